Context: an optimization exercise on an open-source flow, tuned for small area. The choices shown serve that exercise and are no tape-out recipe.
Function was checked by simulation only, so behaviour that the tests miss may differ from the original.
The runs stand in the order in which they began. Some may have run side by side, so a run need not build on the results above it, and the first need not be the original design.
The series may have gaps, and a smaller design here may also do less where the tests do not look.
The clock port is modelled as an ideal driver; clocking choices that lean on that would not hold on a real chip.

File: flow/design.v
module keyboard (input clk,
					  input reset,
					  input ps2_data,
					  input ps2_clk,
					  output reg [7:0] data_o);
parameter idle    = 2'b01;
parameter receive = 2'b10;
parameter ready   = 2'b11;
reg [1:0]  state;
reg [15:0] rxtimeout;
reg [10:0] rxregister;
reg [1:0]  clksr;
reg [7:0]  rxdata;
reg datafetched;
always @(posedge clk) begin
	if (reset)
		data_o <= 8'b00000000;
	else if(datafetched==1)
		data_o <= rxdata;
end
always @(posedge clk) begin
	if (reset) begin
		state       <= idle;
		rxtimeout   <= 16'b0000000000000000;
		rxregister  <= 11'b11111111111;
		clksr       <= 2'b11;
		rxdata      <= 8'b00000000;
		datafetched <= 1'b0;
	end else begin
	rxtimeout <= rxtimeout + 1;
	clksr <= {clksr[0], ps2_clk};
	if (clksr==2'b10)
		rxregister <= {ps2_data,rxregister[10:1]};
	case (state)
		idle:
		begin
			rxregister <= 11'b11111111111;
			rxtimeout  <= 16'b0000000000000000;
			if(ps2_data==0 && clksr[1]==1)
			begin 
				state <= receive;
			end
		end
		receive:
		begin
      if(rxtimeout==50000)
        state<=idle;
      else if(rxregister[0]==0)
			begin
			  rxdata<=rxregister[8:1];
			  state<=ready;
			  datafetched<=1;
			end
		end
		ready: 
		begin
			if(datafetched==1)
			begin
				state     <=idle;
			end  
		end  
		endcase
	end
end
endmodule
module ps2_to_ascii(
    input [7:0] ps2_code,
    output reg [7:0] lcd_dbOut,
    output reg rsOut
);
always@* begin
    case (ps2_code)
        8'h5A : rsOut = 1'b0;  
        default : rsOut = 1'b1;
    endcase
end
always@* begin
    case(ps2_code)
        8'h1C : lcd_dbOut = 8'h61;  
        8'h32 : lcd_dbOut = 8'h62;  
        8'h21 : lcd_dbOut = 8'h63;  
        8'h23 : lcd_dbOut = 8'h64;  
        8'h24 : lcd_dbOut = 8'h65;  
        8'h2B : lcd_dbOut = 8'h66;  
        8'h34 : lcd_dbOut = 8'h67;  
        8'h33 : lcd_dbOut = 8'h68;  
        8'h43 : lcd_dbOut = 8'h69;  
        8'h3B : lcd_dbOut = 8'h6A;  
        8'h42 : lcd_dbOut = 8'h6B;  
        8'h4B : lcd_dbOut = 8'h6C;  
        8'h3A : lcd_dbOut = 8'h6D;  
        8'h31 : lcd_dbOut = 8'h6E;  
        8'h44 : lcd_dbOut = 8'h6F;  
        8'h4D : lcd_dbOut = 8'h70;  
        8'h15 : lcd_dbOut = 8'h71;  
        8'h2D : lcd_dbOut = 8'h72;  
        8'h1B : lcd_dbOut = 8'h73;  
        8'h2C : lcd_dbOut = 8'h74;  
        8'h3C : lcd_dbOut = 8'h75;  
        8'h2A : lcd_dbOut = 8'h76;  
        8'h1D : lcd_dbOut = 8'h77;  
        8'h22 : lcd_dbOut = 8'h78;  
        8'h35 : lcd_dbOut = 8'h79;  
        8'h1A : lcd_dbOut = 8'h7A;  
        8'h45 : lcd_dbOut = 8'h30;  
        8'h16 : lcd_dbOut = 8'h31;  
        8'h1E : lcd_dbOut = 8'h32;  
        8'h26 : lcd_dbOut = 8'h33;  
        8'h25 : lcd_dbOut = 8'h34;  
        8'h2E : lcd_dbOut = 8'h35;  
        8'h36 : lcd_dbOut = 8'h36;  
        8'h3D : lcd_dbOut = 8'h37;  
        8'h3E : lcd_dbOut = 8'h38;  
        8'h46 : lcd_dbOut = 8'h39;  
        8'h5A : lcd_dbOut = 8'hC0;  
        8'h29 : lcd_dbOut = 8'h20;  
        8'hF0 : lcd_dbOut = 8'hF0;  
        default : lcd_dbOut = 8'hF0;
    endcase
end
endmodule
module lcd(
  clock,
  internal_reset,
  d_in,
  data_ready,
  rs,
  e,
  d,
  busy_flag
);
parameter CLK_FREQ = 100000000;
parameter integer D_50ns  = (CLK_FREQ + 10000000) / 20000000;
parameter integer D_250ns = (CLK_FREQ + 2000000) / 4000000;
parameter integer D_40us  = (CLK_FREQ + 12500) / 25000;
parameter integer D_60us  = (3 * CLK_FREQ + 25000) / 50000;
parameter integer D_200us = (CLK_FREQ + 2500) / 5000;
parameter integer D_2ms   = (CLK_FREQ + 250) / 500;
parameter integer D_5ms   = (CLK_FREQ + 100) / 200;
parameter integer D_100ms = (CLK_FREQ + 5) / 10;
parameter STATE00 = 5'b00000;
parameter STATE01 = 5'b00001;
parameter STATE02 = 5'b00010;
parameter STATE03 = 5'b00011;
parameter STATE04 = 5'b00100;
parameter STATE05 = 5'b00101;
parameter STATE06 = 5'b00110;
parameter STATE07 = 5'b00111;
parameter STATE08 = 5'b01000;
parameter STATE09 = 5'b01001;
parameter STATE10 = 5'b01010;
parameter STATE11 = 5'b01011;
parameter STATE12 = 5'b01100;
parameter STATE13 = 5'b01101;
parameter STATE14 = 5'b01110;
parameter STATE15 = 5'b01111;
parameter STATE16 = 5'b10000;
parameter STATE17 = 5'b10001;
parameter STATE18 = 5'b10010;
parameter STATE19 = 5'b10011;
parameter STATE20 = 5'b10100;
parameter STATE21 = 5'b10101;
parameter STATE22 = 5'b10110;
parameter STATE23 = 5'b10111;
parameter STATE24 = 5'b11000;
parameter STATE25 = 5'b11001;
input clock;
input internal_reset;
input [8:0] d_in;
input data_ready;
output rs;
output e;
output [7:0] d;
output busy_flag;
reg rs;
reg e;
reg [7:0] d;
reg busy_flag;
reg [4:0] state;
reg start;
reg [23:0] count;
reg counter_clear;
reg flag_50ns;
reg flag_250ns;
reg flag_40us;
reg flag_60us;
reg flag_200us;
reg flag_2ms;
reg flag_5ms;
reg flag_100ms;
always @(posedge clock) begin
  if (internal_reset) begin
    rs <= 1'b0;
    e <= 1'b0;
    d <= 8'b00000000;
    busy_flag <= 1'b0;
    state <= 5'b00000;
    start <= 1'b0;
    count <= 24'h000000;
    counter_clear <= 1'b0;
    flag_50ns  <= 1'b0;
    flag_250ns <= 1'b0;
    flag_40us  <= 1'b0;
    flag_60us  <= 1'b0;
    flag_200us <= 1'b0;
    flag_2ms   <= 1'b0;
    flag_5ms   <= 1'b0;
    flag_100ms <= 1'b0;
  end else begin
  if (data_ready) begin
    start <= 1'b1;
  end
  if (counter_clear) begin
    count <= 24'h000000;
    counter_clear <= 1'b0;  
    flag_50ns  <= 1'b0;
    flag_250ns <= 1'b0;
    flag_40us  <= 1'b0;
    flag_60us  <= 1'b0;
    flag_200us <= 1'b0;
    flag_2ms   <= 1'b0;
    flag_5ms   <= 1'b0;
    flag_100ms <= 1'b0;
  end
  if (!counter_clear) begin
    count <= count + 1;
    if (count == D_50ns) begin
      flag_50ns  <= 1'b1;
    end
    if (count == D_250ns) begin
      flag_250ns <= 1'b1;
    end
    if (count == D_40us) begin
      flag_40us  <= 1'b1;
    end
    if (count == D_60us) begin
      flag_60us  <= 1'b1;
    end
    if (count == D_200us) begin
      flag_200us <= 1'b1;
    end
    if (count == D_2ms) begin
      flag_2ms   <= 1'b1;
    end
    if (count == D_5ms) begin
      flag_5ms   <= 1'b1;
    end
    if (count == D_100ms) begin
      flag_100ms <= 1'b1;
    end
  end
case (state)
  STATE00: begin                        
    busy_flag <= 1'b1;                   
    if (flag_100ms) begin                
      rs <= 1'b0;                        
      d  <= 8'b00110000;                 
      counter_clear <= 1'b1;             
      state <= STATE01;                  
    end
  end
  STATE01: begin                        
    if (flag_50ns) begin                 
      e <= 1'b1;                         
      counter_clear <= 1'b1;             
      state <= STATE02;                  
    end
  end
  STATE02: begin                         
    if (flag_250ns) begin                
      e <= 1'b0;                         
      counter_clear <= 1'b1;             
      state <= STATE03;                  
    end
  end
  STATE03: begin
    if (flag_5ms) begin                  
      e <= 1'b1;                         
      counter_clear <= 1'b1;             
      state <= STATE04;                  
    end
  end
  STATE04: begin
    if (flag_250ns) begin                
      e <= 1'b0;                         
      counter_clear <= 1'b1;             
      state <= STATE05;                  
    end
  end
  STATE05: begin
    if (flag_200us) begin 
      e <= 1'b1;                           
      counter_clear <= 1'b1;
      state <= STATE06;
      end
    end
  STATE06: begin
    if (flag_250ns) begin
      e <= 1'b0;      
      counter_clear <= 1'b1;
      state <= STATE07;                          
    end
  end
  STATE07: begin
    if (flag_200us) begin
      d  <= 8'b00111000;                 
      counter_clear <= 1'b1;
      state <= STATE08;
    end
  end
  STATE08: begin                        
    if (flag_50ns) begin 
      e <= 1'b1; 
      counter_clear <= 1'b1; 
      state <= STATE09;
    end
  end
  STATE09: begin                        
    if (flag_250ns) begin
      e <= 1'b0; 
      counter_clear <= 1'b1; 
      state <= STATE10;
    end
  end
  STATE10: begin
    if (flag_60us) begin
      d  <= 8'b00001000;                 
      counter_clear <= 1'b1;
      state <= STATE11;
    end
  end
  STATE11: begin                        
    if (flag_50ns) begin 
      e <= 1'b1;                       
      counter_clear <= 1'b1;
      state <= STATE12;
    end
  end
  STATE12: begin                        
    if (flag_250ns) begin
      e <= 1'b0;
      counter_clear <= 1'b1;
      state <= STATE13;
    end
  end
  STATE13: begin
    if (flag_60us) begin
      d  <= 8'b00000001;                 
      counter_clear <= 1'b1;
      state <= STATE14;
     end
  end
  STATE14: begin                        
    if (flag_50ns) begin
      e <= 1'b1;
      counter_clear <= 1'b1;
      state <= STATE15;   
    end
  end
  STATE15: begin                        
    if (flag_250ns) begin
      e <= 1'b0;
      counter_clear <= 1'b1;
      state <= STATE16;     
    end
  end
  STATE16: begin
    if (flag_5ms) begin                  
      d  <= 8'b00000110;                 
      counter_clear <= 1'b1;
      state <= STATE17;
     end
  end
  STATE17: begin                        
    if (flag_50ns) begin
      e <= 1'b1;   
      counter_clear <= 1'b1;
      state <= STATE18;
    end
  end
  STATE18: begin                        
    if (flag_250ns) begin 
      e <= 1'b0;  
      counter_clear <= 1'b1;
      state <= STATE19;    
    end
  end
  STATE19: begin
    if (flag_60us) begin
      d  <= 8'b00001100;                 
      counter_clear <= 1'b1;
      state <= STATE20;
    end
  end
  STATE20: begin                        
    if (flag_50ns) begin
      e <= 1'b1;
      counter_clear <= 1'b1;
      state <= STATE21;
    end
  end
  STATE21: begin                        
    if (flag_250ns) begin
      e <= 1'b0;
      counter_clear <= 1'b1;
      state <= STATE22;
    end
  end
  STATE22: begin
    if (flag_60us) begin
      busy_flag <= 1'b0;                 
      counter_clear <= 1'b1;
      state <= STATE23;  
    end
  end
  STATE23: begin
    if (start && !busy_flag) begin       
      start <= 1'b0;                     
      counter_clear <= 1'b1;
      rs <= d_in[8];                     
      d  <= d_in[7:0];                   
      busy_flag <= 1'b1;                 
      end  
    else if (flag_50ns && busy_flag) begin    
       counter_clear <= 1'b1;            
       state <= STATE24;                 
       end
  end
  STATE24: begin   
    if (counter_clear) begin             
      e <= 1'b1;                         
    end
    else if (flag_250ns) begin           
      counter_clear <= 1'b1;             
      state <= STATE25;                  
    end
  end
  STATE25: begin
    if (counter_clear) begin             
      e <= 1'b0;                         
    end
    else if (flag_40us == 1'b1 && rs == 1'b1) begin   
      busy_flag <= 1'b0;                 
      counter_clear <= 1'b1;             
      state <= STATE23;                  
    end
    else if (flag_2ms == 1'b1 && rs == 1'b0) begin  
      busy_flag <= 1'b0;                 
      counter_clear <= 1'b1;             
      state <= STATE23;                  
    end
  end
  default: ;
endcase
  end
end
endmodule
module controller(input clk,
                  input lcd_busy,
                  input internal_reset,
                  input [7:0]d_i,
                  output reg data_ready);
reg r;              
always@(posedge clk) begin
  if(internal_reset)begin
    data_ready<=1'b0;
    r <= 0;
  end else begin
  if (lcd_busy == 1)
    data_ready <= 0;
  if (!lcd_busy && d_i == 8'hF0)
    r <= 1;
  if (r == 1 && d_i != 8'hF0) begin
    data_ready <= 1;  
    r <= 0;  
  end
  end
end
endmodule
module top(input clk,
           input ps2_clk,
           input ps2_data,
           input internal_reset_lcd,
           output rs,
           output e,
           output [7:0] d
           );
wire [7:0]d_i_p2a;
wire [8:0]d_i_lcd;
wire data_ready;
wire busy_flag;
keyboard kb(clk,internal_reset_lcd,ps2_data,ps2_clk,d_i_p2a);
ps2_to_ascii p2a(d_i_p2a,d_i_lcd[7:0],d_i_lcd[8]);
lcd #(.CLK_FREQ(10000000)) l(clk,internal_reset_lcd,d_i_lcd,data_ready,rs,e,d,busy_flag);
controller ctl(clk,busy_flag,internal_reset_lcd,d_i_p2a,data_ready);
endmodule
File: flow/run.sh
#!/bin/bash
# synth_recipe.tcl (not shown) runs the flow's synth.tcl, then flattens the netlist and writes it again
# the make line also repeats each setting of config.mk as NAME=value (left out here)
make -C /OpenROAD-flow-scripts/flow DESIGN_CONFIG=/design/flow/config.mk WORK_HOME=/design/flow/orfs CLKGATE_MAP_FILE= SYNTH_SCRIPT=/design/flow/synth_recipe.tcl finish
File: flow/config.mk
export PLATFORM = sky130hd
export DESIGN_NAME = top
export DESIGN_NICKNAME = top
export VERILOG_FILES = /design/flow/design.v
export SDC_FILE = /design/flow/constraint.sdc
export NUM_CORES = 4
export LEC_CHECK = 0
export CAP_MARGIN = 20
export CORE_MARGIN = 2
export CORE_UTILIZATION = 40
export SLEW_MARGIN = 20
File: flow/constraint.sdc
create_clock -name core_clock -period 100.0 [get_ports {clk}]
set_input_delay 20.0000 -clock core_clock [delete_from_list [all_inputs] [get_ports {clk}]]
set_output_delay 20.0000 -clock core_clock [all_outputs]
set_load 0.01 [all_outputs]
==> impl_metrics.env, run 1 <==
export IMPL_wire_per_inst_um=14.9
export IMPL_final_hold_violation_count=0
export IMPL_htree_num_levels=3
export IMPL_clk_pin_slew_worst_paths_ns=0.07
export IMPL_hold_path_end="kb.clksr[1]"
export IMPL_grt_start_max_net_pins=47
export IMPL_place_gp_congestion=0.880
export IMPL_synthCells=695
export IMPL_synthFlopType="sky130_fd_sc_hd__dfxtp_1"
export IMPL_synth_compound_gate_area_share=0.151
export IMPL_ant_nets=0
export IMPL_drtPass1Iterations=5
export IMPL_setup_tns_final_ns=0
export IMPL_cts_hold_buffers=0
export IMPL_timing_slew_headroom=0.317
export IMPL_wirelength_met1_um=6370
export IMPL_antenna_violations_before_repair=0
export IMPL_post_route_cells_drive_above_1_share=0.0619
export IMPL_min_period_over_period=0.214
export IMPL_yosys_area_share_simple=0.326
export IMPL_post_synth_num_cell_types=76
export IMPL_core_um2=13800
export IMPL_synth_edf_count=0
export IMPL_num_antenna_cells=0
export IMPL_cts_tree="built"
export IMPL_largest_family_of_logic_cells_by_synthesized_area="simple AND/OR/NAND/NOR gates"
export IMPL_cp_data_arrival_time_ns=21.58
export IMPL_dp_slack_ns=78.27
export IMPL_reg2reg_slack_ns=97.18
export IMPL_max_cap_violations=0
export IMPL_overflow=0
export IMPL_topRoutingLayerUsed="met4"
export IMPL_layout_cells_most_common="sky130_fd_sc_hd__dfxtp_1"
export IMPL_std_cell_rows=43
export IMPL_grt_pass1_wl_um=22000
export IMPL_timing_critical_path_buf_inv=2
export IMPL_cts_repair_timing_setup_buffer_count=0
export IMPL_grt_pass1_vias=4536
export IMPL_total_track_usage=0.179
export IMPL_holdCritPathClass="reg -> reg"
export IMPL_detail_route_drc_violations=0
export IMPL_timing_setup_critical_path_class="in -> reg"
export IMPL_worst_clock_skew_ns=0.00997
export IMPL_finish_instance_area_um2=6040
export IMPL_synth_mux_area_frac=0.0420
export IMPL_cts_root_buf="sky130_fd_sc_hd__clkbuf_16"
export IMPL_worstPathRequired_ns=100.20
export IMPL_synthXorXnorAreaFrac=0.0625
export IMPL_grt_setup_unrepaired="false"
export IMPL_detailedRoute_firstIterationViolations=424
export IMPL_period_minus_slack_ns=21.38
export IMPL_synthesis_area_per_instance_um2=8.07
export IMPL_crit_path_end_kind="flop"
export IMPL_vias_per_cell=5.63
export IMPL_synth_nets=704
export IMPL_dieHeight_um=122
export IMPL_master_of_the_slowest_instance_on_the_critical_path="sky130_fd_sc_hd__or2_2"
export IMPL_route_vias_total=4833
export IMPL_routed_wl_met2_um=5680
export IMPL_hold_path_startpoint="kb.clksr[0]"
export IMPL_floorplan_die_area_um2=15000
export IMPL_finalNetCount=683
export IMPL_synth_adder_area_share=0.0112
export IMPL_cp_cell_instances="clkdlybuf4s50_1, buf_4, or2_2, nor2_1"
export IMPL_status="finished clean"
export IMPL_cp_startpoint_kind="primary input"
export IMPL_path_delay_family="buffers and inverters"
export IMPL_clkLatencyLatePin_ns=0.34
export IMPL_io_pins=14
export IMPL_clock_sink_count=100
export IMPL_met3_wirelength_um=530
export IMPL_syn_area_um2=5610
export IMPL_worst_slew_pin_tran_ns=1.02
export IMPL_initial_core_util=0.407
export IMPL_cts_resized_gates=0
export IMPL_tritoncts_num_buffers=9
export IMPL_postPlaceCellArea_um2=5750
export IMPL_ys_seq_area_frac=0.357
export IMPL_cts_root_to_sink_buffers=2
export IMPL_max_freq_mhz=46.8
export IMPL_setup_viol=0
export IMPL_flow_area_growth_from_synthesis_pct=7.68
export IMPL_slowest_delay_ns=0.59
export IMPL_setup_slack_ns=78.62
export IMPL_postSynthRegisterBits=100
export IMPL_number_of_warnings_reported_in_the_yosys_synthesis_log=4
export IMPL_asyncSetResetFlopFracSynth=0
export IMPL_r2r_end="l.state[2]"
export IMPL_postRouteWirelength_um=12800
export IMPL_min_path_cells=1
export IMPL_maximum_fanout_along_the_worst_path=46
export IMPL_die_width_um=122
export IMPL_commonest_cells_after_routing_fill_and_taps_aside="sky130_fd_sc_hd__dfxtp_1 (100), sky130_fd_sc_hd__nor2_1 (94), sky130_fd_sc_hd__nand2_1 (60)"
export IMPL_worst_r2r_path_depth=6
export IMPL_timing_final_max_slew_violations=0
export IMPL_hpwlAfterDp_um=9010
export IMPL_io_buffers=13
export IMPL_worst_r2r_startpoint="l.state[2]"
export IMPL_fin_hold_ws_ns=0.464
[state kept, by name (all words and copies together) (netlist names), 2 cells and up]
name / flops
l.d: 8
l.state: 5
kb.rxregister: 11
kb.rxtimeout: 16
kb.data_o: 8
l.count: 24
kb.rxdata: 8
kb.state: 2
kb.clksr: 2
[cells in the mapped netlist (all sizes together), types with 19 or more instances]
library cell | number | share of area
clkbuf | 22 | 0.015
nor2 | 94 | 0.063
a21oi | 38 | 0.035
nand3 | 39 | 0.037
buf | 24 | 0.025
dfxtp | 100 | 0.36
mux2i | 22 | 0.039
nor2b | 19 | 0.023
o21ai | 21 | 0.019
nor3 | 33 | 0.034
xor2 | 27 | 0.042
nand2 | 60 | 0.040
[cells by family (layout without fill, tap and decap cells)]
family                   count (synthesis)  in the layout
AND/OR/NAND/NOR                        346            346
AO/OA/AOI/OAI                          119            119
flip-flops                             100            100
buffers and inverters                   62             46
XOR/XNOR                                40             40
multiplexers                            23             23
adder cells (fa/ha/maj)                  5              5
[worst reg2reg max path, delay by kind of cell (launching register included)]
family | cells | cell delay [ns]
DFF | 1 | 1.00
and+or+nand+nor | 2 | 0.33
AOI/OAI and AO/OA | 4 | 1.39
[area by class of cell]
cell class	count	area, um^2
clock buffers	9	225
inverters	16	60.1
fillers	1426	7740
clock inverters	7	63.8
well taps	180	225
repair buffers	14	138
multi-input cells	533	3320
flip-flops and latches	100	2000
[how the worst max path moves through the flow]
stage                            start  cells after the start  slack (ns)             end
floorplan           internal_reset_lcd                      4       79.00  ctl.data_ready
global route        internal_reset_lcd                      4       78.47     l.count[16]
finish              internal_reset_lcd                      4       78.62     l.count[16]
global placement    internal_reset_lcd                      4       78.30     l.count[19]
detailed placement  internal_reset_lcd                      4       78.27     l.count[18]
CTS                               l.rs                      1       78.62              rs
[metal layers]
layer	global-route usage	vias to the layer above
met3	0.0339	22
met1	0.256	2270
met5	0	-
met4	0.0654	0
li1	-	2429
met2	0.267	112
[through the flow]
stage / cells / util
floorplan: 695 / -
global placement: 843 / 0.417
detailed placement: 843 / 0.417
CTS: 859 / 0.438
global route: 859 / 0.438
finish: 859 / 0.438
Power of run 1 is not shown: the default activity estimate is doubtful for this run.
==> inputs of run 2 (changes only) <==
==> flow/design.v (replaced) <==
module keyboard #(parameter TIMEOUT = 50000)
                 (input clk,
                  input reset,
                  input ps2_data,
                  input ps2_clk,
                  output reg [7:0] data_o);
localparam IDLE = 2'd0, RECV = 2'd1, READY = 2'd2;
reg [1:0]  state;
reg [15:0] rxtimeout;    
reg [10:0] rxregister;   
reg [1:0]  clksr;
wire timeout = (rxtimeout & TIMEOUT) == TIMEOUT;
always @(posedge clk) begin
  if (reset)
    clksr <= 2'b11;
  else
    clksr <= {clksr[0], ps2_clk};
  if (state == IDLE) begin
    rxregister <= 11'h7ff;
    rxtimeout  <= 16'd0;
  end else begin
    rxtimeout <= rxtimeout + 1'b1;
    if (clksr == 2'b10)
      rxregister <= {ps2_data, rxregister[10:1]};
  end
  if (reset)
    data_o <= 8'd0;
  else if (state == READY)
    data_o <= rxregister[8:1];
  if (reset)
    state <= IDLE;
  else case (state)
    IDLE:  if (!ps2_data && clksr[1]) state <= RECV;
    RECV:  if (timeout) state <= IDLE;
           else if (!rxregister[0]) state <= READY;
    default: state <= IDLE;
  endcase
end
endmodule
module ps2_to_ascii(
    input [7:0] ps2_code,
    output reg [7:0] lcd_dbOut,
    output reg rsOut
);
always@* begin
    case (ps2_code)
        8'h5A : rsOut = 1'b0;  
        default : rsOut = 1'b1;
    endcase
end
always@* begin
    case(ps2_code)
        8'h1C : lcd_dbOut = 8'h61;  
        8'h32 : lcd_dbOut = 8'h62;  
        8'h21 : lcd_dbOut = 8'h63;  
        8'h23 : lcd_dbOut = 8'h64;  
        8'h24 : lcd_dbOut = 8'h65;  
        8'h2B : lcd_dbOut = 8'h66;  
        8'h34 : lcd_dbOut = 8'h67;  
        8'h33 : lcd_dbOut = 8'h68;  
        8'h43 : lcd_dbOut = 8'h69;  
        8'h3B : lcd_dbOut = 8'h6A;  
        8'h42 : lcd_dbOut = 8'h6B;  
        8'h4B : lcd_dbOut = 8'h6C;  
        8'h3A : lcd_dbOut = 8'h6D;  
        8'h31 : lcd_dbOut = 8'h6E;  
        8'h44 : lcd_dbOut = 8'h6F;  
        8'h4D : lcd_dbOut = 8'h70;  
        8'h15 : lcd_dbOut = 8'h71;  
        8'h2D : lcd_dbOut = 8'h72;  
        8'h1B : lcd_dbOut = 8'h73;  
        8'h2C : lcd_dbOut = 8'h74;  
        8'h3C : lcd_dbOut = 8'h75;  
        8'h2A : lcd_dbOut = 8'h76;  
        8'h1D : lcd_dbOut = 8'h77;  
        8'h22 : lcd_dbOut = 8'h78;  
        8'h35 : lcd_dbOut = 8'h79;  
        8'h1A : lcd_dbOut = 8'h7A;  
        8'h45 : lcd_dbOut = 8'h30;  
        8'h16 : lcd_dbOut = 8'h31;  
        8'h1E : lcd_dbOut = 8'h32;  
        8'h26 : lcd_dbOut = 8'h33;  
        8'h25 : lcd_dbOut = 8'h34;  
        8'h2E : lcd_dbOut = 8'h35;  
        8'h36 : lcd_dbOut = 8'h36;  
        8'h3D : lcd_dbOut = 8'h37;  
        8'h3E : lcd_dbOut = 8'h38;  
        8'h46 : lcd_dbOut = 8'h39;  
        8'h5A : lcd_dbOut = 8'hC0;  
        8'h29 : lcd_dbOut = 8'h20;  
        8'hF0 : lcd_dbOut = 8'hF0;  
        default : lcd_dbOut = 8'hF0;
    endcase
end
endmodule
module lcd #(parameter integer D_40us  = 400,
             parameter integer D_60us  = 600,
             parameter integer D_200us = 2000,
             parameter integer D_2ms   = 20000,
             parameter integer D_5ms   = 50000,
             parameter integer D_100ms = 1000000)
  (input clock,
   input internal_reset,
   input [8:0] d_in,
   input data_ready,
   output reg rs,
   output e,
   output reg [7:0] d,
   output busy_flag);
localparam integer W = 20;
localparam [W-1:0] M_PW   = D_100ms + 1;
localparam [W-1:0] M_E6   = 5;
localparam [W-1:0] M_W5   = D_5ms + 2;
localparam [W-1:0] M_W200 = D_200us + 2;
localparam [W-1:0] M_W60  = D_60us + 2;
localparam [W-1:0] M_W40  = D_40us + 1;
localparam [W-1:0] M_W2   = D_2ms + 1;
localparam [4:0] PW=0, S1=1, E1=2, W1=3, E2=4, W2=5, E3=6, W3=7,
                 S4=8, E4=9, W4=10, S5=11, E5=12, W5=13, S6=14, E6=15, W6=16,
                 S7=17, E7=18, W7=19, S8=20, E8=21, W8=22,
                 IDLE=23, SETUP=24, EH=25, WL=26;
reg [4:0] ph;
reg [W-1:0] t;
reg start;
function hit(input [W-1:0] v, input [W-1:0] m);
  hit = (v & m) == m;
endfunction
reg done;
always @* begin
  case (ph)
    PW:  done = hit(t, M_PW);
    E1, E4, E5, E6, E7, E8, EH: done = hit(t, M_E6);
    W1, W6: done = hit(t, M_W5);
    W2, W3: done = hit(t, M_W200);
    W4, W5, W7, W8: done = hit(t, M_W60);
    SETUP: done = t[2];
    WL:  done = rs ? hit(t, M_W40) : hit(t, M_W2);
    IDLE: done = 1'b0;
    default: done = 1'b1;
  endcase
end
wire accept = (ph == IDLE) && start;
assign e = (ph == E1) || (ph == E2) || (ph == E3) || (ph == E4) || (ph == E5) ||
           (ph == E6) || (ph == E7) || (ph == E8) || (ph == EH);
assign busy_flag = (ph != IDLE);
always @(posedge clock) begin
  if (internal_reset) begin
    ph <= PW;
    t <= 0;
    start <= 1'b0;
    rs <= 1'b0;
    d <= 8'h00;
  end else begin
    if (accept)
      start <= 1'b0;
    else if (data_ready)
      start <= 1'b1;
    if (ph == IDLE) begin
      if (accept)
        t <= t[1] ? 3 : 0;
      else if (!t[1])
        t <= t + 1'b1;
    end else if (done)
      t <= 0;
    else
      t <= t + 1'b1;
    if (accept) begin
      rs <= d_in[8];
      d <= d_in[7:0];
      ph <= SETUP;
    end else if (done) begin
      case (ph)
        PW: d <= 8'h30;
        W3: d <= 8'h38;
        W4: d <= 8'h08;
        W5: d <= 8'h01;
        W6: d <= 8'h06;
        W7: d <= 8'h0C;
        default: ;
      endcase
      ph <= (ph == WL) ? IDLE : ph + 1'b1;
    end
  end
end
endmodule
module controller(input clk,
                  input lcd_busy,
                  input internal_reset,
                  input [7:0] d_i,
                  output reg data_ready);
reg r;
wire is_f0 = (d_i == 8'hF0);
always @(posedge clk) begin
  if (internal_reset) begin
    data_ready <= 1'b0;
    r <= 1'b0;
  end else begin
    if (r && !is_f0) begin
      data_ready <= 1'b1;
      r <= 1'b0;
    end else begin
      if (lcd_busy)
        data_ready <= 1'b0;
      if (!lcd_busy && is_f0)
        r <= 1'b1;
    end
  end
end
endmodule
module top(input clk,
           input ps2_clk,
           input ps2_data,
           input internal_reset_lcd,
           output rs,
           output e,
           output [7:0] d
           );
wire [7:0] scan;
wire [8:0] ch;
wire data_ready;
wire busy;
keyboard kb(.clk(clk), .reset(internal_reset_lcd), .ps2_data(ps2_data), .ps2_clk(ps2_clk), .data_o(scan));
ps2_to_ascii p2a(.ps2_code(scan), .lcd_dbOut(ch[7:0]), .rsOut(ch[8]));
controller ctl(.clk(clk), .lcd_busy(busy), .internal_reset(internal_reset_lcd), .d_i(scan), .data_ready(data_ready));
lcd l(.clock(clk), .internal_reset(internal_reset_lcd), .d_in(ch), .data_ready(data_ready),
      .rs(rs), .e(e), .d(d), .busy_flag(busy));
endmodule
--- a/flow/config.mk
+++ b/flow/config.mk
@@ -6,4 +6,5 @@
 export NUM_CORES = 4
 export LEC_CHECK = 0
+export ABC_AREA = 1
 export CAP_MARGIN = 20
 export CORE_MARGIN = 2
==> run 2 against run 1 <==
Still clean on timing, DRC and antenna. Via count fell by 17%. Critical path depth rose by 5. Sequential cell count fell by 24. Register-to-register slack improved by 0.38 ns. Non-clock buffer count fell by 1. Global-route usage rose by 0.10 points. Clock-buffer cell count did not move. Final cell count fell by 6.3%. Worst setup slack got worse by 0.78 ns. Design area fell by 22%. First-iteration DRC count fell by 52%. Critical path type is now reg -> out.
==> impl_metrics.env, run 2 <==
export IMPL_status="finished clean"
export IMPL_worst_r2r_startpoint="l.ph[0]"
export IMPL_asyncSetResetFlopFracSynth=0
export IMPL_setup_tns_final_ns=0
export IMPL_multiInputGateArea_um2=2370
export IMPL_grt_pass1_vias=3752
export IMPL_layout_area_seq_um2=1520
export IMPL_cp_startpoint_kind="flop"
export IMPL_total_track_usage=0.180
export IMPL_final_fill_count=1079
export IMPL_synthCells=655
export IMPL_timing_setup_critical_path_class="reg -> out"
export IMPL_flip_flop_count_of_the_largest_register_after_layout=20
export IMPL_hold_path_startpoint="kb.rxtimeout[0]"
export IMPL_post_route_cells_drive_above_1_share=0.0538
export IMPL_cts_tree="built"
export IMPL_synth_area_leader_cell="sky130_fd_sc_hd__dfxtp_1"
export IMPL_crit_path_end_kind="output port"
export IMPL_yosys_cell_count_top_type="sky130_fd_sc_hd__nand2_1"
export IMPL_max_cap_violations=0
export IMPL_commonest_cells_after_routing_fill_and_taps_aside="sky130_fd_sc_hd__nand2_1 (190), sky130_fd_sc_hd__nor2_1 (111), sky130_fd_sc_hd__dfxtp_1 (76)"
export IMPL_core_um2=10300
export IMPL_ant_nets=0
export IMPL_tritoncts_num_buffers=9
export IMPL_io_pins=14
export IMPL_holdCritPathClass="reg -> reg"
export IMPL_place_gp_congestion=0.898
export IMPL_flow_area_growth_from_synthesis_pct=11.2
export IMPL_timing_slew_headroom=0.443
export IMPL_detail_route_drc_violations=0
export IMPL_drtPass1Iterations=5
export IMPL_clkLatencyLatePin_ns=0.34
export IMPL_timing_final_max_slew_violations=0
export IMPL_synth_edf_count=0
export IMPL_worst_slew_pin_tran_ns=0.833
export IMPL_cts_repair_timing_setup_buffer_count=0
export IMPL_floorplan_die_area_um2=11400
export IMPL_setup_viol=0
export IMPL_synthFlopType="sky130_fd_sc_hd__dfxtp_1"
export IMPL_die_width_um=107
export IMPL_ys_seq_area_frac=0.362
export IMPL_finalNetCount=678
export IMPL_final_hold_violation_count=0
export IMPL_hold_path_end="kb.rxtimeout[0]"
export IMPL_syn_area_um2=4210
export IMPL_layout_cells_most_common="sky130_fd_sc_hd__nand2_1"
export IMPL_worst_r2r_path_depth=10
export IMPL_clock_sink_count=76
export IMPL_layout_top_registers="l.t x20, kb.rxtimeout x16, kb.rxregister x11"
export IMPL_synth_common_cells="sky130_fd_sc_hd__nand2_1 (190), sky130_fd_sc_hd__nor2_1 (111), sky130_fd_sc_hd__dfxtp_1 (76), sky130_fd_sc_hd__inv_1 (64), sky130_fd_sc_hd__nand3_1 (51)"
export IMPL_antenna_violations_before_repair=0
export IMPL_route_vias_total=3994
export IMPL_htree_num_levels=3
export IMPL_post_synth_top_area_fraction=0.362
export IMPL_synth_nets=668
export IMPL_master_of_the_slowest_instance_on_the_critical_path="sky130_fd_sc_hd__clkdlybuf4s50_1"
export IMPL_io_buffers=13
export IMPL_vias_per_cell=4.96
export IMPL_post_synth_num_cell_types=32
export IMPL_cts_root_to_sink_buffers=2
export IMPL_reg2reg_slack_ns=97.56
export IMPL_grt_pass1_wl_um=16700
export IMPL_min_period_over_period=0.222
export IMPL_period_minus_slack_ns=22.16
export IMPL_cp_data_arrival_time_ns=2.16
export IMPL_overflow=0
export IMPL_initial_core_util=0.409
export IMPL_min_path_cells=1
export IMPL_hpwlAfterDp_um=7290
export IMPL_synthesis_area_per_instance_um2=6.42
export IMPL_slowest_delay_ns=0.53
export IMPL_synth_top_cells_by_area="sky130_fd_sc_hd__dfxtp_1 (36%), sky130_fd_sc_hd__nand2_1 (17%), sky130_fd_sc_hd__nor2_1 (9.9%)"
export IMPL_wire_per_inst_um=11.9
export IMPL_detailedRoute_firstIterationViolations=204
export IMPL_postRouteWirelength_um=9620
export IMPL_dieHeight_um=107
export IMPL_grt_start_max_net_pins=22
export IMPL_number_of_warnings_reported_in_the_yosys_synthesis_log=4
export IMPL_worstPathRequired_ns=80.00
export IMPL_cts_hold_buffers=0
export IMPL_clk_pin_slew_worst_paths_ns=0.08
export IMPL_cts_root_buf="sky130_fd_sc_hd__clkbuf_8"
export IMPL_largest_register="l.t"
export IMPL_num_antenna_cells=0
export IMPL_maximum_fanout_along_the_worst_path=6
export IMPL_std_cell_rows=37
export IMPL_postSynthRegisterBits=76
export IMPL_grt_setup_unrepaired="false"
export IMPL_r2r_end="l.d[0]"
export IMPL_worst_clock_skew_ns=0.00908
export IMPL_cp_cell_instances="ha_1, inv_1, nor2_1, ha_1, inv_1, nand2_1, nor2_1, nand3_1, clkdlybuf4s50_1"
export IMPL_cts_resized_gates=0
export IMPL_max_freq_mhz=45.1
==> run 2: changes by cell type after synthesis, sizes merged, moves of 12 or more <==
cell | before | now
nand2 | 60 | 194
dfxtp | 100 | 76
mux2i | 22 | 0
xor2 | 27 | 10
nand2b | 16 | 0
nor2b | 19 | 0
nand3 | 39 | 53
buf | 24 | 4
clkbuf | 22 | 10
nor2 | 94 | 117
nor3 | 33 | 13
inv | 16 | 68
==> run 2: kinds of logic (layout without fill, tap and decap cells) <==
logic type	Yosys count	count (layout)	synth area share
XOR/XNOR	15	15	0.0312
AO/OA/AOI/OAI	69	69	0.0904
flip-flops	76	76	0.362
adder cells (fa/ha/maj)	9	9	0.0268
AND/OR/NAND/NOR	404	404	0.414
buffers and inverters	82	96	0.0758
==> run 2: critical path, delay by kind of cell, from the launching register on <==
| kind | cells | cell delay (ns) |
|---|---|---|
| adders and majority gates | 2 | 0.42 |
| buffers and inverters | 3 | 0.67 |
| DFF | 1 | 0.43 |
| and+or+nand+nor | 4 | 0.30 |
==> run 2: metal layers <==
metal	global-route usage	up-vias	part of all wire	wire length, um
li1	-	2124	-	-
met1	0.247	1789	0.51	4870
met2	0.282	63	0.44	4220
met3	0.0374	18	0.035	341
met4	0.0584	0	0.019	186
met5	0	-	0	0
==> run 2: worst max path at each step <==
stage / from / end
after floorplan: l.ph[0] / e
after global placement: internal_reset_lcd / l.ph[0]
after detailed placement: internal_reset_lcd / l.ph[0]
after CTS: l.ph[0] / e
after global routing: l.ph[0] / e
final: l.ph[0] / e
==> run 2: layout make-up <==
class	count	share of cell area
Tap cell	136	0.0364
Multi-Input combinational cell	497	0.506
Clock buffer	9	0.0265
Sequential cell	76	0.325
Clock inverter	6	0.0241
Inverter	68	0.0545
Timing Repair Buffer	13	0.0278
==> run 2: metrics by stage <==
step	std cells	setup WS (ns)	utilization	instance area, um^2	hold slack [ns]
floorplan	655	78.82	-	4210	0.418
CTS	805	77.84	0.455	4680	0.457
finish	805	77.84	0.455	4680	0.450
global placement	790	78.23	0.432	4440	0.426
global route	805	77.68	0.455	4680	0.490
detailed placement	790	78.18	0.432	4440	0.437
Power of run 2 is not shown: the default activity estimate is doubtful for this run.
==> inputs of run 3 (changes only) <==
--- a/flow/design.v
+++ b/flow/design.v
@@ -1,8 +1,7 @@
-module keyboard #(parameter TIMEOUT = 50000)
-                 (input clk,
-                  input reset,
-                  input ps2_data,
-                  input ps2_clk,
-                  output reg [7:0] data_o);
+module keyboard (input clk,
+                 input reset,
+                 input ps2_data,
+                 input ps2_clk,
+                 output reg [7:0] data_o);
 localparam IDLE = 2'd0, RECV = 2'd1, READY = 2'd2;
 reg [1:0]  state;
@@ -10,20 +9,18 @@
 reg [10:0] rxregister;   
 reg [1:0]  clksr;
-wire timeout = (rxtimeout & TIMEOUT) == TIMEOUT;
+wire timeout = (~rxtimeout[0] & rxtimeout[1] & rxtimeout[2] & ~rxtimeout[3] & ~rxtimeout[5] & ~rxtimeout[6] & ~rxtimeout[7] & ~rxtimeout[8] & rxtimeout[9] & ~rxtimeout[10] & rxtimeout[11] & ~rxtimeout[12] & ~rxtimeout[13] & ~rxtimeout[14] & rxtimeout[15]);
+wire idle = (state == IDLE);
 always @(posedge clk) begin
-  if (reset)
-    clksr <= 2'b11;
-  else
-    clksr <= {clksr[0], ps2_clk};
-  if (state == IDLE) begin
+  clksr <= {clksr[0], ps2_clk} | {2{reset}};
+  if (idle) begin
     rxregister <= 11'h7ff;
-    rxtimeout  <= 16'd0;
+    rxtimeout  <= 16'h0000;
   end else begin
-    rxtimeout <= rxtimeout + 1'b1;
+    rxtimeout <= {rxtimeout[14:0], ~(rxtimeout[15] ^ rxtimeout[6])};
     if (clksr == 2'b10)
       rxregister <= {ps2_data, rxregister[10:1]};
   end
   if (reset)
-    data_o <= 8'd0;
+    data_o <= 8'h00;
   else if (state == READY)
     data_o <= rxregister[8:1];
@@ -94,58 +91,50 @@
 end
 endmodule
-module lcd #(parameter integer D_40us  = 400,
-             parameter integer D_60us  = 600,
-             parameter integer D_200us = 2000,
-             parameter integer D_2ms   = 20000,
-             parameter integer D_5ms   = 50000,
-             parameter integer D_100ms = 1000000)
-  (input clock,
-   input internal_reset,
-   input [8:0] d_in,
-   input data_ready,
-   output reg rs,
-   output e,
-   output reg [7:0] d,
-   output busy_flag);
-localparam integer W = 20;
-localparam [W-1:0] M_PW   = D_100ms + 1;
-localparam [W-1:0] M_E6   = 5;
-localparam [W-1:0] M_W5   = D_5ms + 2;
-localparam [W-1:0] M_W200 = D_200us + 2;
-localparam [W-1:0] M_W60  = D_60us + 2;
-localparam [W-1:0] M_W40  = D_40us + 1;
-localparam [W-1:0] M_W2   = D_2ms + 1;
-localparam [4:0] PW=0, S1=1, E1=2, W1=3, E2=4, W2=5, E3=6, W3=7,
-                 S4=8, E4=9, W4=10, S5=11, E5=12, W5=13, S6=14, E6=15, W6=16,
-                 S7=17, E7=18, W7=19, S8=20, E8=21, W8=22,
-                 IDLE=23, SETUP=24, EH=25, WL=26;
-reg [4:0] ph;
-reg [W-1:0] t;
+module lcd (input clock,
+            input internal_reset,
+            input [8:0] d_in,
+            input data_ready,
+            output reg rs,
+            output e,
+            output reg [7:0] d,
+            output busy_flag);
+localparam [4:0] PW=5'd0, S1=5'd1, E1=5'd2, W1=5'd3, E2=5'd4, W2=5'd5, E3=5'd6, W3=5'd7, S4=5'd8, E4=5'd9, W4=5'd10, S5=5'd11, E5=5'd12, W5=5'd13, S6=5'd14, E6=5'd15, W6=5'd16, S7=5'd17, E7=5'd18, W7=5'd19, S8=5'd20, E8=5'd21, W8=5'd22, IDLE0=5'd23, IDLE1=5'd24, IDLE2=5'd25, SETUP=5'd26, EH=5'd27, WL=5'd28;
+reg [4:0]  ph;
+reg [19:0] t;       
 reg start;
-function hit(input [W-1:0] v, input [W-1:0] m);
-  hit = (v & m) == m;
-endfunction
+wire t_pw   = (~t[1] & t[2] & ~t[3] & t[4] & ~t[5] & t[6] & t[7] & t[8] & t[9] & ~t[10] & t[11] & ~t[12] & t[13] & t[14] & ~t[16] & ~t[17] & ~t[18] & ~t[19]);
+wire t_w5   = (t[2] & t[5] & ~t[7] & t[8] & t[10] & ~t[11] & ~t[12] & ~t[13] & t[14] & ~t[15] & ~t[16] & ~t[17] & t[18] & t[19]);
+wire t_w200 = (~t[10] & ~t[11] & t[14] & t[15] & t[16] & ~t[17] & t[18] & ~t[19]);
+wire t_w60  = (t[13] & ~t[14] & t[15] & t[16] & t[17] & t[19]);
+wire t_w40  = (t[11] & t[12] & ~t[14] & t[15] & t[18] & t[19]);
+wire t_w2   = (~t[4] & t[6] & t[8] & t[9] & ~t[10] & t[11] & ~t[12] & t[13] & t[14] & t[15] & ~t[16] & t[17] & ~t[18]);
+wire t_e6   = (t[4]);
+wire t_su   = (t[3]);
 reg done;
 always @* begin
   case (ph)
-    PW:  done = hit(t, M_PW);
-    E1, E4, E5, E6, E7, E8, EH: done = hit(t, M_E6);
-    W1, W6: done = hit(t, M_W5);
-    W2, W3: done = hit(t, M_W200);
-    W4, W5, W7, W8: done = hit(t, M_W60);
-    SETUP: done = t[2];
-    WL:  done = rs ? hit(t, M_W40) : hit(t, M_W2);
-    IDLE: done = 1'b0;
+    PW: done = t_pw;
+    E1, E4, E5, E6, E7, E8, EH: done = t_e6;
+    W1, W6: done = t_w5;
+    W2, W3: done = t_w200;
+    W4, W5, W7, W8: done = t_w60;
+    SETUP: done = t_su;
+    WL: done = rs ? t_w40 : t_w2;
+    IDLE2: done = 1'b0;
     default: done = 1'b1;
   endcase
 end
-wire accept = (ph == IDLE) && start;
+wire idle = (ph == IDLE0) || (ph == IDLE1) || (ph == IDLE2);
+wire accept = idle && start;
 assign e = (ph == E1) || (ph == E2) || (ph == E3) || (ph == E4) || (ph == E5) ||
            (ph == E6) || (ph == E7) || (ph == E8) || (ph == EH);
-assign busy_flag = (ph != IDLE);
+assign busy_flag = !idle;
 always @(posedge clock) begin
+  if (internal_reset || done || idle)
+    t <= {17'd0, {3{ph == IDLE2 && !internal_reset}}};
+  else
+    t <= {t[18:0], ~(t[19] ^ t[16])};
   if (internal_reset) begin
     ph <= PW;
-    t <= 0;
     start <= 1'b0;
     rs <= 1'b0;
@@ -156,13 +145,4 @@
     else if (data_ready)
       start <= 1'b1;
-    if (ph == IDLE) begin
-      if (accept)
-        t <= t[1] ? 3 : 0;
-      else if (!t[1])
-        t <= t + 1'b1;
-    end else if (done)
-      t <= 0;
-    else
-      t <= t + 1'b1;
     if (accept) begin
       rs <= d_in[8];
@@ -179,5 +159,5 @@
         default: ;
       endcase
-      ph <= (ph == WL) ? IDLE : ph + 1'b1;
+      ph <= (ph == WL) ? IDLE0 : ph + 5'd1;
     end
   end
@@ -195,14 +175,12 @@
     data_ready <= 1'b0;
     r <= 1'b0;
+  end else if (r && !is_f0) begin
+    data_ready <= 1'b1;
+    r <= 1'b0;
   end else begin
-    if (r && !is_f0) begin
-      data_ready <= 1'b1;
-      r <= 1'b0;
-    end else begin
-      if (lcd_busy)
-        data_ready <= 1'b0;
-      if (!lcd_busy && is_f0)
-        r <= 1'b1;
-    end
+    if (lcd_busy)
+      data_ready <= 1'b0;
+    if (!lcd_busy && is_f0)
+      r <= 1'b1;
   end
 end
==> run 3 against run 2 <==
Via count fell by 7.3%. Clock skew grew 0.0060 ns. Maximum frequency down 1.2%. Still clean on timing, DRC and antenna. Clock-buffer cell count rose by 1.
==> impl_metrics.env, run 3 <==
export IMPL_status="finished clean"
export IMPL_max_cap_violations=0
export IMPL_worst_clock_skew_ns=0.0151
export IMPL_asyncSetResetFlopFracSynth=0
export IMPL_path_delay_family="buffers and inverters"
export IMPL_flow_area_growth_from_synthesis_pct=11.6
export IMPL_ys_seq_area_frac=0.391
export IMPL_cts_root_buf="sky130_fd_sc_hd__clkbuf_8"
export IMPL_clkLatencyLatePin_ns=0.35
export IMPL_overflow=0
export IMPL_place_gp_congestion=0.996
export IMPL_period_minus_slack_ns=22.41
export IMPL_post_synth_num_cell_types=31
export IMPL_std_cell_rows=35
export IMPL_grt_start_max_net_pins=22
export IMPL_worst_slew_pin_tran_ns=0.792
export IMPL_number_of_warnings_reported_in_the_yosys_synthesis_log=4
export IMPL_clk_pin_slew_worst_paths_ns=0.09
export IMPL_cts_tree="built"
export IMPL_synthCells=615
export IMPL_clock_sink_count=76
export IMPL_antenna_violations_before_repair=0
export IMPL_cp_data_arrival_time_ns=2.41
export IMPL_vias_per_cell=4.87
export IMPL_ant_nets=0
export IMPL_final_hold_violation_count=0
export IMPL_finalNetCount=635
export IMPL_die_width_um=103
export IMPL_synth_nets=624
export IMPL_io_buffers=13
export IMPL_hold_path_startpoint="kb.rxtimeout[4]"
export IMPL_multiInputGateArea_um2=1960
export IMPL_synth_area_leader_cell="sky130_fd_sc_hd__dfxtp_1"
export IMPL_post_synth_top_area_fraction=0.391
export IMPL_layout_cells_most_common="sky130_fd_sc_hd__nand2_1"
export IMPL_holdCritPathClass="reg -> reg"
export IMPL_htree_num_levels=3
export IMPL_layout_top_registers="l.t x20, kb.rxtimeout x16, kb.rxregister x11"
export IMPL_floorplan_die_area_um2=10500
export IMPL_master_of_the_slowest_instance_on_the_critical_path="sky130_fd_sc_hd__dfxtp_1"
export IMPL_grt_pass1_wl_um=15300
export IMPL_total_track_usage=0.184
export IMPL_dp_cells=743
export IMPL_cp_startpoint_kind="flop"
export IMPL_io_pins=14
export IMPL_final_fill_count=995
export IMPL_initial_core_util=0.417
export IMPL_postRouteWirelength_um=8870
export IMPL_commonest_cells_after_routing_fill_and_taps_aside="sky130_fd_sc_hd__nand2_1 (164), sky130_fd_sc_hd__nor2_1 (113), sky130_fd_sc_hd__inv_1 (83)"
export IMPL_postSynthRegisterBits=76
export IMPL_drtPass1Iterations=5
export IMPL_syn_area_um2=3890
export IMPL_yosys_cell_count_top_type="sky130_fd_sc_hd__nand2_1"
export IMPL_detailedRoute_firstIterationViolations=159
export IMPL_hpwlAfterDp_um=6770
export IMPL_cts_hold_buffers=0
export IMPL_timing_final_max_slew_violations=0
export IMPL_layout_area_seq_um2=1520
export IMPL_route_vias_total=3701
export IMPL_grt_pass1_vias=3430
export IMPL_fin_cells=760
export IMPL_crit_path_end_kind="output port"
export IMPL_max_freq_mhz=44.6
export IMPL_tritoncts_num_buffers=9
export IMPL_crit_start="l.ph[4]"
export IMPL_cts_repair_timing_setup_buffer_count=0
export IMPL_detail_route_drc_violations=0
export IMPL_timing_slew_headroom=0.470
export IMPL_timing_critical_path_buf_inv=2
export IMPL_synth_common_cells="sky130_fd_sc_hd__nand2_1 (164), sky130_fd_sc_hd__nor2_1 (113), sky130_fd_sc_hd__inv_1 (83), sky130_fd_sc_hd__dfxtp_1 (76), sky130_fd_sc_hd__nand3_1 (51)"
export IMPL_cts_resized_gates=0
export IMPL_grt_setup_unrepaired="false"
export IMPL_synthFlopType="sky130_fd_sc_hd__dfxtp_1"
export IMPL_flip_flop_count_of_the_largest_register_after_layout=20
export IMPL_dieHeight_um=103
export IMPL_worst_r2r_startpoint="l.ph[4]"
export IMPL_maximum_fanout_along_the_worst_path=15
export IMPL_synthesis_area_per_instance_um2=6.32
export IMPL_min_period_over_period=0.224
export IMPL_timing_setup_critical_path_class="reg -> out"
export IMPL_slowest_delay_ns=0.68
export IMPL_post_route_cells_drive_above_1_share=0.0539
export IMPL_largest_register="l.t"
export IMPL_synth_edf_count=0
export IMPL_wire_per_inst_um=11.7
export IMPL_cts_root_to_sink_buffers=2
export IMPL_synth_top_cells_by_area="sky130_fd_sc_hd__dfxtp_1 (39%), sky130_fd_sc_hd__nand2_1 (16%), sky130_fd_sc_hd__nor2_1 (11%)"
export IMPL_setup_viol=0
export IMPL_core_um2=9330
export IMPL_num_antenna_cells=0
export IMPL_cp_cell_instances="inv_2, ha_1, or3b_2, clkdlybuf4s50_1"
export IMPL_setup_tns_final_ns=0
export IMPL_worstPathRequired_ns=80.00
[run 3: changes by cell type in the layout (fill, tap and decap cells not counted), moves of 3 or more]
cell                      previous run  this run
sky130_fd_sc_hd__o21ai_1             0         5
sky130_fd_sc_hd__nand4_1            18        15
sky130_fd_sc_hd__nor3b_1             5         0
sky130_fd_sc_hd__ha_1                9         5
sky130_fd_sc_hd__inv_1              64        83
sky130_fd_sc_hd__o21ai_0            30        17
sky130_fd_sc_hd__xnor2_1             5         0
sky130_fd_sc_hd__nand2_1           190       164
sky130_fd_sc_hd__xor2_1             10         1
sky130_fd_sc_hd__nor4_1              0         4
[run 3: metrics by stage]
step           utilization  setup WS [ns]  instance area, um^2  hold slack, ns
2_1_floorplan            -          78.55                 3890           0.394
3_3_place_gp         0.441          78.03                 4110           0.403
3_5_place_dp         0.441          77.99                 4110           0.401
4_1_cts              0.465          77.58                 4330           0.412
5_1_grt              0.465          77.47                 4340           0.423
6_report             0.465          77.59                 4340           0.409
[run 3: cells by family (layout without fill, tap and decap cells)]
| logic type | after synthesis | after routing | synth area share |
|---|---|---|---|
| AOI/OAI and AO/OA | 57 | 57 | 0.0788 |
| xor gates and xnor gates | 1 | 1 | 0.00225 |
| adders and majority gates | 5 | 5 | 0.0161 |
| buffers and inverters | 104 | 120 | 0.105 |
| DFF | 76 | 76 | 0.391 |
| and+or+nand+nor | 372 | 372 | 0.407 |
[run 3: path summary, 6_finish.rpt]
| path | endpoint | slack [ns] | cells after the start |
|---|---|---|---|
| worst max-delay path | e | 77.59 | 4 |
| worst min-delay path | kb.rxtimeout[5] | 0.41 | 2 |
| worst max register to register | l.t[2] | 97.53 | 12 |
| worst min register to register | kb.rxtimeout[5] | 0.41 | 2 |
[run 3: final cells by class]
class | instances | area share
clock inverters | 6 | 0.0219
clock buffers | 10 | 0.0294
well taps | 129 | 0.0372
flip-flops and latches | 76 | 0.350
inverters | 90 | 0.0778
repair buffers | 14 | 0.0317
multi-input cells | 435 | 0.452
[run 3: routing by layer]
layer  vias to the layer above  wire, um  global-route usage
met5                         -         0                   0
met4                         0       153              0.0769
met3                        16       357              0.0420
met2                        78      3970               0.288
met1                      1651      4390               0.244
li1                       1956         -                   -
[run 3: worst register-to-register path: stages (launching register included)]
cell and delay [ns]:
sky130_fd_sc_hd__dfxtp_1 0.68, sky130_fd_sc_hd__inv_2 0.21, sky130_fd_sc_hd__nand4_1 0.19, sky130_fd_sc_hd__o21ai_1 0.09, sky130_fd_sc_hd__nor2_1 0.17, sky130_fd_sc_hd__nand2_1 0.08
sky130_fd_sc_hd__nand2_1 0.05, sky130_fd_sc_hd__nor2_1 0.06, sky130_fd_sc_hd__nor2_4 0.10, sky130_fd_sc_hd__nand2_2 0.11, sky130_fd_sc_hd__inv_2 0.11, sky130_fd_sc_hd__nand3_2 0.30
sky130_fd_sc_hd__o21ai_1 0.25
Power of run 3 is not shown: the default activity estimate is doubtful for this run.
==> inputs of run 4 (changes only) <==
==> flow/flow/run.sh (new file) <==
#!/bin/bash
# Own layout flow: the standard synthesis, then its combinational logic
# re-mapped with a stronger ABC script (flip-flops kept as they are), then
# the standard ORFS steps from floorplan to finish.
set -euo pipefail
W=$(pwd)
R=$W/orfs/results/$FLOW_PLATFORM/top/base
LIB=$FLOW_HOME/platforms/$FLOW_PLATFORM/lib/sky130_fd_sc_hd__tt_025C_1v80.lib
YOSYS=yosys
[[ -x $FLOW_HOME/../tools/install/yosys/bin/yosys ]] && YOSYS=$FLOW_HOME/../tools/install/yosys/bin/yosys

bash standard.sh synth > 1_standard_synth.log 2>&1
cp $R/1_2_yosys.v $W/std_synth.v

REOPT_LIB=$LIB REOPT_DONT_USE="$(cat $W/flow/dont_use.txt)" REOPT_SCRIPT=$W/flow/deep.abc \
REOPT_IN=$W/std_synth.v REOPT_OUT=$W/reopt.v \
  $YOSYS -c $W/flow/reopt.tcl > 1_reopt.log 2>&1

# prove the re-mapped netlist equals the standard one (same flip-flops)
python3 $W/flow/cutff.py $W/std_synth.v $W/std_cut.v
python3 $W/flow/cutff.py $W/reopt.v $W/reopt_cut.v
REQ_GOLD=$W/std_cut.v REQ_GATE=$W/reopt_cut.v REQ_LIB=$LIB \
  $YOSYS -c $W/flow/equiv.tcl > 1_equiv.log 2>&1

cp $W/reopt.v $R/1_2_yosys.v
rm -f $R/1_synth.odb $R/1_synth.sdc
bash standard.sh ${FLOW_MAKE_VARS:-} finish > 2_standard_finish.log 2>&1
==> flow/flow/cutff.py (new file) <==
#!/usr/bin/env python3
"""Cut the flip-flops of a flat netlist: each flip-flop's Q becomes an input
port and its D an output port, named after the instance, so two netlists
with the same flip-flops can be compared as combinational logic.
usage: cutff.py IN.v OUT.v"""
import re, sys
src = open(sys.argv[1]).read()
inst_re = re.compile(r'\n\s*(sky130_fd_sc_hd__df\w+)\s+(\\\S+|\w+)\s*\((.*?)\);', re.S)
ports = []
decls = []
assigns = []
def repl(m):
    name = m.group(2)
    pins = dict(re.findall(r'\.(\w+)\s*\(\s*(.*?)\s*\)\s*(?:,|$)', m.group(3), re.S))
    base = 'ff_' + re.sub(r'\W', '_', name.lstrip('\\'))
    ports.extend([base + '_q', base + '_d'])
    decls.append('  input %s_q;\n  output %s_d;\n' % (base, base))
    assigns.append('  assign %s = %s_q;\n  assign %s_d = %s;\n' % (pins['Q'], base, base, pins['D']))
    return '\n'
body = inst_re.sub(repl, src)
m = re.search(r'module\s+top\s*\((.*?)\);', body, re.S)
body = body[:m.end(1)] + ', ' + ', '.join(ports) + body[m.end(1):]
i = body.index(';', m.start()) + 1
body = body[:i] + '\n' + ''.join(decls) + body[i:]
body = body.replace('endmodule', ''.join(assigns) + 'endmodule')
open(sys.argv[2], 'w').write(body)
==> flow/flow/deep.abc (new file) <==
strash
&get -n
&deepsyn -T 20
&put
dch -f
amap
topo
==> flow/flow/dont_use.txt (new file) <==
-dont_use sky130_fd_sc_hd__probe_p_8 -dont_use sky130_fd_sc_hd__probec_p_8 -dont_use sky130_fd_sc_hd__lpflow_bleeder_1 -dont_use sky130_fd_sc_hd__lpflow_clkbufkapwr_1 -dont_use sky130_fd_sc_hd__lpflow_clkbufkapwr_16 -dont_use sky130_fd_sc_hd__lpflow_clkbufkapwr_2 -dont_use sky130_fd_sc_hd__lpflow_clkbufkapwr_4 -dont_use sky130_fd_sc_hd__lpflow_clkbufkapwr_8 -dont_use sky130_fd_sc_hd__lpflow_clkinvkapwr_1 -dont_use sky130_fd_sc_hd__lpflow_clkinvkapwr_16 -dont_use sky130_fd_sc_hd__lpflow_clkinvkapwr_2 -dont_use sky130_fd_sc_hd__lpflow_clkinvkapwr_4 -dont_use sky130_fd_sc_hd__lpflow_clkinvkapwr_8 -dont_use sky130_fd_sc_hd__lpflow_decapkapwr_12 -dont_use sky130_fd_sc_hd__lpflow_decapkapwr_3 -dont_use sky130_fd_sc_hd__lpflow_decapkapwr_4 -dont_use sky130_fd_sc_hd__lpflow_decapkapwr_6 -dont_use sky130_fd_sc_hd__lpflow_decapkapwr_8 -dont_use sky130_fd_sc_hd__lpflow_inputiso0n_1 -dont_use sky130_fd_sc_hd__lpflow_inputiso0p_1 -dont_use sky130_fd_sc_hd__lpflow_inputiso1n_1 -dont_use sky130_fd_sc_hd__lpflow_inputiso1p_1 -dont_use sky130_fd_sc_hd__lpflow_inputisolatch_1 -dont_use sky130_fd_sc_hd__lpflow_isobufsrc_1 -dont_use sky130_fd_sc_hd__lpflow_isobufsrc_16 -dont_use sky130_fd_sc_hd__lpflow_isobufsrc_2 -dont_use sky130_fd_sc_hd__lpflow_isobufsrc_4 -dont_use sky130_fd_sc_hd__lpflow_isobufsrc_8 -dont_use sky130_fd_sc_hd__lpflow_isobufsrckapwr_16 -dont_use sky130_fd_sc_hd__lpflow_lsbuf_lh_hl_isowell_tap_1 -dont_use sky130_fd_sc_hd__lpflow_lsbuf_lh_hl_isowell_tap_2 -dont_use sky130_fd_sc_hd__lpflow_lsbuf_lh_hl_isowell_tap_4 -dont_use sky130_fd_sc_hd__lpflow_lsbuf_lh_isowell_4 -dont_use sky130_fd_sc_hd__lpflow_lsbuf_lh_isowell_tap_1 -dont_use sky130_fd_sc_hd__lpflow_lsbuf_lh_isowell_tap_2 -dont_use sky130_fd_sc_hd__lpflow_lsbuf_lh_isowell_tap_4 -dont_use sky130_fd_sc_hd__fill_1 -dont_use sky130_fd_sc_hd__fill_2 -dont_use sky130_fd_sc_hd__fill_4 -dont_use sky130_fd_sc_hd__fill_8
==> flow/flow/equiv.tcl (new file) <==
# Combinational equivalence of two netlists whose flip-flops have been cut
# (cutff.py): same next states and outputs for every state and input.
set lib $::env(REQ_LIB)
yosys read_liberty -ignore_miss_func $lib
yosys read_verilog $::env(REQ_GOLD)
yosys rename top gold
yosys read_verilog $::env(REQ_GATE)
yosys rename top gate
yosys flatten
yosys opt_clean
yosys miter -equiv -flatten -make_assert gold gate miter
yosys hierarchy -top miter
yosys sat -verify -prove-asserts -show-ports miter
==> flow/flow/reopt.tcl (new file) <==
# Re-map the combinational logic of a synthesised netlist with a stronger ABC
# script; flip-flop instances (and their names) are kept as they are.
set lib $::env(REOPT_LIB)
set dont_use $::env(REOPT_DONT_USE)
set script $::env(REOPT_SCRIPT)
yosys read_liberty -ignore_miss_func $lib
yosys read_verilog $::env(REOPT_IN)
yosys hierarchy -top top
# keep sequential cells as instances
foreach c {dfxtp_1 dfxtp_2 dfxtp_4 dfrtp_1 dfstp_1 conb_1 edfxtp_1} {
  catch {yosys setattr -mod -set keep_hierarchy 1 sky130_fd_sc_hd__$c}
}
yosys flatten
yosys opt_clean -purge
yosys stat -liberty $lib
yosys techmap
yosys opt -fast
yosys abc -script $script -liberty $lib {*}$dont_use
yosys opt_clean -purge
yosys hilomap -singleton -hicell sky130_fd_sc_hd__conb_1 HI -locell sky130_fd_sc_hd__conb_1 LO
yosys splitnets
yosys opt_clean -purge
yosys insbuf -buf sky130_fd_sc_hd__buf_4 A X
yosys stat -liberty $lib
yosys select top
yosys write_verilog -noattr -nohex -nodec -selected $::env(REOPT_OUT)
==> flow/standard.sh (new file) <==
#!/bin/bash
# synth_recipe.tcl (not shown) runs the flow's synth.tcl, then flattens the netlist and writes it again
# the make line also repeats each setting of config.mk as NAME=value (left out here)
make -C /OpenROAD-flow-scripts/flow DESIGN_CONFIG=/design/flow/config.mk WORK_HOME=/design/flow/orfs CLKGATE_MAP_FILE= SYNTH_SCRIPT=/design/flow/synth_recipe.tcl "${@:-finish}"
--- a/flow/config.mk
+++ b/flow/config.mk
@@ -6,5 +6,4 @@
 export NUM_CORES = 4
 export LEC_CHECK = 0
-export ABC_AREA = 1
 export CAP_MARGIN = 20
 export CORE_MARGIN = 2
removed: flow/run.sh
==> run 4 against run 3 <==
Still clean. Synthesized cell count shrank 36%. Die area is 18% lower. First-iteration DRC count up 23%. Critical path depth up 4. Sequential cell count is the same. Worst setup slack worse by 0.57 ns. Utilization down 0.21 points. Routed wire length fell by 23%. Clock-buffer cell count shrank 1. Register-to-register slack got worse by 1.3 ns. Maximum frequency shrank 2.5%. Worst hold slack better by 0.020 ns.
==> impl_metrics.env, run 4 <==
export IMPL_grt_setup_unrepaired="false"
export IMPL_io_buffers=13
export IMPL_min_period_over_period=0.230
export IMPL_final_hold_violation_count=0
export IMPL_cts_root_buf="sky130_fd_sc_hd__clkbuf_8"
export IMPL_dieHeight_um=93.0
export IMPL_detailedRoute_firstIterationViolations=195
export IMPL_hpwlAfterDp_um=5020
export IMPL_status="finished clean"
export IMPL_setup_tns_final_ns=0
export IMPL_worst_clock_skew_ns=0.00707
export IMPL_antenna_violations_before_repair=0
export IMPL_finalCoreUtilization=0.463
export IMPL_cp_startpoint_kind="flop"
export IMPL_number_of_warnings_reported_in_the_yosys_synthesis_log=4
export IMPL_overflow=0
export IMPL_cts_hold_buffers=0
export IMPL_postRouteWirelength_um=6850
export IMPL_cts_root_to_sink_buffers=2
export IMPL_commonest_cells_after_routing_fill_and_taps_aside="sky130_fd_sc_hd__dfxtp_1 (76), sky130_fd_sc_hd__nor2_1 (71), sky130_fd_sc_hd__clkinv_1 (62)"
export IMPL_dp_slack_ns=77.47
export IMPL_path_delay_family="simple AND/OR/NAND/NOR gates"
export IMPL_setup_viol=0
export IMPL_clock_sink_count=76
export IMPL_master_of_the_slowest_instance_on_the_critical_path="sky130_fd_sc_hd__nor4_1"
export IMPL_total_track_usage=0.167
export IMPL_crit_path_end_kind="output port"
export IMPL_tritoncts_num_buffers=9
export IMPL_vias_per_cell=5.36
export IMPL_grt_start_max_net_pins=21
export IMPL_die_width_um=93.0
export IMPL_clk_pin_slew_worst_paths_ns=0.07
export IMPL_route_vias_total=2771
export IMPL_layout_cells_most_common="sky130_fd_sc_hd__dfxtp_1"
export IMPL_synth_nets=398
export IMPL_floorplan_die_area_um2=8640
export IMPL_clkLatencyLatePin_ns=0.34
export IMPL_setup_slack_ns=77.02
export IMPL_flip_flop_count_of_the_largest_register_after_layout=20
export IMPL_finalNetCount=415
export IMPL_syn_area_um2=3170
export IMPL_timing_final_max_slew_violations=0
export IMPL_grt_pass1_wl_um=11500
export IMPL_maximum_fanout_along_the_worst_path=8
export IMPL_initial_core_util=0.412
export IMPL_post_route_cells_drive_above_1_share=0.0386
export IMPL_max_cap_violations=0
export IMPL_synthesis_area_per_instance_um2=8.04
export IMPL_holdCritPathClass="reg -> reg"
export IMPL_max_freq_mhz=43.5
export IMPL_std_cell_rows=32
export IMPL_slowest_delay_ns=0.66
export IMPL_io_pins=14
export IMPL_cp_data_arrival_time_ns=2.98
export IMPL_period_minus_slack_ns=22.98
export IMPL_drtPass1Iterations=6
export IMPL_num_antenna_cells=0
export IMPL_ant_nets=0
export IMPL_core_um2=7690
export IMPL_cts_resized_gates=0
export IMPL_place_gp_congestion=0.917
export IMPL_cts_repair_timing_setup_buffer_count=0
export IMPL_cts_tree="built"
export IMPL_worstPathRequired_ns=80.00
export IMPL_cp_cell_instances="clkinv_1, nor4_1, nor2_1, nor2_1, nor3_1, a311oi_1, clkinv_1, clkdlybuf4s50_1"
export IMPL_timing_setup_critical_path_class="reg -> out"
export IMPL_timing_slew_headroom=0.459
export IMPL_worst_slew_pin_tran_ns=0.803
export IMPL_layout_top_registers="l.t x20, kb.rxtimeout x16, kb.rxregister x11"
export IMPL_detail_route_drc_violations=0
export IMPL_timing_critical_path_buf_inv=3
export IMPL_synthCells=394
export IMPL_flow_area_growth_from_synthesis_pct=12.5
export IMPL_grt_pass1_vias=2459
export IMPL_wire_per_inst_um=13.2
export IMPL_largest_register="l.t"
export IMPL_htree_num_levels=3
run 4: through the flow:
step | cells | hold slack [ns] | instance area [um^2]
floorplan | 394 | 0.403 | 3170
global placement | 501 | 0.408 | 3360
detailed placement | 501 | 0.420 | 3360
CTS | 516 | 0.431 | 3550
global route | 517 | 0.445 | 3560
finish | 517 | 0.429 | 3560
run 4: layout make-up:
type | instances | area, um^2
clock buffers | 9 | 124
flip-flops and latches | 76 | 1520
clock inverters | 6 | 66.3
inverters | 62 | 233
fillers | 769 | 4130
well taps | 102 | 128
multi-input cells | 248 | 1350
repair buffers | 14 | 138
run 4: per-layer routing:
layer	share of wire	global-route usage	up-vias
met3	0.057	0.0363	14
li1	-	-	1404
met4	0.024	0.0870	0
met1	0.50	0.238	1246
met2	0.42	0.236	107
met5	0	0	-
run 4: path summary, 6_finish.rpt:
kind,cells after the start,to,slack [ns],start
worst max-delay path,8,e,77.02,l.ph[4]
worst min register to register,2,kb.rxtimeout[11],0.43,kb.rxtimeout[10]
worst max register to register,11,l.t[1],96.26,l.ph[4]
worst min-delay path,2,kb.rxtimeout[11],0.43,kb.rxtimeout[10]
run 4: worst min-delay path, delay by kind of cell, from the launching register on:
| family | cells | cell delay (ns) |
|---|---|---|
| buffers and inverters | 1 | 0.05 |
| DFF | 1 | 0.31 |
| and+or+nand+nor | 1 | 0.04 |
Power of run 4 is not shown: the default activity estimate is doubtful for this run.
==> inputs of run 5 (changes only) <==
--- a/flow/flow/run.sh
+++ b/flow/flow/run.sh
@@ -25,3 +25,8 @@
 cp $W/reopt.v $R/1_2_yosys.v
 rm -f $R/1_synth.odb $R/1_synth.sdc
-bash standard.sh ${FLOW_MAKE_VARS:-} finish > 2_standard_finish.log 2>&1
+# smaller clock tree (no dummy loads, fewer and smaller buffers) and the
+# smallest buffer on each port
+bash standard.sh \
+  "CTS_ARGS=-sink_clustering_enable -repair_clock_nets -dont_use_dummy_load $(cat $W/flow/cts_args.txt)" \
+  "BUFFER_PORTS_ARGS=-buffer_cell sky130_fd_sc_hd__buf_1" \
+  finish > 2_standard_finish.log 2>&1
==> flow/flow/cts_args.txt (new file) <==
-buf_list sky130_fd_sc_hd__clkbuf_4 -sink_clustering_size 30 -sink_clustering_max_diameter 100
==> flow/flow/deep.abc (replaced) <==
strash
&get -n
&deepsyn -T 60
&put
dch -f
amap
topo
==> run 5 against run 4 <==
Highest routed layer unchanged. Clock-buffer cell count is the same. Via count shrank 1.6%. Register-to-register slack gained 0.12 ns. Clock skew grew 0.027 ns. Design area shrank 7.1%.
==> impl_metrics.env, run 5 <==
export IMPL_status="finished clean"
export IMPL_worst_r2r_path_depth=16
export IMPL_hold_path_startpoint="kb.rxtimeout[7]"
export IMPL_setup_tns_final_ns=0
export IMPL_holdCritPathClass="reg -> reg"
export IMPL_reg2reg_slack_ns=96.38
export IMPL_floorplan_die_area_um2=8540
export IMPL_grt_setup_unrepaired="false"
export IMPL_cts_hold_buffers=0
export IMPL_max_cap_violations=0
export IMPL_worst_slew_pin_tran_ns=1.00
export IMPL_max_freq_mhz=45.1
export IMPL_clk_pin_slew_worst_paths_ns=0.11
export IMPL_clock_sink_count=76
export IMPL_finalNetCount=406
export IMPL_std_cell_rows=32
export IMPL_final_fill_count=801
export IMPL_worst_clock_skew_ns=0.0339
export IMPL_detail_route_drc_violations=0
export IMPL_multiInputGateArea_um2=1310
export IMPL_route_vias_total=2728
export IMPL_antenna_violations_before_repair=0
export IMPL_cp_data_arrival_time_ns=2.16
export IMPL_cp_startpoint_kind="flop"
export IMPL_flip_flop_count_of_the_largest_register_after_layout=20
export IMPL_num_antenna_cells=0
export IMPL_hpwlAfterDp_um=4860
export IMPL_timing_final_max_slew_violations=0
export IMPL_overflow=0
export IMPL_layout_top_registers="l.t x20, kb.rxtimeout x16, kb.rxregister x11"
export IMPL_dieHeight_um=92.4
export IMPL_syn_area_um2=3130
export IMPL_cts_resized_gates=0
export IMPL_total_track_usage=0.168
export IMPL_timing_setup_critical_path_class="reg -> out"
export IMPL_commonest_cells_after_routing_fill_and_taps_aside="sky130_fd_sc_hd__nor2_1 (78), sky130_fd_sc_hd__dfxtp_1 (76), sky130_fd_sc_hd__clkinv_1 (63)"
export IMPL_dp_cells=493
export IMPL_final_hold_violation_count=0
export IMPL_synth_nets=390
export IMPL_htree_num_levels=3
export IMPL_clkLatencyLatePin_ns=0.42
export IMPL_layout_area_seq_um2=1520
export IMPL_hold_path_end="kb.rxtimeout[8]"
export IMPL_worst_r2r_startpoint="l.ph[2]"
export IMPL_setup_viol=0
export IMPL_synthesis_area_per_instance_um2=8.10
export IMPL_maximum_fanout_along_the_worst_path=8
export IMPL_cts_tree="built"
export IMPL_fin_cells=502
export IMPL_number_of_warnings_reported_in_the_yosys_synthesis_log=4
export IMPL_largest_register="l.t"
export IMPL_grt_pass1_wl_um=11400
export IMPL_crit_path_end_kind="output port"
export IMPL_core_um2=7650
export IMPL_timing_slew_headroom=0.330
export IMPL_min_path_cells=2
export IMPL_post_route_cells_drive_above_1_share=0.0225
export IMPL_vias_per_cell=5.43
export IMPL_worstPathRequired_ns=80.00
export IMPL_io_pins=14
export IMPL_r2r_end="l.t[0]"
export IMPL_drtPass1Iterations=5
export IMPL_grt_pass1_vias=2534
export IMPL_ant_nets=0
export IMPL_dp_slack_ns=78.27
export IMPL_setup_slack_ns=77.84
export IMPL_cts_repair_timing_setup_buffer_count=0
export IMPL_detailedRoute_firstIterationViolations=130
export IMPL_die_width_um=92.4
export IMPL_initial_core_util=0.409
export IMPL_flow_area_growth_from_synthesis_pct=5.88
export IMPL_io_buffers=13
export IMPL_wire_per_inst_um=13.1
export IMPL_synthCells=386
export IMPL_cts_root_buf="sky130_fd_sc_hd__clkbuf_4"
export IMPL_crit_start="l.ph[2]"
export IMPL_min_period_over_period=0.222
export IMPL_place_gp_congestion=0.923
export IMPL_tritoncts_num_buffers=9
export IMPL_period_minus_slack_ns=22.16
export IMPL_cts_root_to_sink_buffers=2
export IMPL_grt_start_max_net_pins=20
export IMPL_postRouteWirelength_um=6600
export IMPL_layout_cells_most_common="sky130_fd_sc_hd__nor2_1"
[run 5: cell types whose count changed in the layout (fill, tap and decap cells not counted), moves of 9 or more]
| cell | change |
|---|---|
| sky130_fd_sc_hd__clkdlybuf4s50_1 | -13 |
| sky130_fd_sc_hd__clkbuf_8 | -9 |
| sky130_fd_sc_hd__clkbuf_4 | +9 |
| sky130_fd_sc_hd__buf_1 | +13 |
| sky130_fd_sc_hd__nor3_1 | +10 |
[run 5: layer usage]
layer  share of wire  GRT usage  vias to the layer above
met5               0          0                        -
met4           0.031     0.0833                        0
met3           0.066     0.0439                       26
met2            0.42      0.259                      122
met1            0.48      0.217                     1215
li1                -          -                     1365
[run 5: final cells by class]
class | instances | area share
flip-flops and latches | 76 | 0.460
multi-input cells | 239 | 0.395
well taps | 102 | 0.0386
clock buffers | 9 | 0.0204
inverters | 63 | 0.0715
repair buffers | 13 | 0.0147
[run 5: critical path, cell delays in order (launching register included)]
cell	delay, ns
sky130_fd_sc_hd__dfxtp_1	0.45
sky130_fd_sc_hd__clkinv_1	0.24
sky130_fd_sc_hd__nor2_1	0.23
sky130_fd_sc_hd__clkinv_1	0.12
sky130_fd_sc_hd__a211oi_1	0.25
sky130_fd_sc_hd__a41oi_1	0.07
sky130_fd_sc_hd__o21ai_0	0.19
sky130_fd_sc_hd__buf_1	0.20
[run 5: stage by stage]
stage          hold slack [ns]  cell area [um^2]   util
3_3_place_gp             0.408              3240  0.424
2_1_floorplan            0.400              3130      -
6_report                 0.426              3310  0.433
5_1_grt                  0.452              3310  0.433
3_5_place_dp             0.416              3240  0.424
4_1_cts                  0.429              3310  0.433
[run 5: how the worst max path moves through the flow]
stage	to	slack, ns	cells past startpoint
6_report	e	77.84	7
5_1_grt	e	77.55	7
4_1_cts	e	77.81	7
3_5_place_dp	l.d[2]	78.27	6
3_3_place_gp	e	78.33	7
2_1_floorplan	e	78.64	6
Power of run 5 is not shown: the default activity estimate is doubtful for this run.
==> inputs of run 6 (changes only) <==
--- a/flow/flow/run.sh
+++ b/flow/flow/run.sh
@@ -25,8 +25,13 @@
 cp $W/reopt.v $R/1_2_yosys.v
 rm -f $R/1_synth.odb $R/1_synth.sdc
-# smaller clock tree (no dummy loads, fewer and smaller buffers) and the
-# smallest buffer on each port
-bash standard.sh \
-  "CTS_ARGS=-sink_clustering_enable -repair_clock_nets -dont_use_dummy_load $(cat $W/flow/cts_args.txt)" \
-  "BUFFER_PORTS_ARGS=-buffer_cell sky130_fd_sc_hd__buf_1" \
-  finish > 2_standard_finish.log 2>&1
+# smaller clock tree (no dummy loads, small buffers) and the smallest
+# buffer on each port
+VARS=("CTS_ARGS=-sink_clustering_enable -repair_clock_nets -dont_use_dummy_load $(cat $W/flow/cts_args.txt)"
+      "BUFFER_PORTS_ARGS=-buffer_cell sky130_fd_sc_hd__buf_1")
+bash standard.sh "${VARS[@]}" cts > 2_standard_to_cts.log 2>&1
+
+# clock buffers with many flip-flops get a larger size (clock-pin slew)
+LIB_FILE=$LIB CLKFIX_DB=$R/4_cts.odb CLKFIX_MIN_FANOUT=10 \
+  openroad -no_init -exit $W/flow/clkfix.tcl > 3_clkfix.log 2>&1
+
+bash standard.sh "${VARS[@]}" finish > 4_standard_finish.log 2>&1
==> flow/flow/clkfix.tcl (new file) <==
# After CTS: clock buffers that drive many flip-flops get the next larger
# size, so that every flip-flop clock pin keeps a small slew; then legalize.
read_liberty $::env(LIB_FILE)
read_db $::env(CLKFIX_DB)
set n 0
foreach inst [[ord::get_db_block] getInsts] {
  set m [[$inst getMaster] getName]
  if {![string match sky130_fd_sc_hd__clkbuf_4 $m]} { continue }
  set fo 0
  foreach it [$inst getITerms] {
    if {[$it isOutputSignal]} {
      set net [$it getNet]
      if {$net ne "NULL"} { set fo [expr {[llength [$net getITerms]] - 1}] }
    }
  }
  if {$fo >= $::env(CLKFIX_MIN_FANOUT)} {
    replace_cell [$inst getName] sky130_fd_sc_hd__clkbuf_8
    incr n
  }
}
puts "clkfix: upsized $n clock buffers"
detailed_placement
check_placement
write_db $::env(CLKFIX_DB)
==> flow/flow/cts_args.txt (replaced) <==
-buf_list sky130_fd_sc_hd__clkbuf_4
==> flow/flow/deep.abc (replaced) <==
strash
&get -n
&deepsyn -T 240
&put
dch -f
amap
topo
==> run 6 against run 5 <==
Utilization rose by 1.4 points. Clock-buffer cell count did not move. Final cell count fell by 1.8%. Routed wire length rose by 1.5%. Clock skew rose by 0.0051 ns. Maximum frequency fell by 0.18%. Design area fell by 0.60%. Area after synthesis fell by 1.6%. Non-clock buffer count rose by 1. Worst hold slack got worse by 0.0010 ns.
==> impl_metrics.env, run 6 <==
export IMPL_use_met1=0.211
export IMPL_period_minus_slack_ns=22.20
export IMPL_grt_start_max_net_pins=21
export IMPL_die_width_um=91.7
export IMPL_initial_core_util=0.417
export IMPL_hpwlAfterDp_um=5020
export IMPL_grt_pass1_vias=2554
export IMPL_cts_root_to_sink_buffers=2
export IMPL_route_vias_total=2643
export IMPL_syn_area_um2=3080
export IMPL_timing_slew_headroom=0.430
export IMPL_cts_resized_gates=0
export IMPL_max_freq_mhz=45.0
export IMPL_vias_per_cell=5.36
export IMPL_finalNetCount=400
export IMPL_dp_slack_ns=77.97
export IMPL_postRouteWirelength_um=6700
export IMPL_global_route_met2_utilization=0.281
export IMPL_dp_cells=483
export IMPL_status="finished clean"
export IMPL_cp_startpoint_kind="flop"
export IMPL_place_gp_congestion=0.922
export IMPL_io_buffers=13
export IMPL_met3_layer_usage_reported_by_global_route=0.0526
export IMPL_fin_cells=493
export IMPL_flow_area_growth_from_synthesis_pct=6.91
export IMPL_worstPathRequired_ns=80.00
export IMPL_commonest_cells_after_routing_fill_and_taps_aside="sky130_fd_sc_hd__dfxtp_1 (76), sky130_fd_sc_hd__clkinv_1 (59), sky130_fd_sc_hd__nor2_1 (54)"
export IMPL_grt_setup_unrepaired="false"
export IMPL_post_route_cells_drive_above_1_share=0.0254
export IMPL_worst_slew_pin_tran_ns=0.846
export IMPL_synthCells=379
export IMPL_min_path_cells=2
export IMPL_overflow=0
export IMPL_setup_slack_ns=77.80
export IMPL_maximum_fanout_along_the_worst_path=8
export IMPL_min_period_over_period=0.222
export IMPL_grt_pass1_wl_um=11600
export IMPL_floorplan_die_area_um2=8410
export IMPL_worst_clock_skew_ns=0.0390
export IMPL_final_hold_violation_count=0
export IMPL_flip_flop_count_of_the_largest_register_after_layout=20
export IMPL_dieHeight_um=91.7
export IMPL_holdCritPathClass="reg -> reg"
export IMPL_timing_final_max_slew_violations=0
export IMPL_number_of_warnings_reported_in_the_yosys_synthesis_log=4
export IMPL_largest_register="l.t"
export IMPL_detail_route_drc_violations=0
export IMPL_synthesis_area_per_instance_um2=8.12
export IMPL_cts_repair_timing_setup_buffer_count=0
export IMPL_max_cap_violations=0
export IMPL_crit_path_end_kind="output port"
export IMPL_grt_most_used_layer="met2"
export IMPL_clkLatencyLatePin_ns=0.42
export IMPL_cts_hold_buffers=0
export IMPL_tritoncts_num_buffers=9
export IMPL_wire_per_inst_um=13.6
export IMPL_final_fill_count=771
export IMPL_timing_setup_critical_path_class="reg -> out"
export IMPL_layout_top_registers="l.t x20, kb.rxtimeout x16, kb.rxregister x11"
export IMPL_htree_num_levels=3
export IMPL_io_pins=14
export IMPL_setup_viol=0
export IMPL_drtPass1Iterations=4
export IMPL_antenna_violations_before_repair=0
export IMPL_std_cell_rows=31
export IMPL_cts_tree="built"
export IMPL_cts_root_buf="sky130_fd_sc_hd__clkbuf_4"
export IMPL_layout_cells_most_common="sky130_fd_sc_hd__dfxtp_1"
export IMPL_clock_sink_count=76
export IMPL_synth_nets=383
export IMPL_total_track_usage=0.170
export IMPL_num_antenna_cells=0
export IMPL_setup_tns_final_ns=0
export IMPL_core_um2=7370
export IMPL_cp_data_arrival_time_ns=2.20
export IMPL_ant_nets=0
export IMPL_fin_hold_ws_ns=0.425
export IMPL_clk_pin_slew_worst_paths_ns=0.11
export IMPL_worst_r2r_path_depth=12
export IMPL_detailedRoute_firstIterationViolations=138
run 6: cell count changes in the layout (fill, tap and decap cells not counted), sizes merged, moves of 4 or more:
cell,change
clkinv,-4
nand3,+7
nor3,-4
a21oi,+8
nand2,+12
nor2,-24
o21ai,+11
run 6: final cells by class:
| type | count | area, um^2 | area share |
|---|---|---|---|
| clock buffers | 9 | 92.6 | 0.0281 |
| inverters | 59 | 221 | 0.0673 |
| multi-input cells | 236 | 1270 | 0.387 |
| flip-flops and latches | 76 | 1520 | 0.463 |
| well taps | 99 | 124 | 0.0377 |
| repair buffers | 14 | 56.3 | 0.0171 |
run 6: path summary, 6_finish.rpt:
path	startpoint	endpoint	slack, ns
worst max-delay path	l.ph[4]	e	77.80
worst min-delay path	kb.rxtimeout[5]	kb.rxtimeout[6]	0.43
worst max register to register	l.ph[3]	l.t[0]	96.37
worst min register to register	kb.rxtimeout[5]	kb.rxtimeout[6]	0.43
run 6: per-layer routing:
metal	vias to the layer above	wire (um)
met5	-	0
met4	0	86
met2	77	3160
li1	1324	-
met1	1235	3160
met3	7	294
run 6: worst max-delay path, stage by stage (launching register included):
cell and delay (ns):
sky130_fd_sc_hd__dfxtp_1 0.48, sky130_fd_sc_hd__clkinv_1 0.21, sky130_fd_sc_hd__nor2_1 0.20, sky130_fd_sc_hd__nor3_1 0.08, sky130_fd_sc_hd__a21oi_1 0.13, sky130_fd_sc_hd__o22ai_1 0.11, sky130_fd_sc_hd__o31ai_1 0.36, sky130_fd_sc_hd__buf_1 0.20
run 6: per-stage QoR:
stage	cell area [um^2]	utilization
6_report	3290	0.446
3_3_place_gp	3190	0.433
2_1_floorplan	3080	-
3_5_place_dp	3190	0.433
5_1_grt	3290	0.446
4_1_cts	3260	0.442
Power of run 6 is not shown: the default activity estimate is doubtful for this run.
==> inputs of run 7 (changes only) <==
--- a/flow/design.v
+++ b/flow/design.v
@@ -3,11 +3,14 @@
                  input ps2_data,
                  input ps2_clk,
-                 output reg [7:0] data_o);
+                 output [7:0] data_o);
 localparam IDLE = 2'd0, RECV = 2'd1, READY = 2'd2;
 reg [1:0]  state;
-reg [15:0] rxtimeout;    
+reg [15:0] rxtimeout_r;  
+wire [15:0] rxtimeout = rxtimeout_r ^ 16'hAAAA;
 reg [10:0] rxregister;   
 reg [1:0]  clksr;
-wire timeout = (~rxtimeout[0] & rxtimeout[1] & rxtimeout[2] & ~rxtimeout[3] & ~rxtimeout[5] & ~rxtimeout[6] & ~rxtimeout[7] & ~rxtimeout[8] & rxtimeout[9] & ~rxtimeout[10] & rxtimeout[11] & ~rxtimeout[12] & ~rxtimeout[13] & ~rxtimeout[14] & rxtimeout[15]);
+reg [7:0]  data_n;       
+assign data_o = ~data_n;
+wire timeout = (rxtimeout[0] & rxtimeout[1] & rxtimeout[2] & ~rxtimeout[3] & rxtimeout[4] & ~rxtimeout[5] & ~rxtimeout[6] & ~rxtimeout[7] & rxtimeout[8] & rxtimeout[9] & ~rxtimeout[12] & ~rxtimeout[13] & rxtimeout[14] & rxtimeout[15]);
 wire idle = (state == IDLE);
 always @(posedge clk) begin
@@ -15,14 +18,14 @@
   if (idle) begin
     rxregister <= 11'h7ff;
-    rxtimeout  <= 16'h0000;
+    rxtimeout_r <= 16'hAAAA;
   end else begin
-    rxtimeout <= {rxtimeout[14:0], ~(rxtimeout[15] ^ rxtimeout[6])};
+    rxtimeout_r <= {rxtimeout[14:0], ~(rxtimeout[15] ^ rxtimeout[12])} ^ 16'hAAAA;
     if (clksr == 2'b10)
       rxregister <= {ps2_data, rxregister[10:1]};
   end
   if (reset)
-    data_o <= 8'h00;
+    data_n <= 8'hff;
   else if (state == READY)
-    data_o <= rxregister[8:1];
+    data_n <= ~rxregister[8:1];
   if (reset)
     state <= IDLE;
@@ -101,12 +104,13 @@
 localparam [4:0] PW=5'd0, S1=5'd1, E1=5'd2, W1=5'd3, E2=5'd4, W2=5'd5, E3=5'd6, W3=5'd7, S4=5'd8, E4=5'd9, W4=5'd10, S5=5'd11, E5=5'd12, W5=5'd13, S6=5'd14, E6=5'd15, W6=5'd16, S7=5'd17, E7=5'd18, W7=5'd19, S8=5'd20, E8=5'd21, W8=5'd22, IDLE0=5'd23, IDLE1=5'd24, IDLE2=5'd25, SETUP=5'd26, EH=5'd27, WL=5'd28;
 reg [4:0]  ph;
-reg [19:0] t;       
+reg [19:0] t_r;     
+wire [19:0] t = t_r ^ 20'hAAAAA;
 reg start;
 wire t_pw   = (~t[1] & t[2] & ~t[3] & t[4] & ~t[5] & t[6] & t[7] & t[8] & t[9] & ~t[10] & t[11] & ~t[12] & t[13] & t[14] & ~t[16] & ~t[17] & ~t[18] & ~t[19]);
-wire t_w5   = (t[2] & t[5] & ~t[7] & t[8] & t[10] & ~t[11] & ~t[12] & ~t[13] & t[14] & ~t[15] & ~t[16] & ~t[17] & t[18] & t[19]);
-wire t_w200 = (~t[10] & ~t[11] & t[14] & t[15] & t[16] & ~t[17] & t[18] & ~t[19]);
-wire t_w60  = (t[13] & ~t[14] & t[15] & t[16] & t[17] & t[19]);
-wire t_w40  = (t[11] & t[12] & ~t[14] & t[15] & t[18] & t[19]);
-wire t_w2   = (~t[4] & t[6] & t[8] & t[9] & ~t[10] & t[11] & ~t[12] & t[13] & t[14] & t[15] & ~t[16] & t[17] & ~t[18]);
+wire t_w5   = (t[2] & ~t[4] & t[5] & ~t[6] & t[8] & t[9] & t[10] & ~t[11] & ~t[13] & t[14] & ~t[15] & ~t[16] & t[19]);
+wire t_w200 = (t[0] & ~t[5] & t[6] & ~t[7] & t[9] & ~t[11] & t[12] & t[15]);
+wire t_w60  = (~t[5] & t[6] & ~t[7] & ~t[10] & t[12] & t[18]);
+wire t_w40  = (t[8] & t[12] & ~t[13] & t[15] & t[19]);
+wire t_w2   = (t[2] & ~t[4] & ~t[5] & t[6] & t[8] & t[9] & ~t[10] & t[11] & t[13] & t[14] & t[15] & t[19]);
 wire t_e6   = (t[4]);
 wire t_su   = (t[3]);
@@ -132,7 +136,7 @@
 always @(posedge clock) begin
   if (internal_reset || done || idle)
-    t <= {17'd0, {3{ph == IDLE2 && !internal_reset}}};
+    t_r <= {17'd0, {3{ph == IDLE2 && !internal_reset}}} ^ 20'hAAAAA;
   else
-    t <= {t[18:0], ~(t[19] ^ t[16])};
+    t_r <= {t[18:0], ~(t[19] ^ t[16])} ^ 20'hAAAAA;
   if (internal_reset) begin
     ph <= PW;
==> run 7 against run 6 <==
Utilization is 0.54 points lower. Synthesized cell count is 4.5% lower. Worst hold slack worse by 0.063 ns. Final cell count is 3.7% lower. Die area is 2.6% lower. Critical endpoint unchanged. Maximum frequency is 0.43% higher. Sequential share of layout area is 1.3 points higher. Design area is 2.8% lower. Routed wire length is 5.8% lower. Largest cell class unchanged. Highest routed layer unchanged.
==> impl_metrics.env, run 7 <==
export IMPL_overflow=0
export IMPL_synthesis_area_per_instance_um2=8.27
export IMPL_status="finished clean"
export IMPL_syn_area_um2=2990
export IMPL_timing_slew_headroom=0.463
export IMPL_route_vias_total=2569
export IMPL_core_um2=7250
export IMPL_clk_pin_slew_worst_paths_ns=0.09
export IMPL_initial_core_util=0.413
export IMPL_grt_start_max_net_pins=14
export IMPL_layout_top_registers="l.t_r x20, kb.rxtimeout_r x16, kb.rxregister x11"
export IMPL_setup_viol=0
export IMPL_io_buffers=13
export IMPL_cts_resized_gates=0
export IMPL_num_antenna_cells=0
export IMPL_cts_tree="built"
export IMPL_post_route_cells_drive_above_1_share=0.0239
export IMPL_grt_pass1_vias=2407
export IMPL_vias_per_cell=5.41
export IMPL_detailedRoute_firstIterationViolations=146
export IMPL_final_hold_violation_count=0
export IMPL_max_freq_mhz=45.2
export IMPL_clkLatencyLatePin_ns=0.40
export IMPL_place_gp_congestion=0.892
export IMPL_setup_tns_final_ns=0
export IMPL_die_width_um=90.5
export IMPL_crit_path_end_kind="output port"
export IMPL_dp_slack_ns=78.33
export IMPL_commonest_cells_after_routing_fill_and_taps_aside="sky130_fd_sc_hd__dfxtp_1 (76), sky130_fd_sc_hd__nor2_1 (68), sky130_fd_sc_hd__nand2_1 (38)"
export IMPL_layout_cells_most_common="sky130_fd_sc_hd__dfxtp_1"
export IMPL_fin_hold_ws_ns=0.363
export IMPL_hpwlAfterDp_um=4710
export IMPL_cp_startpoint_kind="flop"
export IMPL_number_of_warnings_reported_in_the_yosys_synthesis_log=4
export IMPL_setup_slack_ns=77.89
export IMPL_cts_root_to_sink_buffers=2
export IMPL_dieHeight_um=90.5
export IMPL_worstPathRequired_ns=80.00
export IMPL_timing_final_max_slew_violations=0
export IMPL_total_track_usage=0.162
export IMPL_worst_clock_skew_ns=0.0241
export IMPL_wire_per_inst_um=13.3
export IMPL_synthCells=362
export IMPL_ant_nets=0
export IMPL_floorplan_die_area_um2=8190
export IMPL_postRouteWirelength_um=6310
export IMPL_grt_pass1_wl_um=11000
export IMPL_timing_setup_critical_path_class="reg -> out"
export IMPL_cts_root_buf="sky130_fd_sc_hd__clkbuf_4"
export IMPL_antenna_violations_before_repair=0
export IMPL_detail_route_drc_violations=0
export IMPL_flow_area_growth_from_synthesis_pct=6.86
export IMPL_htree_num_levels=3
export IMPL_clock_sink_count=76
export IMPL_period_minus_slack_ns=22.11
export IMPL_cts_hold_buffers=0
export IMPL_flip_flop_count_of_the_largest_register_after_layout=20
export IMPL_drtPass1Iterations=6
export IMPL_grt_setup_unrepaired="false"
export IMPL_cts_repair_timing_setup_buffer_count=0
export IMPL_cp_data_arrival_time_ns=2.11
export IMPL_tritoncts_num_buffers=9
export IMPL_maximum_fanout_along_the_worst_path=9
export IMPL_worst_slew_pin_tran_ns=0.803
export IMPL_synth_nets=366
export IMPL_max_cap_violations=0
export IMPL_holdCritPathClass="reg -> reg"
export IMPL_std_cell_rows=31
export IMPL_min_period_over_period=0.221
export IMPL_finalNetCount=382
export IMPL_largest_register="l.t_r"
export IMPL_io_pins=14
-- run 7: cell types whose count changed in the layout (fill, tap and decap cells not counted), sizes merged, moves of 7 or more --
cell,previous run,this run
o21ai,25,15
nor2b,17,1
nor2,54,68
a21oi,15,22
o22ai,11,3
nand2,26,38
clkinv,59,36
-- run 7: area by class of cell --
type	count	area, um^2
Fill cell	782	4060
Multi-Input combinational cell	242	1280
Tap cell	99	124
Clock buffer	9	92.6
Sequential cell	76	1520
Inverter	36	135
Timing Repair Buffer	13	48.8
-- run 7: per-stage QoR --
step           cells  utilization  cell area [um^2]
6_report         475        0.441              3200
5_1_grt          475        0.441              3200
3_3_place_gp     466        0.428              3110
2_1_floorplan    362            -              2990
3_5_place_dp     466        0.428              3110
4_1_cts          475        0.437              3170
-- run 7: layer usage --
| metal | vias up | routed length [um] | part of all wire | track usage |
|---|---|---|---|---|
| li1 | 1308 | - | - | - |
| met1 | 1183 | 3130 | 0.50 | 0.227 |
| met2 | 69 | 2770 | 0.44 | 0.244 |
| met3 | 9 | 322 | 0.051 | 0.0309 |
| met4 | 0 | 90 | 0.014 | 0.0705 |
| met5 | - | 0 | 0 | 0 |
-- run 7: worst paths after layout --
path / start / to / slack [ns] / depth (start not counted)
worst min-delay path: kb.rxtimeout_r[14] / kb.rxtimeout_r[15] / 0.36 / 1
worst max register to register: kb.data_n[4] / l.d[2] / 95.93 / 20
worst min register to register: kb.rxtimeout_r[14] / kb.rxtimeout_r[15] / 0.36 / 1
worst max-delay path: l.ph[3] / e / 77.89 / 7
-- run 7: worst max-delay path, stage by stage (launching register included) --
cell and delay (ns):
sky130_fd_sc_hd__dfxtp_1 0.49, sky130_fd_sc_hd__nor2_1 0.11, sky130_fd_sc_hd__a21oi_1 0.16, sky130_fd_sc_hd__nand2_1 0.09, sky130_fd_sc_hd__a21oi_1 0.19, sky130_fd_sc_hd__nor2_1 0.08
sky130_fd_sc_hd__o32ai_1 0.40, sky130_fd_sc_hd__buf_1 0.20
Power of run 7 is not shown: the default activity estimate is doubtful for this run.
==> inputs of run 8 (changes only) <==
==> flow/flow/run.sh (replaced) <==
#!/bin/bash
# Own layout flow:
#  2. two candidate netlists with the same flip-flops, both mapped with a
#     stronger ABC script: (a) the standard netlist's logic re-mapped,
#     (b) design.v synthesised again, its flip-flops renamed to the standard
#     names; each must be proven equal to the standard netlist (flip-flops
#     paired by name, logic compared by SAT); the smaller one is used;
#  3. the standard ORFS steps from floorplan on, with a smaller clock tree and
#     the smallest port buffers, and clock buffers with many sinks upsized.
set -euo pipefail
W=$(pwd)
R=$W/orfs/results/$FLOW_PLATFORM/top/base
LIB=$FLOW_HOME/platforms/$FLOW_PLATFORM/lib/sky130_fd_sc_hd__tt_025C_1v80.lib
YOSYS=yosys
[[ -x $FLOW_HOME/../tools/install/yosys/bin/yosys ]] && YOSYS=$FLOW_HOME/../tools/install/yosys/bin/yosys
export REOPT_LIB=$LIB REOPT_DONT_USE="$(cat $W/flow/dont_use.txt)" REOPT_SCRIPT=$W/flow/deep.abc

bash standard.sh synth > 1_standard_synth.log 2>&1
cp $R/1_2_yosys.v $W/std_synth.v
python3 $W/flow/cutff.py $W/std_synth.v $W/std_cut.v

REOPT_IN=$W/std_synth.v REOPT_OUT=$W/cand_a.v $YOSYS -c $W/flow/reopt.tcl > 1_reopt_a.log 2>&1 &
PA=$!
OWN_DESIGN=$FLOW_DESIGN REOPT_OUT=$W/own_b.v $YOSYS -c $W/flow/ownsyn.tcl > 1_ownsyn_b.log 2>&1 &
PB=$!
wait $PA || true
wait $PB || true

best=""; best_area=""
for c in a b; do
  f=$W/cand_$c.v
  if [[ $c == b ]]; then
    [[ -s $W/own_b.v ]] && python3 $W/flow/rename_ff.py $W/std_synth.v $W/own_b.v $f > 1_rename_b.log 2>&1 || continue
  fi
  [[ -s $f ]] || continue
  python3 $W/flow/cutff.py $f $W/cand_${c}_cut.v || continue
  if REQ_GOLD=$W/std_cut.v REQ_GATE=$W/cand_${c}_cut.v REQ_LIB=$LIB \
       $YOSYS -c $W/flow/equiv.tcl > 1_equiv_$c.log 2>&1; then
    a=$(python3 $W/flow/area.py $LIB $f)
    echo "candidate $c: area $a (proven equal to the standard netlist)" | tee -a 1_choice.log
    if [[ -z $best ]] || python3 -c "import sys; sys.exit(0 if $a < $best_area else 1)"; then
      best=$f; best_area=$a
    fi
  else
    echo "candidate $c: not proven equal, not used" | tee -a 1_choice.log
  fi
done
if [[ -n $best ]]; then
  echo "using $best" | tee -a 1_choice.log
  cp $best $R/1_2_yosys.v
  rm -f $R/1_synth.odb $R/1_synth.sdc
else
  echo "using the standard netlist" | tee -a 1_choice.log
fi

# smaller clock tree (no dummy loads, small buffers) and the smallest
# buffer on each port
VARS=("CTS_ARGS=-sink_clustering_enable -repair_clock_nets -dont_use_dummy_load $(cat $W/flow/cts_args.txt)"
      "BUFFER_PORTS_ARGS=-buffer_cell sky130_fd_sc_hd__buf_1")
bash standard.sh "${VARS[@]}" cts > 2_standard_to_cts.log 2>&1

# clock buffers with many flip-flops get a larger size (clock-pin slew)
LIB_FILE=$LIB CLKFIX_DB=$R/4_cts.odb CLKFIX_MIN_FANOUT=10 \
  openroad -no_init -exit $W/flow/clkfix.tcl > 3_clkfix.log 2>&1

bash standard.sh "${VARS[@]}" finish > 4_standard_finish.log 2>&1
==> flow/flow/area.py (new file) <==
#!/usr/bin/env python3
"""Total cell area of a netlist. usage: area.py LIB NETLIST"""
import re, sys
area = {}; cur = None
for line in open(sys.argv[1]):
    m = re.match(r'\s*cell\s*\(\s*"?(\w+)"?\s*\)', line)
    if m:
        cur = m.group(1); continue
    m = re.match(r'\s*area\s*:\s*([\d.]+)', line)
    if m and cur and cur not in area:
        area[cur] = float(m.group(1))
v = open(sys.argv[2]).read()
print('%.4f' % sum(area.get(c, 0.0) for c in re.findall(r'^\s*(sky130_fd_sc_hd__\w+)\s', v, re.M)))
==> flow/flow/ownsyn.tcl (new file) <==
# Synthesis of design.v with a stronger ABC script; flip-flops are renamed
# afterwards (rename_ff.py) to the standard synthesis's names.
set lib $::env(REOPT_LIB)
set dont_use $::env(REOPT_DONT_USE)
yosys read_verilog -defer -sv $::env(OWN_DESIGN)
yosys hierarchy -check -top top
yosys synth -top top -flatten -nofsm -noshare
yosys dfflibmap -liberty $lib {*}$dont_use
yosys opt
yosys abc -script $::env(REOPT_SCRIPT) -liberty $lib {*}$dont_use
yosys opt_clean -purge
yosys hilomap -singleton -hicell sky130_fd_sc_hd__conb_1 HI -locell sky130_fd_sc_hd__conb_1 LO
yosys splitnets
yosys opt_clean -purge
yosys insbuf -buf sky130_fd_sc_hd__buf_4 A X
yosys stat -liberty $lib
yosys write_verilog -noattr -nohex -nodec $::env(REOPT_OUT)
==> flow/flow/rename_ff.py (new file) <==
#!/usr/bin/env python3
"""Give the flip-flops of our netlist the instance names the standard synthesis
gave them, pairing flip-flops by the net their Q pin drives.
usage: rename_ff.py STD.v OURS.v OUT.v   (exit 1 if they do not pair up)"""
import re, sys
inst_re = re.compile(r'(\n\s*)(sky130_fd_sc_hd__df\w+)\s+(\\\S+|\w+)(\s*\()(.*?)\);', re.S)
def ffs(txt):
    out = {}
    for m in inst_re.finditer(txt):
        q = re.search(r'\.Q\(\s*(.*?)\s*\)', m.group(5), re.S).group(1).strip()
        out[q] = (m.group(2), m.group(3))
    return out
std = open(sys.argv[1]).read()
ours = open(sys.argv[2]).read()
s, o = ffs(std), ffs(ours)
# a flip-flop whose Q net got another (aliased) name pairs by elimination,
# only when a single one is left on each side
ls, lo = sorted(set(s) - set(o)), sorted(set(o) - set(s))
if len(ls) == 1 and len(lo) == 1:
    o[ls[0]] = o.pop(lo[0])
    alias = {lo[0]: ls[0]}
else:
    alias = {}
if set(s) != set(o) or len(s) != len(re.findall(r'sky130_fd_sc_hd__df', std)) \
        or any(s[q][0] != o[q][0] for q in s):
    sys.stderr.write('flip-flops do not pair up: %d vs %d\n' % (len(s), len(o)))
    sys.exit(1)
def repl(m):
    q = re.search(r'\.Q\(\s*(.*?)\s*\)', m.group(5), re.S).group(1).strip()
    name = s[alias.get(q, q)][1]
    if not name.startswith('\\'):
        name = name
    return '%s%s %s %s%s);' % (m.group(1), m.group(2), name, m.group(4).lstrip(), m.group(5))
out = inst_re.sub(repl, ours)
open(sys.argv[3], 'w').write(out)
print('renamed %d flip-flops' % len(o))
==> run 8 against run 7 <==
Clock-buffer cell count is the same. Still clean on timing, DRC and antenna. Non-clock buffer count is the same. Largest cell class unchanged. Critical path type unchanged. Via count shrank 1.9%. Highest routed layer unchanged. Global-route usage grew 0.89 points. Die area shrank 2.8%. Worst setup slack lost 0.17 ns. Clock skew grew 0.0042 ns.
==> impl_metrics.env, run 8 <==
export IMPL_cts_tree="built"
export IMPL_synthesis_area_per_instance_um2=8.33
export IMPL_std_cell_rows=31
export IMPL_layout_top_registers="l.t_r x20, kb.rxtimeout_r x16, kb.rxregister x11"
export IMPL_total_track_usage=0.171
export IMPL_clk_pin_slew_worst_paths_ns=0.09
export IMPL_dp_slack_ns=77.84
export IMPL_crit_top_cell="sky130_fd_sc_hd__clkinv_1"
export IMPL_grt_setup_unrepaired="false"
export IMPL_grt_start_max_net_pins=15
export IMPL_dieHeight_um=89.2
export IMPL_tritoncts_num_buffers=9
export IMPL_detail_route_drc_violations=0
export IMPL_num_antenna_cells=0
export IMPL_ant_nets=0
export IMPL_hold_path_end="kb.rxtimeout_r[11]"
export IMPL_worst_clock_skew_ns=0.0283
export IMPL_synth_nets=353
export IMPL_hpwlAfterDp_um=4630
export IMPL_timing_slew_headroom=0.426
export IMPL_cp_startpoint_kind="flop"
export IMPL_fin_cells=470
export IMPL_timing_setup_critical_path_class="reg -> out"
export IMPL_floorplan_die_area_um2=7960
export IMPL_r2r_end="l.t_r[16]"
export IMPL_slowest_delay_ns=0.66
export IMPL_clock_sink_count=76
export IMPL_worst_r2r_path_depth=10
export IMPL_flow_area_growth_from_synthesis_pct=9.13
export IMPL_cts_repair_timing_setup_buffer_count=0
export IMPL_wire_per_inst_um=13.2
export IMPL_drtPass1Iterations=5
export IMPL_worst_r2r_startpoint="l.ph[3]"
export IMPL_detailedRoute_firstIterationViolations=304
export IMPL_worstPathRequired_ns=80.00
export IMPL_postRouteWirelength_um=6200
export IMPL_finalNetCount=377
export IMPL_setup_viol=0
export IMPL_reg2reg_slack_ns=96.24
export IMPL_cts_root_buf="sky130_fd_sc_hd__clkbuf_4"
export IMPL_cts_root_to_sink_buffers=2
export IMPL_max_cap_violations=0
export IMPL_max_freq_mhz=44.9
export IMPL_number_of_warnings_reported_in_the_yosys_synthesis_log=4
export IMPL_crit_path_end_kind="output port"
export IMPL_hold_path_startpoint="kb.rxtimeout_r[10]"
export IMPL_overflow=0
export IMPL_io_buffers=13
export IMPL_master_of_the_slowest_instance_on_the_critical_path="sky130_fd_sc_hd__nor4_1"
export IMPL_antenna_violations_before_repair=0
export IMPL_grt_pass1_wl_um=10500
export IMPL_vias_per_cell=5.36
export IMPL_syn_area_um2=2910
export IMPL_commonest_cells_after_routing_fill_and_taps_aside="sky130_fd_sc_hd__dfxtp_1 (76), sky130_fd_sc_hd__nor2_1 (73), sky130_fd_sc_hd__clkinv_1 (37), sky130_fd_sc_hd__nand2_1 (37), sky130_fd_sc_hd__a21oi_1 (17)"
export IMPL_cp_data_arrival_time_ns=2.28
export IMPL_cts_resized_gates=0
export IMPL_holdCritPathClass="reg -> reg"
export IMPL_largest_register="l.t_r"
export IMPL_worst_slew_pin_tran_ns=0.859
export IMPL_final_hold_violation_count=0
export IMPL_timing_final_max_slew_violations=0
export IMPL_setup_slack_ns=77.72
export IMPL_route_vias_total=2519
export IMPL_initial_core_util=0.407
export IMPL_place_gp_congestion=0.944
export IMPL_setup_tns_final_ns=0
export IMPL_die_width_um=89.2
export IMPL_dp_cells=461
export IMPL_io_pins=14
export IMPL_maximum_fanout_along_the_worst_path=8
export IMPL_grt_pass1_vias=2246
export IMPL_layout_cells_most_common="sky130_fd_sc_hd__dfxtp_1"
export IMPL_flip_flop_count_of_the_largest_register_after_layout=20
export IMPL_status="finished clean"
export IMPL_cts_hold_buffers=0
export IMPL_htree_num_levels=3
export IMPL_post_route_cells_drive_above_1_share=0.0243
export IMPL_core_um2=7140
export IMPL_synthCells=349
export IMPL_min_period_over_period=0.223
export IMPL_min_path_cells=1
export IMPL_clkLatencyLatePin_ns=0.41
export IMPL_period_minus_slack_ns=22.28
export IMPL_cp_cell_instances="clkinv_1, nor4_1, nor2_1, a22oi_1, clkinv_1, buf_1"
[run 8: worst max path at each step]
stage	startpoint	cells after the start	endpoint
2_1_floorplan	l.ph[3]	5	e
3_3_place_gp	internal_reset_lcd	9	l.d[2]
3_5_place_dp	internal_reset_lcd	9	l.d[2]
4_1_cts	l.ph[3]	6	e
5_1_grt	l.ph[3]	6	e
6_report	l.ph[3]	6	e
[run 8: critical path, delay by kind of cell (launching register included)]
| kind | cells | cell delay, ns |
|---|---|---|
| simple gates | 2 | 0.75 |
| flops | 1 | 0.47 |
| buf+inv | 3 | 0.44 |
| compound gates | 1 | 0.25 |
[run 8: layout make-up]
class | instances | area, um^2
Multi-Input combinational cell | 236 | 1250
Sequential cell | 76 | 1520
Tap cell | 99 | 124
Inverter | 37 | 139
Timing Repair Buffer | 13 | 48.8
Fill cell | 765 | 3970
Clock buffer | 9 | 92.6
[run 8: metrics by stage]
step	utilization	hold WS [ns]	area [um^2]
final	0.444	0.368	3170
after global routing	0.444	0.379	3170
after CTS	0.441	0.370	3150
after detailed placement	0.431	0.348	3080
after global placement	0.431	0.348	3080
after floorplan	-	0.343	2910
[run 8: metal layers]
layer | part of all wire | global-route usage | wire length (um) | vias up
met2 | 0.42 | 0.242 | 2630 | 67
met1 | 0.50 | 0.244 | 3110 | 1149
met4 | 0.029 | 0.0855 | 177 | 0
li1 | - | - | - | 1285
met5 | 0 | 0 | 0 | -
met3 | 0.046 | 0.0388 | 284 | 18
Power of run 8 is not shown: the default activity estimate is doubtful for this run.
==> inputs of run 9 (changes only) <==
--- a/flow/flow/run.sh
+++ b/flow/flow/run.sh
@@ -1,8 +1,7 @@
 #!/bin/bash
 # Own layout flow:
-#  2. two candidate netlists with the same flip-flops, both mapped with a
-#     stronger ABC script: (a) the standard netlist's logic re-mapped,
-#     (b) design.v synthesised again, its flip-flops renamed to the standard
-#     names; each must be proven equal to the standard netlist (flip-flops
+#  2. candidate netlists with the same flip-flops, mapped with stronger ABC
+#     scripts: (a) the standard netlist's logic re-mapped, (b-d) design.v
+#     synthesised again, its flip-flops renamed to the standard names; each must be proven equal to the standard netlist (flip-flops
 #     paired by name, logic compared by SAT); the smaller one is used;
 #  3. the standard ORFS steps from floorplan on, with a smaller clock tree and
@@ -20,16 +19,20 @@
 python3 $W/flow/cutff.py $W/std_synth.v $W/std_cut.v
 
+# candidates: a = the standard netlist re-mapped; b, c, d = design.v
+# synthesised again with three ABC scripts
 REOPT_IN=$W/std_synth.v REOPT_OUT=$W/cand_a.v $YOSYS -c $W/flow/reopt.tcl > 1_reopt_a.log 2>&1 &
-PA=$!
-OWN_DESIGN=$FLOW_DESIGN REOPT_OUT=$W/own_b.v $YOSYS -c $W/flow/ownsyn.tcl > 1_ownsyn_b.log 2>&1 &
-PB=$!
-wait $PA || true
-wait $PB || true
+i=0
+for c in b c d; do
+  i=$((i+1)); scr=$W/flow/deep.abc; [[ $i -gt 1 ]] && scr=$W/flow/deep$i.abc
+  REOPT_SCRIPT=$scr OWN_DESIGN=$FLOW_DESIGN REOPT_OUT=$W/own_$c.v \
+    $YOSYS -c $W/flow/ownsyn.tcl > 1_ownsyn_$c.log 2>&1 &
+done
+wait || true
 
 best=""; best_area=""
-for c in a b; do
+for c in a b c d; do
   f=$W/cand_$c.v
-  if [[ $c == b ]]; then
-    [[ -s $W/own_b.v ]] && python3 $W/flow/rename_ff.py $W/std_synth.v $W/own_b.v $f > 1_rename_b.log 2>&1 || continue
+  if [[ $c != a ]]; then
+    [[ -s $W/own_$c.v ]] && python3 $W/flow/rename_ff.py $W/std_synth.v $W/own_$c.v $f > 1_rename_$c.log 2>&1 || continue
   fi
   [[ -s $f ]] || continue
==> flow/flow/deep2.abc (new file) <==
strash
&get -n
&deepsyn -T 240
&put
dch -f
amap
strash
dch -f
amap
topo
==> flow/flow/deep3.abc (new file) <==
strash
&get -n
&deepsyn -T 240
&put
dch -f
amap
topo
&get -n
&st
&dch -f
&nf -a -p -R 1000
&put
topo
==> run 9 against run 8 <==
Still clean on timing, DRC and antenna. Routed wire length is 3.2% lower. Area after synthesis is 0.47% lower. Global-route usage is 0.89 points lower. First-iteration DRC count is 55% lower. Via count is 4.5% lower.
==> impl_metrics.env, run 9 <==
export IMPL_status="finished clean"
export IMPL_r2r_end="l.t_r[9]"
export IMPL_grt_pass1_vias=2170
export IMPL_routed_wl_met2_um=2680
export IMPL_setup_viol=0
export IMPL_dieHeight_um=89.0
export IMPL_layout_cells_most_common="sky130_fd_sc_hd__dfxtp_1"
export IMPL_antenna_violations_before_repair=0
export IMPL_hold_path_end="kb.rxtimeout_r[1]"
export IMPL_io_pins=14
export IMPL_reg2reg_slack_ns=96.62
export IMPL_detail_route_drc_violations=0
export IMPL_timing_slew_headroom=0.502
export IMPL_tritoncts_num_buffers=9
export IMPL_clk_pin_slew_worst_paths_ns=0.10
export IMPL_worst_r2r_startpoint="l.ph[1]"
export IMPL_topRoutingLayerUsed="met4"
export IMPL_finalNetCount=365
export IMPL_clock_sink_count=76
export IMPL_vias_per_cell=5.25
export IMPL_cp_startpoint_kind="flop"
export IMPL_synth_nets=341
export IMPL_initial_core_util=0.405
export IMPL_flow_area_growth_from_synthesis_pct=9.17
export IMPL_master_of_the_slowest_instance_on_the_critical_path="sky130_fd_sc_hd__dfxtp_1"
export IMPL_wire_per_inst_um=13.1
export IMPL_worst_slew_pin_tran_ns=0.742
export IMPL_wirelength_met1_um=2980
export IMPL_cts_hold_buffers=0
export IMPL_std_cell_rows=31
export IMPL_worstPathRequired_ns=80.00
export IMPL_final_hold_violation_count=0
export IMPL_htree_num_levels=3
export IMPL_io_buffers=13
export IMPL_largest_register="l.t_r"
export IMPL_num_antenna_cells=0
export IMPL_synthCells=337
export IMPL_timing_final_max_slew_violations=0
export IMPL_cts_resized_gates=0
export IMPL_hpwlAfterDp_um=4280
export IMPL_postRouteWirelength_um=6000
export IMPL_core_um2=7140
export IMPL_max_cap_violations=0
export IMPL_place_gp_congestion=0.821
export IMPL_cp_data_arrival_time_ns=2.14
export IMPL_min_path_cells=1
export IMPL_layout_top_registers="l.t_r x20, kb.rxtimeout_r x16, kb.rxregister x11"
export IMPL_ant_nets=0
export IMPL_timing_setup_critical_path_class="reg -> out"
export IMPL_holdCritPathClass="reg -> reg"
export IMPL_cts_tree="built"
export IMPL_period_minus_slack_ns=22.14
export IMPL_max_freq_mhz=45.2
export IMPL_commonest_cells_after_routing_fill_and_taps_aside="sky130_fd_sc_hd__dfxtp_1 (76), sky130_fd_sc_hd__nor2_1 (56), sky130_fd_sc_hd__nand2_1 (48)"
export IMPL_detailedRoute_firstIterationViolations=138
export IMPL_cts_repair_timing_setup_buffer_count=0
export IMPL_cts_root_to_sink_buffers=2
export IMPL_syn_area_um2=2890
export IMPL_overflow=0
export IMPL_floorplan_die_area_um2=7930
export IMPL_setup_tns_final_ns=0
export IMPL_timing_critical_path_buf_inv=1
export IMPL_grt_pass1_wl_um=10000
export IMPL_total_track_usage=0.162
export IMPL_clkLatencyLatePin_ns=0.41
export IMPL_min_period_over_period=0.221
export IMPL_cp_cell_instances="nand2_1, nor2b_1, or3b_1, o21ai_0, o22ai_1, buf_1"
export IMPL_slowest_delay_ns=0.59
export IMPL_crit_path_end_kind="output port"
export IMPL_worst_clock_skew_ns=0.0326
export IMPL_synthesis_area_per_instance_um2=8.58
export IMPL_grt_start_max_net_pins=17
export IMPL_hold_path_startpoint="kb.rxtimeout_r[0]"
export IMPL_met3_wirelength_um=243
export IMPL_cts_root_buf="sky130_fd_sc_hd__clkbuf_4"
export IMPL_die_width_um=89.0
export IMPL_drtPass1Iterations=4
export IMPL_number_of_warnings_reported_in_the_yosys_synthesis_log=4
export IMPL_route_vias_total=2406
export IMPL_worst_r2r_path_depth=12
export IMPL_path_delay_family="simple AND/OR/NAND/NOR gates"
export IMPL_grt_setup_unrepaired="false"
export IMPL_maximum_fanout_along_the_worst_path=14
export IMPL_flip_flop_count_of_the_largest_register_after_layout=20
export IMPL_post_route_cells_drive_above_1_share=0.0251
-- run 9: routing by layer --
layer | vias up | track usage
met4 | 0 | 0.0678
li1 | 1248 | -
met1 | 1106 | 0.212
met3 | 10 | 0.0499
met2 | 42 | 0.250
met5 | - | 0
-- run 9: how the worst max path moves through the flow --
stage / start / to / cells after the start
3_3_place_gp: internal_reset_lcd / l.d[3] / 6
2_1_floorplan: l.ph[1] / e / 5
3_5_place_dp: internal_reset_lcd / l.d[6] / 7
5_1_grt: l.ph[1] / e / 6
4_1_cts: l.ph[1] / e / 6
6_report: l.ph[1] / e / 6
-- run 9: final cells by class --
type	instances	area [um^2]
clock buffer	9	92.6
fill	737	3980
inverter	8	30.0
multi-input combinational	253	1340
sequential	76	1520
tap	99	124
timing repair buffer	13	48.8
-- run 9: worst reg2reg max path, stage by stage (launching register included) --
cell	delay [ns]
sky130_fd_sc_hd__dfxtp_1	0.59
sky130_fd_sc_hd__nand2_1	0.12
sky130_fd_sc_hd__nor2b_1	0.16
sky130_fd_sc_hd__or3b_1	0.36
sky130_fd_sc_hd__o21ai_0	0.15
sky130_fd_sc_hd__o22ai_1	0.18
sky130_fd_sc_hd__a31oi_1	0.20
sky130_fd_sc_hd__mux2i_1	0.21
sky130_fd_sc_hd__o211ai_1	0.15
sky130_fd_sc_hd__a21o_1	0.22
sky130_fd_sc_hd__or2_0	0.27
sky130_fd_sc_hd__nor2_1	0.50
sky130_fd_sc_hd__nand2_1	0.12
-- run 9: per-stage QoR --
stage          cell area, um^2  setup slack [ns]  utilization  hold WS (ns)  cells
2_1_floorplan             2890             78.61            -         0.343    337
3_3_place_gp              3070             78.29        0.430         0.357    449
3_5_place_dp              3070             78.22        0.430         0.365    449
4_1_cts                   3130             77.85        0.439         0.367    458
5_1_grt                   3160             77.68        0.442         0.397    458
6_report                  3160             77.86        0.442         0.374    458
Power of run 9 is not shown: the default activity estimate is doubtful for this run.

[afterwards: timing with drivers on the ports]
The flow's constraints put no driver on any port. The routed layouts listed below were extracted and timed again, unchanged, in two steps.
Step 1 sets driving cells, clkbuf_16 on the clock port and buf_2 on the other inputs (assumed; they add their load-dependent delay and slew).
Step 2 times the ports against the registers' clock, not the clock port: input delays grow and output delays shrink by t, the midpoint of the rising clock arrivals with the driver on.
Three values: ideal, step 1, step 2; two values: the first two.
run	shift t [ns]	setup WS [ns]	hold WS [ns]	slew at the worst register clock pin (ns)
run 1	0.373	78.623 / 78.617 / 78.268	0.464 / 0.464 / 0.464	0.07 / 0.07
run 2	0.365	77.844 / 77.813 / 78.176	0.450 / 0.450 / 0.450	0.08 / 0.08
run 3	0.371	77.586 / 77.555 / 77.927	0.409 / 0.409 / 0.409	0.09 / 0.09
run 4	0.368	77.016 / 76.986 / 77.354	0.429 / 0.429 / 0.429	0.08 / 0.08
run 5	0.427	77.837 / 77.809 / 78.236	0.426 / 0.426 / 0.426	0.12 / 0.12
run 6	0.431	77.797 / 77.767 / 77.997	0.425 / 0.425 / 0.425	0.11 / 0.11
run 7	0.415	77.891 / 77.865 / 78.281	0.363 / 0.363 / 0.363	0.09 / 0.09
run 8	0.418	77.717 / 77.693 / 77.870	0.368 / 0.368 / 0.368	0.09 / 0.09
run 9	0.425	77.861 / 77.834 / 78.153	0.374 / 0.374 / 0.374	0.10 / 0.10
After both steps setup and hold are still met in every run listed. The setup slack of run 1, which loses most, moves by -0.006 ns with the drivers and by -0.355 ns with both steps.
